Background: an optimization exercise with open tools, aiming at small area and a short achievable clock period. Do not read the settings as production practice.
Where RTL was checked, it was by simulation tests only, not by an equivalence proof against the original.
Order is by start time. A run may have started before the one above it ended, and the first run may already hold edits.
Not every run is shown, and edits may drop behaviour that the tests do not exercise.
The RTL of run 2 was laid out without a check of its function.

==> design.v <==
`timescale 1ns / 1ps
module CalcDeterminant(clk, reset, MatrixIn, determinant);
input clk, reset; 
input [287:0] MatrixIn; 
output reg [31:0] determinant; 
reg [31:0] X; 
reg [31:0] Y; 
reg [31:0] Z; 
always @(posedge reset, posedge clk) begin 
    if (reset) begin 
        determinant <= 16'b0;
    end 
    else begin  
    X <= MatrixIn[287:256]*((MatrixIn[159:128]*MatrixIn[31:0])- (MatrixIn[63:32]*MatrixIn[127:96]));
    Y <= MatrixIn[255:224]*((MatrixIn[191:160]*MatrixIn[31:0])-(MatrixIn[95:64]*MatrixIn[127:96]));
    Z <= MatrixIn[223:192]*((MatrixIn[191:160]*MatrixIn[63:32])-(MatrixIn[95:64]*MatrixIn[159:128]));
    determinant <= X-Y+Z;
    end
 end 
endmodule
`timescale 1ns / 1ps
module DeterminantTopModule(clk, reset, SW, LED,
                             E00, E01, E02, 
                             E10, E11, E12, 
                             E20, E21, E22, 
                             determinant);
input clk, reset; 
input [2:0] SW; 
input [31:0] E00, E01, E02, 
             E10, E11, E12, 
             E20, E21, E22;
output  wire  [15:0] LED;
output wire [31:0] determinant;
CalcDeterminant one (.clk (clk), .reset(reset), .MatrixIn({E00, E01, E02, E10, E11, E12, E20, E21,E22}), 
                     .determinant(determinant));
assign LED = E02[15:0];
endmodule
==> run.sh <==
#!/bin/bash
# synth_recipe.tcl (not shown) runs the flow's synth.tcl, then flattens the netlist and writes it again
# the make line also repeats each setting of config.mk as NAME=value (left out here)
make -C /OpenROAD-flow-scripts/flow DESIGN_CONFIG=/design/flow/config.mk WORK_HOME=/design/flow/orfs CLKGATE_MAP_FILE= SYNTH_SCRIPT=/design/flow/synth_recipe.tcl finish
==> config.mk <==
export PLATFORM = sky130hd
export DESIGN_NAME = DeterminantTopModule
export DESIGN_NICKNAME = DeterminantTopModule
export VERILOG_FILES = /design/flow/design.v
export SDC_FILE = /design/flow/constraint.sdc
export NUM_CORES = 4
export LEC_CHECK = 0
export CAP_MARGIN = 20
export CORE_MARGIN = 2
export CORE_UTILIZATION = 40
export SLEW_MARGIN = 20
==> constraint.sdc <==
create_clock -name core_clock -period 24.0 [get_ports {clk}]
set_input_delay 4.8000 -clock core_clock [delete_from_list [all_inputs] [get_ports {clk}]]
set_output_delay 4.8000 -clock core_clock [all_outputs]
set_load 0.01 [all_outputs]
==> results of run 1 <==
==> cell usage in the layout, fill, tap and decap left out, types with 35 or more instances in the layout <==
master,instances
diode_2,47
xor2_1,112
edfxtp_1,96
fa_1,3886
ha_1,1235
xnor2_1,571
and2_1,2215
nand3_1,35
inv_1,4267
nand2_1,2503
nor3_1,55
o21bai_1,36
buf_2,94
buf_4,387
nand2b_1,85
a21oi_1,117
o21ai_0,50
nor2_1,99
clkdlybuf4s50_1,238
nor2b_1,38
==> how the worst min path moves through the flow <==
stage,end,cells after the start
3_5_place_dp,one.determinant[0],1
6_report,one.determinant[0],1
2_1_floorplan,one.determinant[0],1
3_3_place_gp,one.determinant[0],1
4_1_cts,one.determinant[0],1
5_1_grt,one.determinant[0],1
==> registers in the layout, indices dropped and copies added (netlist names) <==
| name | flops |
|---|---|
| one.Y | 32 |
| one.X | 32 |
| one.Z | 32 |
| one.determinant | 32 |
==> area by class of cell <==
type | instances | area, sq um
clock buffers | 19 | 475
well taps | 4994 | 6250
multi-input cells | 11296 | 128000
flip-flops and latches | 128 | 3680
fillers | 37210 | 215000
diodes | 47 | 118
clock inverters | 13 | 153
inverters | 4268 | 16000
repair buffers | 733 | 6020
==> worst max-delay path: cells and delay by family <==
| kind | cells | cell delay (ns) |
|---|---|---|
| xor+xnor | 21 | 4.56 |
| fa+ha+maj | 19 | 8.36 |
| buf+inv | 8 | 1.53 |
| compound gates | 12 | 3.19 |
| simple gates | 2 | 0.43 |
==> metrics by stage <==
stage,cells,utilization,hold slack (ns),setup WS [ns]
after detailed placement,21418,0.425,0.773,0.927
after CTS,21450,0.427,0.792,1.36
after global placement,21418,0.425,0.786,1.07
final,21498,0.427,0.787,1.24
after global routing,21480,0.427,0.793,0.477
after floorplan,16596,-,0.456,3.37
==> metal layers <==
metal  vias up  share of wire  GRT usage
met4        34          0.065      0.132
met5         -        0.00048          0
li1      46463              -          -
met2      4018           0.46      0.417
met3       904          0.079     0.0467
met1     56306           0.39      0.328
==> kinds of logic after synthesis <==
| group | Yosys count | synth area share |
|---|---|---|
| buffers and inverters | 5172 | 0.129 |
| adder cells (fa/ha/maj) | 5123 | 0.619 |
| AND/OR/NAND/NOR | 5079 | 0.167 |
| XOR/XNOR | 724 | 0.0433 |
| AO/OA/AOI/OAI | 369 | 0.0163 |
| flip-flops | 128 | 0.0245 |
| multiplexers | 1 | 0.0000665 |
==> summary.md, run 1 <==
| Metric | Value |
|---|---|
| Avg Cell Area, Syn | 9.07 sq um |
| Initial antenna violation count | 68 |
| Crit path largest cell delay | 0.73 ns |
| CP endpoint kind | flop |
| CTS Sinks | 128 |
| # Post-CTS Setup Buffers | 0 |
| Share of layout cells above drive strength 1 | 0.0353 |
| Final Net Count | 21860 |
| Final Skew | 0.0150 ns |
| Yosys warnings | 1 |
| CP required | 24.18 ns |
| Seq/Total Area, Yosys | 0.0245 |
| Critical R2R Capture | one.determinant[28] |
| Starting Density | 0.401 |
| Ys flop type | edfxtp_1 |
| Die extent in x | 618 um |
| Synthesized flop and latch total | 128 |
| Synth area leaders | fa_1 52%, inv_1 11%, ha_1 10% |
| Crit Path Class | input port to flop |
| GPL Wtd Cong | 0.961 |
| Netlist cell types | 67 |
| Drt wl/cell | 21.9 um |
| Worst-skew pair later-pin latency | 0.45 ns |
| TritonCTS clock tree | done |
| Maxcap violations | 0 |
| Worst R2R Path Depth | 23 |
| RSZ-0062 raised after global routing | no |
| Core Region | 0.375 sq mm |
| Setup TNS | 0 ns |
| Vias in the first global route | 118060 |
| Final hold violations | 0 |
| Post_cts resized | 0 |
| Post-DP HPWL | 387000 um |
| Synth async-reset ratio | 0.250 |
| First-pass DRT Iterations | 6 |
| Number of hold buffers added after CTS | 0 |
| Yosys top cell by area | fa_1 |
| Final Max Slew Viols | 0 |
| Final instance area | 0.160 sq mm |
| Vias/cell | 5.01 |
| Die height | 618 um |
| Rel. slew slack | 0.179 |
| Max H-tree Level | 4 |
| Via count | 107725 |
| Max Buffers Root-to-Sink | 2 |
| Crit path capture | one.Y[31] |
| Die footprint | 0.381 sq mm |
| Fmax | 43.9 MHz |
| Mapped Area | 0.151 sq mm |
| Synth top area share | 0.517 |
| Cells after Synth | 16596 |
| Final setup fails | 0 |
| Tcrit/Tclk final | 0.948 |
| Placement row count | 225 |
| Clock-pin slew of the registers on the worst-case setup and hold paths | 0.08 ns |
| Placed cell area | 0.160 sq mm |
| Crit path time final | 22.76 ns |
| Most frequent CP cell | xnor2_1 |
| Critical path arrival | 22.94 ns |
| # IOs | 341 |
| Commonest cells in the netlist | 4268 x inv_1, 3886 x fa_1, 2503 x nand2_1, 2215 x and2_1, 1237 x ha_1 |
| EDFF count, synth | 96 |
| Largest net degree at the start of global routing | 71 |
| Net Count, Synth | 22012 |
| R2r startpoint | one.Z[1] |
| Worst-Margin Slew | 1.23 ns |
| Min-delay src | one.Z[0] |
| Crit. Startpoint | E20[5] |
| CTS buffer count | 17 |
| Crit path max-delay cell type | buf_2 |
| DRC | 0 |
| CTS root buf | clkbuf_16 |
| Area growth syn-to-layout | 6.52% |
| Count leader, synth | inv_1 |
| Status | complete, no violations |
| Detailed Route Iter0 Violations | 7428 |
| Hold Path Class | flop to flop |
| GR Util All Layers | 0.257 |
| Port buffer count | 337 |
| Worst setup SP type | input port |
| Detail Route Antenna Nets | 0 |
| Grt ovf | 0 |
| Global-route wire length before repair | 733000 um |
| Max FO, Critical Path | 34 |
| Reg-to-reg slack, setup | 17.82 ns |
| Detailed Route WL | 471000 um |
Power of run 1 is left out: the tool's default activity adds up to more than one toggle a clock period on the data nets, which glitch-free logic cannot reach.
==> run 2: too many edits to list; what changed since run 1 <==
design.v: 37 -> 7438 lines; modules unchanged: 1
  CalcDeterminant: edited, 19 -> 7421 lines, shown in part
  code outside the modules changed too, not shown
==> module CalcDeterminant, changes in run 2, first 51 of 7439 lines <==
@@ -1,19 +1,7421 @@
 module CalcDeterminant(clk, reset, MatrixIn, determinant);
-input clk, reset; 
-input [287:0] MatrixIn; 
-output reg [31:0] determinant; 
-reg [31:0] X; 
-reg [31:0] Y; 
-reg [31:0] Z; 
-always @(posedge reset, posedge clk) begin 
-    if (reset) begin 
-        determinant <= 16'b0;
-    end 
-    else begin  
-    X <= MatrixIn[287:256]*((MatrixIn[159:128]*MatrixIn[31:0])- (MatrixIn[63:32]*MatrixIn[127:96]));
-    Y <= MatrixIn[255:224]*((MatrixIn[191:160]*MatrixIn[31:0])-(MatrixIn[95:64]*MatrixIn[127:96]));
-    Z <= MatrixIn[223:192]*((MatrixIn[191:160]*MatrixIn[63:32])-(MatrixIn[95:64]*MatrixIn[159:128]));
-    determinant <= X-Y+Z;
-    end
- end 
+input clk, reset;
+input [287:0] MatrixIn;
+output reg [31:0] determinant;
+wire [31:0] a = MatrixIn[287:256];
+wire [31:0] b = MatrixIn[255:224];
+wire [31:0] c = MatrixIn[223:192];
+wire [31:0] d = MatrixIn[191:160];
+wire [31:0] e = MatrixIn[159:128];
+wire [31:0] f = MatrixIn[127:96];
+wire [31:0] g = MatrixIn[95:64];
+wire [31:0] h = MatrixIn[63:32];
+wire [31:0] i = MatrixIn[31:0];
+reg [31:0] m1_s;
+reg [31:0] m1_c;
+reg [31:0] m2_s;
+reg [31:0] m2_c;
+reg [31:0] m3_s;
+reg [31:0] m3_c;
+reg [31:0] ra;
+reg [31:0] rb;
+reg [31:0] rc;
+  wire two1 = e[1] & ~e[0];
+  wire neg2 = e[1];
+  wire pp3 = (i[0] & e[0]) ^ neg2;
+  wire pp4 = ((i[1] & e[0]) | (i[0] & two1)) ^ neg2;
+  wire pp5 = ((i[2] & e[0]) | (i[1] & two1)) ^ neg2;
+  wire pp6 = ((i[3] & e[0]) | (i[2] & two1)) ^ neg2;
+  wire pp7 = ((i[4] & e[0]) | (i[3] & two1)) ^ neg2;
+  wire pp8 = ((i[5] & e[0]) | (i[4] & two1)) ^ neg2;
+  wire pp9 = ((i[6] & e[0]) | (i[5] & two1)) ^ neg2;
+  wire pp10 = ((i[7] & e[0]) | (i[6] & two1)) ^ neg2;
+  wire pp11 = ((i[8] & e[0]) | (i[7] & two1)) ^ neg2;
--- a/config.mk
+++ b/config.mk
@@ -5,7 +5,8 @@
 export SDC_FILE = /design/flow/constraint.sdc
 export NUM_CORES = 4
 export LEC_CHECK = 0
+export ABC_AREA = 1
 export CAP_MARGIN = 20
 export CORE_MARGIN = 2
-export CORE_UTILIZATION = 40
+export CORE_UTILIZATION = 50
 export SLEW_MARGIN = 20
==> run 2 against run 1 <==
  * Register-to-register slack lost 3.4 ns
  * Critical path depth shrank 40
  * Sequential cell count grew 192
  * Critical path type unchanged
  * Critical endpoint is now one.m2_c[31]
  * Largest cell class unchanged
==> summary.md, run 2 <==
| Metric | Value |
|---|---|
| Synthesized flop and latch total | 320 (+150%) |
| Core Region | 0.219 sq mm (-42%) |
| Clock-pin slew of the registers on the worst-case setup and hold paths | 0.06 ns (-0.02 ns) |
| Detailed Route Iter0 Violations | 14260 (+92%) |
| Crit path buffers/inverters | 5 (-3) |
| GR Util met1 | 0.555 (+0.226) |
| Yosys top cell by area | fa_1 |
| Net Count, Synth | 15430 (-30%) |
| Die footprint | 0.224 sq mm (-41%) |
| Worst setup SP type | input port |
| Storage element area | 0.00657 sq mm (+78%) |
| Vias/cell | 6.70 (+34%) |
| Delay-heaviest family, CP | adder cells |
| Netlist cell types | 51 (-24%) |
| Max FO, Critical Path | 18 (-47%) |
| Crit path largest cell delay | 0.66 ns (-0.07 ns) |
| TritonCTS clock tree | done |
| Rel. slew slack | 0.175 (-0.00402) |
| Starting Density | 0.502 (+0.100) |
| Final core area utilization | 0.535 (+0.108) |
| Die height | 473 um (-23%) |
| Status | complete, no violations |
| Met3 Track Usage GR | 0.179 (+0.132) |
| Placement row count | 172 (-24%) |
| Count leader, synth | xor2_1 |
| Ys flop type | dfxtp_1 |
| Final Max Slew Viols | 0 (unchanged) |
| Grt met2 use | 0.731 (+0.313) |
| Detail Route Antenna Nets | 0 (unchanged) |
| Fillers | 20447 (-45%) |
| Setup TNS | 0 ns (unchanged) |
| Detailed Route WL | 564000 um (+20%) |
| Final Net Count | 15116 (-31%) |
| Synth top area share | 0.376 (-0.141) |
| Hold WS | 0.977 ns (+0.191 ns) |
| Synth async-reset ratio | 0.100 (-0.150) |
| # IOs | 341 (unchanged) |
| Yosys warnings | 1 (unchanged) |
| Tcrit/Tclk final | 0.513 (-0.435) |
| CP required | 24.57 ns (+0.39 ns) |
| Worst-skew pair later-pin latency | 0.69 ns (+0.24 ns) |
| Max H-tree Level | 2 (-2) |
| Multi-input gate area | 0.0921 sq mm (-28%) |
| Largest net degree at the start of global routing | 59 (-17%) |
| Critical path arrival | 12.89 ns (-10.05 ns) |
| Number of hold buffers added after CTS | 0 (unchanged) |
| Initial antenna violation count | 25 (-63%) |
| Crit path max-delay cell type | o21ai_4 |
| Avg Cell Area, Syn | 8.57 sq um (-5.6%) |
| Drt wl/cell | 36.5 um (+67%) |
| Crit Path Class | input port to flop |
| Share of layout cells above drive strength 1 | 0.0538 (+0.0185) |
| Cells after Synth | 12825 (-23%) |
| CTS buffer count | 42 (+25) |
| CTS root buf | clkbuf_16 |
| Post_cts resized | 0 (unchanged) |
| Most frequent CP cell | xor2_1 |
| Port buffer count | 337 (unchanged) |
| Final Skew | 0.0444 ns (+0.0294 ns) |
| Mapped Area | 0.110 sq mm (-27%) |
| Vias in the first global route | 106173 (-10%) |
| CP Cell Sequence | clkdlybuf4s50_1 -> buf_4 -> inv_2 -> o21ai_4 -> buf_4 -> o22ai_1 -> xor2_1 -> fa_1 -> fa_1 -> fa_1 -> fa_1 -> fa_1 -> fa_1 -> xnor2_1 -> xnor2_1 -> xor2_1 -> xor2_1 -> xor2_1 -> xor2_1 -> xor2_1 -> xor2_1 -> inv_1 |
| Seq/Total Area, Yosys | 0.0598 (+0.0353) |
| Crit path time final | 12.32 ns (-10.44 ns) |
| Final setup fails | 0 (unchanged) |
| Synth area leaders | fa_1 38%, xor2_1 20%, o22ai_1 13% |
| Hold Path Class | flop to flop |
| Via count | 103454 (-4.0%) |
| Commonest non-fill, non-tap cell in the layout | xor2_1 |
| Most frequent cells in the layout | 2514 x xor2_1, 2241 x o22ai_1, 2064 x fa_1 |
| Global-route wire length before repair | 789000 um (+7.6%) |
| Fmax | 81.2 MHz (+85%) |
| Max Buffers Root-to-Sink | 3 (+1) |
| Area growth syn-to-layout | 6.68% |
| CP endpoint kind | flop |
| Worst-Margin Slew | 1.24 ns (+0.00851 ns) |
| CTS Sinks | 320 (+150%) |
| Die extent in x | 473 um (-23%) |
| # Post-CTS Setup Buffers | 0 (unchanged) |
| GR Util All Layers | 0.499 (+0.242) |
| First-pass DRT Iterations | 11 (+5) |
| Grt ovf | 0 (unchanged) |
| RSZ-0062 raised after global routing | no |
| Post-DP HPWL | 405000 um (+4.7%) |
| Final hold violations | 0 (unchanged) |
| Commonest cells in the netlist | 2518 x xor2_1, 2241 x o22ai_1, 2064 x fa_1, 1851 x inv_1, 1165 x nand2_1 |
| Grt peak-use layer | met2 |
| DRC | 0 (unchanged) |
| GPL Wtd Cong | 1.04 (+8.1%) |
| Maxcap violations | 0 (unchanged) |
| EDFF count, synth | 0 (-100%) |
-- run 2: worst min-delay path: cells and delay by family (launching register included) --
family	cells	cell delay, ns
flops	1	0.39
fa+ha+maj	2	0.27
simple gates	1	0.12
buf+inv	1	0.09
xor+xnor	1	0.06
-- run 2: per-stage QoR --
step / area, sq um / instances / setup slack [ns]
finish: 117000 / 15434 / 11.68
CTS: 117000 / 15411 / 12.11
global placement: 116000 / 15334 / 11.22
detailed placement: 116000 / 15334 / 11.38
floorplan: 110000 / 12825 / 13.52
global route: 117000 / 15419 / 11.67
-- run 2: layout make-up --
| class | instances | share of cell area |
|---|---|---|
| diodes | 19 | 0.000406 |
| clock buffers | 53 | 0.00993 |
| clock inverters | 24 | 0.00240 |
| inverters | 1973 | 0.0633 |
| multi-input cells | 9469 | 0.785 |
| flip-flops and latches | 320 | 0.0560 |
| well taps | 2871 | 0.0306 |
| repair buffers | 705 | 0.0521 |
-- run 2: metal layers --
metal	wire, um	share of wire	up-vias
met3	73600	0.13	3055
met5	173	0.00031	-
met1	182000	0.32	50689
met4	72500	0.13	16
li1	-	-	40623
met2	235000	0.42	9071
-- run 2: logic make-up (layout without fill, tap and decap cells) --
kind of cell,after synthesis,count (layout),synth area share
adders and majority gates,2312,2312,0.404
other,0,19,0
buffers and inverters,3036,2755,0.106
xor gates and xnor gates,2677,2677,0.213
DFF,320,320,0.0598
AOI/OAI and AO/OA,2561,2561,0.144
and+or+nand+nor,1919,1919,0.0729
-- run 2: final timing paths --
check                                      endpoint  slack (ns)         from  cells after the start
worst max register to register  one.determinant[31]       14.45  one.m1_c[0]                     39
worst max-delay path                   one.m2_c[31]       11.68      E20[19]                     22
min in group asynchronous        one.determinant[8]        4.53        reset                      3
worst min-delay path             one.determinant[0]        0.98    one.ra[0]                      5
max in group asynchronous       one.determinant[31]       19.10        reset                      3
worst min register to register   one.determinant[0]        0.98    one.ra[0]                      5
Power of run 2 is left out for the same reason.
--- run 3: outline of the changes from run 2 ---
design.v: 7438 -> 7592 lines; modules unchanged: 1
  CalcDeterminant: edited, 7421 -> 7567 lines, shown in part
  FA: new, 4 lines
  HA: new, 4 lines
==> module CalcDeterminant, changes in run 3, first 51 of 13675 lines <==
@@ -11,12 +11,15 @@
 wire [31:0] g = MatrixIn[95:64];
 wire [31:0] h = MatrixIn[63:32];
 wire [31:0] i = MatrixIn[31:0];
-reg [31:0] m1_s;
-reg [31:0] m1_c;
-reg [31:0] m2_s;
-reg [31:0] m2_c;
-reg [31:0] m3_s;
-reg [31:0] m3_c;
+reg [31:0] m1_r0;
+reg [31:0] m1_r1;
+reg [31:0] m1_r2;
+reg [31:0] m2_r0;
+reg [31:0] m2_r1;
+reg [31:0] m2_r2;
+reg [31:0] m3_r0;
+reg [31:0] m3_r1;
+reg [31:0] m3_r2;
 reg [31:0] ra;
 reg [31:0] rb;
 reg [31:0] rc;
@@ -658,6758 +661,6901 @@
   wire neg636 = ~h[31];
   wire pp637 = (f[0] & one634) ^ neg636;
   wire pp638 = ((f[1] & one634) | (f[0] & two635)) ^ neg636;
-  wire m1_s639 = neg301 ^ neg620 ^ pp122;
-  wire m1_c640 = (neg301 & neg620) | (pp122 & (neg301 ^ neg620));
-  wire m1_s641 = pp123 ^ pp150;
-  wire m1_c642 = pp123 & pp150;
-  wire m1_s643 = neg310 ^ neg629 ^ pp124;
-  wire m1_c644 = (neg310 & neg629) | (pp124 & (neg310 ^ neg629));
-  wire m1_s645 = pp151 ^ pp176 ^ pp199;
-  wire m1_c646 = (pp151 & pp176) | (pp199 & (pp151 ^ pp176));
-  wire m1_s647 = pp220 ^ pp239;
-  wire m1_c648 = pp220 & pp239;
-  wire m1_s649 = pp125 ^ pp152 ^ pp177;
-  wire m1_c650 = (pp125 & pp152) | (pp177 & (pp125 ^ pp152));
-  wire m1_s651 = pp200 ^ pp221 ^ pp240;
-  wire m1_c652 = (pp200 & pp221) | (pp240 & (pp200 ^ pp221));
-  wire m1_s653 = pp257 ^ pp272;
-  wire m1_c654 = pp257 & pp272;
-  wire m1_s655 = neg317 ^ neg636 ^ pp126;
-  wire m1_c656 = (neg317 & neg636) | (pp126 & (neg317 ^ neg636));
-  wire m1_s657 = pp153 ^ pp178 ^ pp201;
-  wire m1_c658 = (pp153 & pp178) | (pp201 & (pp153 ^ pp178));
-  wire m1_s659 = pp222 ^ pp241 ^ pp258;
-  wire m1_c660 = (pp222 & pp241) | (pp258 & (pp222 ^ pp241));
-  wire m1_s661 = pp273 ^ pp286 ^ pp297;
-  wire m1_c662 = (pp273 & pp286) | (pp297 & (pp273 ^ pp286));
-  wire m1_s663 = pp306 ^ pp313;
==> module FA as of run 3 <==
module FA(input a, input b, input c, output s, output co);
  assign s = a ^ b ^ c;
  assign co = (a & b) | (c & (a ^ b));
endmodule
==> module HA as of run 3 <==
module HA(input a, input b, output s, output co);
  assign s = a ^ b;
  assign co = a & b;
endmodule
removed: run.sh
==> flow/run.sh (new file) <==
#!/bin/bash
set -euo pipefail
export BUFFER_PORTS_ARGS="-buffer_cell sky130_fd_sc_hd__buf_2"
bash standard.sh > standard_flow.log 2>&1
==> standard.sh (new file) <==
#!/bin/bash
# synth_recipe.tcl (not shown) runs the flow's synth.tcl, then flattens the netlist and writes it again
# the make line also repeats each setting of config.mk as NAME=value (left out here)
make -C /OpenROAD-flow-scripts/flow DESIGN_CONFIG=/design/flow/config.mk WORK_HOME=/design/flow/orfs CLKGATE_MAP_FILE= SYNTH_SCRIPT=/design/flow/synth_recipe.tcl "${@:-finish}"
--- a/config.mk
+++ b/config.mk
@@ -10,3 +10,5 @@
 export CORE_MARGIN = 2
 export CORE_UTILIZATION = 50
 export SLEW_MARGIN = 20
+export SYNTH_HIERARCHICAL = 1
+export SYNTH_MINIMUM_KEEP_SIZE = 0
==> run 3 against run 2 <==
  * Wire length is 1.7% lower
  * Still clean on timing, DRC and antenna
  * Clock skew is 0.027 ns higher
  * Cell area is 0.15% higher
  * Global-route usage is 2.4 points lower
  * Non-clock buffer count is 66 lower
  * Critical path type unchanged
  * First-iteration DRC count is 14% higher
  * Via count is 4.4% higher
==> summary.md, run 3 <==
| Metric | Value |
|---|---|
| Reg-to-reg slack, setup | 14.50 ns (+0.05 ns) |
| Clock-pin slew of the registers on the worst-case setup and hold paths | 0.06 ns (about the same) |
| Grt peak-use layer | met2 |
| Mapped Area | 0.112 sq mm (+2.1%) |
| Synth top area share | 0.392 (+0.0164) |
| Max FO, Critical Path | 20 (+2) |
| Largest net degree at the start of global routing | 63 (+6.8%) |
| Critical R2R Capture | one.determinant[25] |
| Maxcap violations | 0 (unchanged) |
| Global-route wire length before repair | 778000 um (-1.3%) |
| Count leader, synth | nand2_1 |
| TritonCTS clock tree | done |
| Crit Path Class | input port to flop |
| Synth area leaders | fa_1 39%, xor2_1 16%, o22ai_1 10% |
| Min-Delay Endpoint | one.determinant[0] |
| Final hold violations | 0 (unchanged) |
| Commonest non-fill, non-tap cell in the layout | fa_1 |
| Die extent in x | 478 um (+1.0%) |
| Delay-heaviest family, CP | adder cells |
| Ys flop type | dfxtp_1 |
| Crit path largest cell delay | 1.33 ns (+0.67 ns) |
| Status | complete, no violations |
| CP endpoint kind | flop |
| First-pass DRT Iterations | 10 (-1) |
| Detailed Route Iter0 Violations | 16186 (+14%) |
| Storage element area | 0.00850 sq mm (+29%) |
| Max Buffers Root-to-Sink | 3 (unchanged) |
| Yosys warnings | 7 (+6) |
| Crit path buffers/inverters | 2 (-3) |
| Share of layout cells above drive strength 1 | 0.0787 (+0.0249) |
| Grt ovf | 0 (unchanged) |
| GPL Wtd Cong | 1.05 (+0.65%) |
| Vias/cell | 6.92 (+3.2%) |
| Synthesized flop and latch total | 416 (+30%) |
| CTS Sinks | 416 (+30%) |
| Net Count, Synth | 15764 (+2.2%) |
| Hold Path Class | flop to flop |
| Worst setup SP type | input port |
| Final setup fails | 0 (unchanged) |
| Worst-Margin Slew | 1.30 ns (+0.0661 ns) |
| R2r startpoint | one.m2_r0[7] |
| Number of hold buffers added after CTS | 0 (unchanged) |
| Area growth syn-to-layout | 4.62% |
| Final Skew | 0.0711 ns (+0.0267 ns) |
| Commonest cells in the netlist | 2212 x nand2_1, 2200 x fa_1, 2076 x xor2_1, 1865 x o22ai_1, 887 x nand3_1 |
| Starting Density | 0.504 (+0.00227) |
| Cells after Synth | 13019 (+1.5%) |
| RSZ-0062 raised after global routing | no |
| # IOs | 341 (unchanged) |
| Grt met2 use | 0.683 (-0.0478) |
| Final Max Slew Viols | 0 (unchanged) |
| Critical path arrival | 11.40 ns (-1.49 ns) |
| CP Cell Sequence | buf_2 -> clkinv_1 -> o21ai_2 -> o22ai_1 -> xor2_1 -> fa_1 -> fa_1 -> fa_1 -> fa_1 -> fa_1 -> fa_1 |
| Port buffer count | 337 (unchanged) |
| Worst R2R Path Depth | 29 (-26%) |
| Final Net Count | 15333 (+1.4%) |
| Most frequent cells in the layout | 2200 x fa_1, 2191 x nand2_1, 2072 x xor2_1 |
| Worst-skew pair later-pin latency | 0.78 ns (+0.09 ns) |
| Yosys top cell by area | fa_1 |
| CTS root buf | clkbuf_16 |
| Multi-input gate area | 0.0961 sq mm (+4.3%) |
| Netlist cell types | 43 (-16%) |
| Die height | 478 um (+1.0%) |
| Via count | 108026 (+4.4%) |
| Synth async-reset ratio | 0.0769 (-0.0231) |
| Max H-tree Level | 2 (unchanged) |
| Drt wl/cell | 35.5 um (-2.8%) |
| Most frequent CP cell | fa_1 |
| Crit path time final | 10.77 ns (-1.54 ns) |
| CTS buffer count | 52 (+24%) |
| Min-delay src | one.ra[0] |
| Placement row count | 173 (+0.58%) |
| Vias in the first global route | 108968 (+2.6%) |
| Met3 Track Usage GR | 0.178 (-0.000340) |
| Seq/Total Area, Yosys | 0.0756 (+0.0159) |
| EDFF count, synth | 0 (unchanged) |
| CP required | 24.62 ns (+0.05 ns) |
| Post_cts resized | 0 (unchanged) |
| GR Util met1 | 0.549 (-0.00580) |
| DRC | 0 (unchanged) |
| Crit path max-delay cell type | o21ai_2 |
| Core Region | 0.223 sq mm (+1.7%) |
| Fillers | 20839 (+1.9%) |
| Tcrit/Tclk final | 0.449 (-0.0643) |
| Rel. slew slack | 0.132 (-0.0432) |
| Crit. path cell count | 11 (-50%) |
| GR Util All Layers | 0.474 (-0.0245) |
| Worst Hold Depth | 5 (unchanged) |
| # Post-CTS Setup Buffers | 0 (unchanged) |
| Fmax | 92.8 MHz (+14%) |
| Post-DP HPWL | 385000 um (-5.0%) |
| Initial antenna violation count | 12 (-52%) |
| Detailed Route WL | 554000 um (-1.7%) |
| Die footprint | 0.228 sq mm (+2.1%) |
| Detail Route Antenna Nets | 0 (unchanged) |
| Avg Cell Area, Syn | 8.62 sq um (+0.61%) |
| Setup TNS | 0 ns (unchanged) |
[run 3: cell types whose count changed after synthesis, sizes merged, moves of 96 or more]
cell / delta
xor2: -442
fa: +136
dfxtp: +96
o22ai: -376
nand2: +1057
inv: -1103
o21ai: +193
buf: +147
nand3: +700
xnor2: -141
[run 3: kinds of logic (layout without fill, tap and decap cells)]
| kind of cell | Yosys count | count (layout) | synth area share |
|---|---|---|---|
| buf+inv | 2011 | 1623 | 0.0721 |
| simple gates | 3654 | 3654 | 0.138 |
| other cells | 0 | 10 | 0 |
| xor+xnor | 2094 | 2094 | 0.164 |
| compound gates | 2392 | 2392 | 0.130 |
| flops | 416 | 416 | 0.0756 |
| fa+ha+maj | 2452 | 2452 | 0.421 |
[run 3: area by class of cell]
type	instances	share of cell area
Clock buffer	72	0.0123
Tap cell	2975	0.0317
Antenna cell	10	0.000213
Timing Repair Buffer	639	0.0341
Sequential cell	416	0.0724
Clock inverter	25	0.00272
Inverter	887	0.0285
Multi-Input combinational cell	10592	0.818
[run 3: tightest hold or removal path, stage by stage, from the launching register on]
cell	delay (ns)
dfxtp_1	0.29
buf_4	0.28
nand2_1	0.15
xor2_1	0.10
ha_1	0.28
ha_1	0.13
[run 3: modules after synthesis (local to each module, per instance)]
module	copies in the design	cell area, sq um	flip-flops and latches
DeterminantTopModule	1	120	0
CalcDeterminant	1	66600	416
FA	2196	20.0	0
HA	128	12.5	0
[run 3: stage by stage]
step / area (sq um) / worst slack, ns / std cells / utilization / hold slack (ns)
after floorplan: 112000 / 14.28 / 13019 / - / 0.761
after global placement: 116000 / 12.99 / 15505 / 0.519 / 1.24
after global routing: 117000 / 13.54 / 15609 / 0.527 / 1.32
after detailed placement: 116000 / 12.98 / 15507 / 0.519 / 1.25
final: 117000 / 13.23 / 15616 / 0.527 / 1.27
after CTS: 117000 / 13.76 / 15604 / 0.527 / 1.27
[run 3: worst max-delay path by stage]
stage | start | to
after floorplan | E02[0] | LED[0]
after global placement | E11[17] | one.m1_r2[31]
after detailed placement | E11[17] | one.m1_r2[31]
after CTS | E11[17] | one.m1_r2[31]
after global routing | E11[17] | one.m1_r2[31]
final | E11[17] | one.m1_r2[31]
[run 3: per-layer routing]
metal  up-vias  routed length (um)
met1     52680              185000
met5         -                 135
met3      2997               77200
met2     10270              230000
met4        10               62500
li1      42069                   -
Power of run 3 is left out for the same reason.
==> run 4, diff against run 3 <==
==> flow/run.sh (replaced) <==
#!/bin/bash
set -euo pipefail
export BUFFER_PORTS_ARGS="-buffer_cell sky130_fd_sc_hd__buf_2"
export SETUP_SLACK_MARGIN=14.1
bash standard.sh > standard_flow.log 2>&1
==> run 4 against run 3 <==
  * Final cell count is essentially flat
  * Worst hold slack lost 0.014 ns
  * Clock skew is essentially flat
  * Fmax grew 7.5%
  * Register-to-register slack is essentially flat
  * Critical endpoint unchanged
==> summary.md, run 4 <==
| Metric | Value |
|---|---|
| CP required | 24.61 ns (about the same) |
| Detail Route Antenna Nets | 0 (unchanged) |
| Critical path arrival | 10.64 ns (-0.76 ns) |
| Via count | 108048 (+0.020%) |
| EDFF count, synth | 0 (unchanged) |
| TritonCTS clock tree | done |
| Die extent in x | 478 um (unchanged) |
| Seq/Total Area, Yosys | 0.0756 (unchanged) |
| Synth top area share | 0.392 (unchanged) |
| Maxcap violations | 0 (unchanged) |
| Hold Path Class | flop to flop |
| # IOs | 341 (unchanged) |
| CP endpoint kind | flop |
| Global-route wire length before repair | 779000 um (about the same) |
| Yosys top cell by area | fa_1 |
| Cells after Synth | 13019 (unchanged) |
| Tcrit/Tclk final | 0.418 (-0.0312) |
| Max FO, Critical Path | 62 (+210%) |
| Worst setup SP type | input port |
| Final Skew | 0.0714 ns (+0.000372 ns) |
| GPL Wtd Cong | 1.05 (unchanged) |
| Delay-heaviest family, CP | adder cells |
| Worst-Margin Slew | 1.32 ns (+0.0210 ns) |
| Port buffer count | 337 (unchanged) |
| Synth async-reset ratio | 0.0769 (unchanged) |
| CTS root buf | clkbuf_16 |
| Net Count, Synth | 15764 (unchanged) |
| Synth area leaders | fa_1 39%, xor2_1 16%, o22ai_1 10% |
| Max Buffers Root-to-Sink | 3 (unchanged) |
| Count leader, synth | nand2_1 |
| Largest net degree at the start of global routing | 63 (unchanged) |
| Post-DP HPWL | 385000 um (unchanged) |
| RSZ-0062 raised after global routing | no |
| Starting Density | 0.504 (unchanged) |
| Mapped Area | 0.112 sq mm (unchanged) |
| Share of layout cells above drive strength 1 | 0.0789 (+0.000219) |
| Final setup fails | 0 (unchanged) |
| Final Net Count | 15336 (+0.020%) |
| Netlist cell types | 43 (unchanged) |
| Yosys warnings | 7 (unchanged) |
| Avg Cell Area, Syn | 8.62 sq um (unchanged) |
| Fmax | 99.8 MHz (+7.5%) |
| Initial antenna violation count | 18 (+6) |
| Commonest non-fill, non-tap cell in the layout | fa_1 |
| Status | complete, no violations |
| Worst-skew pair later-pin latency | 0.77 ns (about the same) |
| Detailed Route WL | 555000 um (+0.20%) |
| DRC | 0 (unchanged) |
| Crit path buffers/inverters | 3 (+1) |
| Ys flop type | dfxtp_1 |
| Fillers | 20833 (-0.029%) |
| CTS Sinks | 416 (unchanged) |
| Final Max Slew Viols | 0 (unchanged) |
| First-pass DRT Iterations | 10 (unchanged) |
| Rel. slew slack | 0.118 (-0.0140) |
| Area growth syn-to-layout | 4.68% (about the same) |
| Synthesized flop and latch total | 416 (unchanged) |
| Max H-tree Level | 2 (unchanged) |
| Setup TNS | 0 ns (unchanged) |
| Clock-pin slew of the registers on the worst-case setup and hold paths | 0.06 ns (about the same) |
| Commonest cells in the netlist | 2212 x nand2_1, 2200 x fa_1, 2076 x xor2_1, 1865 x o22ai_1, 887 x nand3_1 |
| Drt wl/cell | 35.6 um (+0.18%) |
| Most frequent cells in the layout | 2200 x fa_1, 2191 x nand2_1, 2072 x xor2_1 |
| CTS buffer count | 52 (unchanged) |
| Most frequent CP cell | fa_1 |
| GR Util All Layers | 0.475 (+0.000643) |
| Crit path largest cell delay | 0.87 ns (-0.46 ns) |
| Final core area utilization | 0.527 (about the same) |
| Storage element area | 0.00850 sq mm (unchanged) |
| Crit path time final | 10.02 ns (-0.750 ns) |
| Crit Path Class | input port to flop |
| Crit path max-delay cell type | buf_4 |
| Die height | 478 um (unchanged) |
| Die footprint | 0.228 sq mm (unchanged) |
| Detailed Route Iter0 Violations | 16673 (+3.0%) |
| Core Region | 0.223 sq mm (unchanged) |
| Multi-input gate area | 0.0961 sq mm (about the same) |
| Vias/cell | 6.92 (about the same) |
| Grt ovf | 0 (unchanged) |
| Vias in the first global route | 108885 (-0.076%) |
| Final hold violations | 0 (unchanged) |
| Placement row count | 173 (unchanged) |
| CP Cell Sequence | buf_2 -> inv_2 -> buf_4 -> nand2_2 -> o22ai_1 -> xor2_1 -> fa_1 -> fa_1 -> fa_1 -> fa_1 -> fa_1 -> fa_1 |
-- run 4: through the flow --
stage	hold slack (ns)	cells	worst slack (ns)	area, sq um
after global routing	1.32	15612	14.15	117000
after CTS	1.27	15604	14.12	117000
final	1.26	15620	13.98	117000
after global placement	1.24	15505	12.99	116000
after detailed placement	1.25	15507	12.98	116000
after floorplan	0.761	13019	14.28	112000
-- run 4: tightest hold or removal path: stages, from the launching register on --
cell and delay, ns:
dfxtp_1 0.29, buf_4 0.28, nand2_1 0.15, xor2_1 0.21, ha_1 0.16, ha_1 0.13
-- run 4: path summary, 6_finish.rpt --
path	slack (ns)	startpoint	endpoint	cells after the start
min	1.26	one.ra[0]	one.determinant[0]	5
max reg2reg	14.50	one.m2_r0[8]	one.determinant[26]	30
min in group asynchronous	4.18	reset	one.determinant[29]	3
min reg2reg	1.26	one.ra[0]	one.determinant[0]	5
max in group asynchronous	19.50	reset	one.determinant[1]	3
max	13.98	E21[0]	one.m1_r2[31]	12
-- run 4: final cells by class --
type / instances / area share
multi-input combinational: 10593 / 0.818
sequential: 416 / 0.0723
timing repair buffer: 641 / 0.0345
tap: 2975 / 0.0317
inverter: 887 / 0.0285
clock buffer: 72 / 0.0123
clock inverter: 25 / 0.00272
antenna: 11 / 0.000234
-- run 4: logic make-up after synthesis --
family,count (synthesis),synth area share
xor gates and xnor gates,2094,0.164
adders and majority gates,2452,0.421
and+or+nand+nor,3654,0.138
AOI/OAI and AO/OA,2392,0.130
buffers and inverters,2011,0.0721
DFF,416,0.0756
-- run 4: what timing repair did --
| action | in CTS | in global routing |
|---|---|---|
| gates cloned | 0 | 1 |
| setup buffers | 0 | 0 |
| pin swaps | 1 | 1 |
| hold buffers | 0 | 0 |
| resized for setup | 2 | 5 |
| endpoints found under the setup margin | 16 | 9 |
-- run 4: metal layers --
metal  share of wire  GRT usage  up-vias  wire length (um)
met2            0.41      0.682    10142            229000
li1                -          -    42125                 -
met1            0.33      0.551    52725            186000
met4            0.12      0.425       12             64000
met3            0.14      0.177     3044             76400
met5         0.00021    0.00273        -               118
-- run 4: modules after synthesis, one instance, submodules excluded --
module,flip-flops and latches,times used,cells
CalcDeterminant,416,1,10679
DeterminantTopModule,0,1,16
FA,0,2196,1
HA,0,128,1
Power of run 4 is left out for the same reason.
==> run 5, diff against run 4 <==
==> flow/run.sh (replaced) <==
#!/bin/bash
set -euo pipefail
export BUFFER_PORTS_ARGS="-buffer_cell sky130_fd_sc_hd__buf_2"
export SETUP_SLACK_MARGIN=14.5
bash standard.sh > standard_flow.log 2>&1
==> run 5 against run 4 <==
  * Via count shrank 0.40%
  * Die area did not move
  * Area after synthesis unchanged
  * Non-clock buffer count grew 17
  * Critical endpoint is now LED[11]
  * Synthesized cell count is the same
  * Highest routed layer unchanged
  * Worst hold slack lost 0.0041 ns
  * Register-to-register slack gained 0.36 ns
  * Final cell count is 0.13% higher
  * Sequential cell count unchanged
  * Critical path depth fell by 10
  * First-iteration DRC count down 4.2%
==> summary.md, run 5 <==
| Metric | Value |
|---|---|
| Yosys top cell by area | fa_1 |
| Seq/Total Area, Yosys | 0.0756 (unchanged) |
| Min-delay src | one.ra[0] |
| Worst-skew pair later-pin latency | 0.77 ns (about the same) |
| Vias/cell | 6.88 (-0.52%) |
| Yosys warnings | 7 (unchanged) |
| Starting Density | 0.504 (unchanged) |
| Die footprint | 0.228 sq mm (unchanged) |
| Ys flop type | dfxtp_1 |
| Die height | 478 um (unchanged) |
| Delay-heaviest family, CP | buffers and inverters |
| CP required | 19.20 ns (-5.41 ns) |
| Worst setup SP type | input port |
| Status | complete, no violations |
| Commonest non-fill, non-tap cell in the layout | fa_1 |
| Setup TNS | 0 ns (unchanged) |
| GR Util All Layers | 0.471 (-0.00380) |
| Vias in the first global route | 108291 (-0.55%) |
| CTS root buf | clkbuf_16 |
| Most frequent CP cell | buf_6 |
| Global-route wire length before repair | 773000 um (-0.76%) |
| GPL Wtd Cong | 1.02 (-2.3%) |
| Grt peak-use layer | met2 |
| CTS Sinks | 416 (unchanged) |
| Crit. Startpoint | E02[11] |
| Met3 Track Usage GR | 0.164 (-0.0129) |
| DRC | 0 (unchanged) |
| Synthesized flop and latch total | 416 (unchanged) |
| Number of hold buffers added after CTS | 0 (unchanged) |
| Grt ovf | 0 (unchanged) |
| Commonest cells in the netlist | 2212 x nand2_1, 2200 x fa_1, 2076 x xor2_1, 1865 x o22ai_1, 887 x nand3_1 |
| Netlist cell types | 43 (unchanged) |
| Final setup fails | 0 (unchanged) |
| EDFF count, synth | 0 (unchanged) |
| Clock-pin slew of the registers on the worst-case setup and hold paths | 0.07 ns (about the same) |
| Net Count, Synth | 15764 (unchanged) |
| Post-DP HPWL | 383000 um (-0.30%) |
| Avg Cell Area, Syn | 8.62 sq um (unchanged) |
| Hold Path Class | flop to flop |
| Count leader, synth | nand2_1 |
| Mapped Area | 0.112 sq mm (unchanged) |
| Placement row count | 173 (unchanged) |
| Max FO, Critical Path | 2 (-97%) |
| Die extent in x | 478 um (unchanged) |
| Grt met2 use | 0.681 (-0.000958) |
| # IOs | 341 (unchanged) |
| Synth async-reset ratio | 0.0769 (unchanged) |
| Critical path arrival | 5.00 ns (-5.64 ns) |
| Cells after Synth | 13019 (unchanged) |
| Fmax | 102 MHz (+2.2%) |
| Rel. slew slack | 0.0973 (-0.0206) |
| Max Buffers Root-to-Sink | 3 (unchanged) |
| Core Region | 0.223 sq mm (unchanged) |
| Share of layout cells above drive strength 1 | 0.0803 (+0.00140) |
| Crit path max-delay cell type | buf_6 |
| Via count | 107620 (-0.40%) |
| Final Max Slew Viols | 0 (unchanged) |
| Initial antenna violation count | 19 (+1) |
| Max H-tree Level | 2 (unchanged) |
| Crit path buffers/inverters | 2 (-1) |
| CP Cell Sequence | buf_6 -> buf_6 |
| R2r startpoint | one.m1_r0[3] |
| Port buffer count | 337 (unchanged) |
| Detailed Route Iter0 Violations | 15970 (-4.2%) |
| Maxcap violations | 0 (unchanged) |
| Final Net Count | 15354 (+0.12%) |
| Area growth syn-to-layout | 5.17% |
| Largest net degree at the start of global routing | 62 (-1.6%) |
| CTS buffer count | 50 (-3.8%) |
| Final Skew | 0.0645 ns (-0.00692 ns) |
| GR Util met1 | 0.544 (-0.00759) |
| Synth area leaders | fa_1 39%, xor2_1 16%, o22ai_1 10% |
| Final hold violations | 0 (unchanged) |
| First-pass DRT Iterations | 9 (-1) |
| Crit path largest cell delay | 0.11 ns (-0.76 ns) |
| Most frequent cells in the layout | 2200 x fa_1, 2190 x nand2_1, 2072 x xor2_1 |
| Detailed Route WL | 552000 um (-0.57%) |
| Detail Route Antenna Nets | 0 (unchanged) |
| Crit Path Class | input port to primary output |
| CP endpoint kind | primary output |
| Worst-Margin Slew | 1.35 ns (+0.0276 ns) |
| Crit path time final | 9.80 ns (-0.220 ns) |
| TritonCTS clock tree | done |
| Tcrit/Tclk final | 0.408 (-0.00915) |
| Drt wl/cell | 35.3 um (-0.70%) |
| Synth top area share | 0.392 (unchanged) |
| RSZ-0062 raised after global routing | yes |
run 5: cell counts after synthesis:
No cell type changed its count.
run 5: layer usage:
metal / vias up / wire length [um]
met2: 9909 / 229000
li1: 42149 / -
met5: - / 152
met3: 2852 / 73900
met1: 52696 / 184000
met4: 14 / 65000
run 5: area by class of cell:
cell class                 count  area, sq um
antenna                       15         37.5
clock buffer                  65         1370
clock inverter                28          375
fill                       20726       105000
inverter                     887         3360
multi-input combinational  10596        96100
sequential                   416         8500
tap                         2975         3720
timing repair buffer         658         4530
run 5: per-stage QoR:
| stage | utilization | area (sq um) | hold slack [ns] | instances | setup slack [ns] |
|---|---|---|---|---|---|
| 6_report | 0.530 | 118000 | 1.26 | 15640 | 14.20 |
| 5_1_grt | 0.530 | 118000 | 1.36 | 15630 | 14.19 |
| 4_1_cts | 0.528 | 118000 | 1.26 | 15608 | 14.20 |
| 3_3_place_gp | 0.518 | 115000 | 1.23 | 15499 | 13.15 |
| 2_1_floorplan | - | 112000 | 0.761 | 13019 | 14.30 |
| 3_5_place_dp | 0.519 | 116000 | 1.23 | 15503 | 13.27 |
run 5: per-module statistics from Yosys, one instance, submodules excluded:
module                times used  cells  area (sq um)  flip-flops and latches
CalcDeterminant                1  10679         66600                     416
DeterminantTopModule           1     16           120                       0
FA                          2196      1          20.0                       0
HA                           128      1          12.5                       0
run 5: final timing paths:
kind                                       end  slack, ns  cells after the start
min in group asynchronous  one.determinant[30]       4.18                      3
max reg2reg                one.determinant[26]      14.86                     27
max in group asynchronous   one.determinant[4]      19.51                      3
min reg2reg                 one.determinant[0]       1.26                      5
min                         one.determinant[0]       1.26                      5
max                                    LED[11]      14.20                      2
run 5: kinds of logic after synthesis:
group           Yosys count  synth area share
compound gates         2392             0.130
xor+xnor               2094             0.164
fa+ha+maj              2452             0.421
buf+inv                2011            0.0721
flops                   416            0.0756
simple gates           3654             0.138
run 5: what timing repair did:
action / CTS / global route
setup endpoints to repair: 69 / 60
pin swaps: 5 / 4
buffers inserted: 9 / 13
resized for setup: 52 / 48
hold endpoints to repair: 0 / 0
gates cloned: 3 / 1
Power of run 5 is left out for the same reason.
--- run 6: outline of the changes from run 5 ---
design.v: 7592 -> 7670 lines; modules unchanged: 3
  CalcDeterminant: edited, 7567 -> 7645 lines, shown in part
==> module CalcDeterminant as of run 6, first 49 of 7645 lines <==
module CalcDeterminant(clk, reset, MatrixIn, determinant);
input clk, reset;
input [287:0] MatrixIn;
output reg [31:0] determinant;
wire [31:0] a = MatrixIn[287:256];
wire [31:0] b = MatrixIn[255:224];
wire [31:0] c = MatrixIn[223:192];
wire [31:0] d = MatrixIn[191:160];
wire [31:0] e = MatrixIn[159:128];
wire [31:0] f = MatrixIn[127:96];
wire [31:0] g = MatrixIn[95:64];
wire [31:0] h = MatrixIn[63:32];
wire [31:0] i = MatrixIn[31:0];
reg [31:0] m1_r0;
reg [31:0] m1_r1;
reg [31:0] m1_r2;
reg [31:0] m1_r3;
reg [31:0] m2_r0;
reg [31:0] m2_r1;
reg [31:0] m2_r2;
reg [31:0] m2_r3;
reg [31:0] m3_r0;
reg [31:0] m3_r1;
reg [31:0] m3_r2;
reg [31:0] m3_r3;
reg [31:0] ra;
reg [31:0] rb;
reg [31:0] rc;
  wire two1 = e[1] & ~e[0];
  wire neg2 = e[1];
  wire pp3 = (i[0] & e[0]) ^ neg2;
  wire pp4 = ((i[1] & e[0]) | (i[0] & two1)) ^ neg2;
  wire pp5 = ((i[2] & e[0]) | (i[1] & two1)) ^ neg2;
  wire pp6 = ((i[3] & e[0]) | (i[2] & two1)) ^ neg2;
  wire pp7 = ((i[4] & e[0]) | (i[3] & two1)) ^ neg2;
  wire pp8 = ((i[5] & e[0]) | (i[4] & two1)) ^ neg2;
  wire pp9 = ((i[6] & e[0]) | (i[5] & two1)) ^ neg2;
  wire pp10 = ((i[7] & e[0]) | (i[6] & two1)) ^ neg2;
  wire pp11 = ((i[8] & e[0]) | (i[7] & two1)) ^ neg2;
  wire pp12 = ((i[9] & e[0]) | (i[8] & two1)) ^ neg2;
  wire pp13 = ((i[10] & e[0]) | (i[9] & two1)) ^ neg2;
  wire pp14 = ((i[11] & e[0]) | (i[10] & two1)) ^ neg2;
  wire pp15 = ((i[12] & e[0]) | (i[11] & two1)) ^ neg2;
  wire pp16 = ((i[13] & e[0]) | (i[12] & two1)) ^ neg2;
  wire pp17 = ((i[14] & e[0]) | (i[13] & two1)) ^ neg2;
  wire pp18 = ((i[15] & e[0]) | (i[14] & two1)) ^ neg2;
  wire pp19 = ((i[16] & e[0]) | (i[15] & two1)) ^ neg2;
  wire pp20 = ((i[17] & e[0]) | (i[16] & two1)) ^ neg2;
  wire pp21 = ((i[18] & e[0]) | (i[17] & two1)) ^ neg2;
==> run 6 against run 5 <==
  * Critical path depth unchanged
  * Cell area decreased by 0.93%
  * Count of clock-buffer cells in the layout is 10 lower
  * Sequential cell count is 57 lower
  * Non-clock buffer count grew 12
  * Fmax hardly changed
  * Die area fell by 0.92%
  * Global-route usage grew 0.72 points
  * Largest cell class unchanged
==> summary.md, run 6 <==
| Metric | Value |
|---|---|
| Initial antenna violation count | 15 (-4) |
| EDFF count, synth | 0 (unchanged) |
| Final Max Slew Viols | 0 (unchanged) |
| Clock-pin slew of the registers on the worst-case setup and hold paths | 0.06 ns (about the same) |
| Ys flop type | dfxtp_1 |
| Mapped Area | 0.111 sq mm (-0.93%) |
| Count leader, synth | nand2_1 |
| Synthesized flop and latch total | 359 (-14%) |
| RSZ-0062 raised after global routing | yes |
| Grt ovf | 0 (unchanged) |
| Synth top area share | 0.396 (+0.00315) |
| Max FO, Critical Path | 2 (unchanged) |
| Largest family of logic cells by synthesized area | adder cells |
| Yosys top cell by area | fa_1 |
| Crit path max-delay cell type | buf_6 |
| Worst setup SP type | input port |
| Hold Path Class | flop to flop |
| CP Cell Sequence | buf_6 -> buf_6 |
| Worst-Margin Slew | 1.26 ns (-0.0894 ns) |
| Seq/Total Area, Yosys | 0.0661 (-0.00955) |
| Most frequent cells in the layout | 2197 x fa_1, 2181 x nand2_1, 2073 x xor2_1 |
| Cells after Synth | 12984 (-0.27%) |
| Fmax | 102 MHz (about the same) |
| Fillers | 20705 (-0.10%) |
| Area growth syn-to-layout | 5.18% (about the same) |
| Synth async-reset ratio | 0.0891 (+0.0122) |
| CP endpoint kind | primary output |
| TritonCTS clock tree | done |
| Compound-gate portion of the synthesized area | 0.132 (+0.00238) |
| Setup TNS | 0 ns (unchanged) |
| Status | complete, no violations |
| # IOs | 341 (unchanged) |
| Netlist cell types | 42 (-2.3%) |
| Crit path time final | 9.80 ns (+0.000400 ns) |
| Global-route wire length before repair | 772000 um (about the same) |
| GR Util All Layers | 0.478 (+0.00717) |
| Crit path largest cell delay | 0.11 ns (about the same) |
| Vias/cell | 6.89 (+0.19%) |
| Yosys warnings | 7 (unchanged) |
| First-pass DRT Iterations | 9 (unchanged) |
| Xor and xnor area share after synthesis | 0.165 (+0.00114) |
| Net Count, Synth | 15765 (+0.0063%) |
| Starting Density | 0.502 (-0.00225) |
| Adder-Cell Fraction of Synth Area | 0.428 (+0.00780) |
| Avg Cell Area, Syn | 8.56 sq um (-0.66%) |
| CP required | 19.20 ns (about the same) |
| Maxcap violations | 0 (unchanged) |
| Max H-tree Level | 2 (unchanged) |
| Detailed Route WL | 552000 um (-0.11%) |
| DRC | 0 (unchanged) |
| Via count | 107565 (-0.051%) |
| Share of layout cells above drive strength 1 | 0.0765 (-0.00383) |
| Crit Path Class | input port to primary output |
| Placement row count | 173 (unchanged) |
| Largest net degree at the start of global routing | 62 (unchanged) |
| Post-DP HPWL | 383000 um (-0.25%) |
| Most frequent CP cell | buf_6 |
| Die extent in x | 476 um (-0.46%) |
| Commonest non-fill, non-tap cell in the layout | fa_1 |
| CTS root buf | clkbuf_16 |
| Rel. slew slack | 0.158 (+0.0605) |
| Final Skew | 0.0376 ns (-0.0269 ns) |
| Final setup fails | 0 (unchanged) |
| Core Region | 0.222 sq mm (-0.49%) |
| Vias in the first global route | 108034 (-0.24%) |
| Port buffer count | 337 (unchanged) |
| GPL Wtd Cong | 1.03 (+0.48%) |
| Final Net Count | 15362 (+0.052%) |
| CTS Sinks | 359 (-14%) |
| Drt wl/cell | 35.4 um (+0.12%) |
| Max Buffers Root-to-Sink | 3 (unchanged) |
| Mux cell area share after synthesis | 0 (unchanged) |
| CTS buffer count | 45 (-10%) |
| Commonest cells in the netlist | 2206 x nand2_1, 2197 x fa_1, 2076 x xor2_1, 1865 x o22ai_1, 919 x nand3_1 |
| Tcrit/Tclk final | 0.409 (about the same) |
| Synth area leaders | fa_1 40%, xor2_1 16%, o22ai_1 10% |
| Critical path arrival | 5.00 ns (about the same) |
| Simple-gate area share of the yosys netlist | 0.137 (-0.000809) |
| Die height | 476 um (-0.46%) |
| Delay-heaviest family, CP | buffers and inverters |
| Detailed Route Iter0 Violations | 16223 (+1.6%) |
| Crit path buffers/inverters | 2 (unchanged) |
| Worst-skew pair later-pin latency | 0.71 ns (-0.06 ns) |
| Final hold violations | 0 (unchanged) |
| Detail Route Antenna Nets | 0 (unchanged) |
| Die footprint | 0.226 sq mm (-0.92%) |
run 6: cell count changes after synthesis, moves of 32 or more:
cell,previous run,this run
buf_2,253,205
clkbuf_1,676,727
dfxtp_1,384,327
ha_1,252,291
nand3_1,887,919
o21ai_0,169,278
o21ai_1,159,47
run 6: worst paths after layout:
kind / start / endpoint / cells past startpoint / slack (ns)
worst min register to register: one.ra[0] / one.determinant[0] / 5 / 1.23
worst max register to register: one.m1_r0[21] / one.determinant[30] / 28 / 14.76
worst max-delay path: E02[2] / LED[2] / 2 / 14.20
max in group asynchronous: reset / one.determinant[1] / 3 / 19.48
worst min-delay path: one.ra[0] / one.determinant[0] / 5 / 1.23
min in group asynchronous: reset / one.determinant[23] / 3 / 4.18
run 6: layout make-up:
type                            instances  area (sq um)  share of cell area
Multi-Input combinational cell      10640         96500               0.825
Sequential cell                       359          7360              0.0629
Timing Repair Buffer                  670          4590              0.0392
Tap cell                             2975          3720              0.0318
Inverter                              865          3280              0.0280
Clock buffer                           55          1190              0.0102
Clock inverter                         27           293             0.00250
Antenna cell                           12          30.0            0.000257
run 6: cells by family after synthesis:
| group | count (synthesis) |
|---|---|
| flip-flops | 359 |
| buffers and inverters | 1991 |
| AND/OR/NAND/NOR | 3645 |
| XOR/XNOR | 2094 |
| adder cells (fa/ha/maj) | 2488 |
| AO/OA/AOI/OAI | 2407 |
run 6: per-stage QoR:
stage | cell area, sq um | setup slack (ns) | instances | util | hold WS, ns
5_1_grt | 117000 | 14.19 | 15594 | 0.528 | 1.29
3_5_place_dp | 115000 | 13.06 | 15477 | 0.517 | 1.20
2_1_floorplan | 111000 | 14.30 | 12984 | - | 0.816
3_3_place_gp | 115000 | 13.09 | 15474 | 0.517 | 1.20
6_report | 117000 | 14.20 | 15603 | 0.528 | 1.23
4_1_cts | 117000 | 14.20 | 15573 | 0.526 | 1.23
run 6: per-module statistics from Yosys, one instance, submodules excluded:
module / flops+latches / copies in the design / cell area, sq um / cells inside
HA: 0 / 167 / 12.5 / 1
FA: 0 / 2193 / 20.0 / 1
CalcDeterminant: 359 / 1 / 65100 / 10608
DeterminantTopModule: 0 / 1 / 120 / 16
run 6: per-layer routing:
layer	vias up	routed length [um]	global-route usage	share of wire
li1	42124	-	-	-
met1	52659	184000	0.549	0.33
met2	9829	228000	0.687	0.41
met3	2945	73200	0.168	0.13
met4	8	66600	0.459	0.12
met5	-	137	0.00448	0.00025
run 6: repair_timing:
action | CTS | global route
buffers inserted | 9 | 15
setup endpoints to repair | 130 | 72
gates cloned | 5 | 1
resized for setup | 65 | 45
hold buffers | 0 | 0
pin swaps | 7 | 6
Power of run 6 is left out for the same reason.
==> run 7: too many edits to list; what changed since run 6 <==
design.v: 7670 -> 8690 lines; modules unchanged: 3
  CalcDeterminant: edited, 7645 -> 8665 lines, shown in part
==> module CalcDeterminant as of run 7, first 49 of 8665 lines <==
module CalcDeterminant(clk, reset, MatrixIn, determinant);
input clk, reset;
input [287:0] MatrixIn;
output reg [31:0] determinant;
wire [31:0] a = MatrixIn[287:256];
wire [31:0] b = MatrixIn[255:224];
wire [31:0] c = MatrixIn[223:192];
wire [31:0] d = MatrixIn[191:160];
wire [31:0] e = MatrixIn[159:128];
wire [31:0] f = MatrixIn[127:96];
wire [31:0] g = MatrixIn[95:64];
wire [31:0] h = MatrixIn[63:32];
wire [31:0] i = MatrixIn[31:0];
reg [31:0] m1_r0;
reg [31:0] m1_r1;
reg [31:0] m1_r2;
reg [31:0] m1_r3;
reg [31:0] m2_r0;
reg [31:0] m2_r1;
reg [31:0] m2_r2;
reg [31:0] m2_r3;
reg [31:0] m3_r0;
reg [31:0] m3_r1;
reg [31:0] m3_r2;
reg [31:0] m3_r3;
reg [31:0] ra;
reg [31:0] rb;
reg [31:0] rc;
  wire two1 = e[1] & ~e[0];
  wire neg2 = e[1];
  wire pp3 = (i[0] & e[0]) ^ neg2;
  wire pp4 = ((i[1] & e[0]) | (i[0] & two1)) ^ neg2;
  wire pp5 = ((i[2] & e[0]) | (i[1] & two1)) ^ neg2;
  wire pp6 = ((i[3] & e[0]) | (i[2] & two1)) ^ neg2;
  wire pp7 = ((i[4] & e[0]) | (i[3] & two1)) ^ neg2;
  wire pp8 = ((i[5] & e[0]) | (i[4] & two1)) ^ neg2;
  wire pp9 = ((i[6] & e[0]) | (i[5] & two1)) ^ neg2;
  wire pp10 = ((i[7] & e[0]) | (i[6] & two1)) ^ neg2;
  wire pp11 = ((i[8] & e[0]) | (i[7] & two1)) ^ neg2;
  wire pp12 = ((i[9] & e[0]) | (i[8] & two1)) ^ neg2;
  wire pp13 = ((i[10] & e[0]) | (i[9] & two1)) ^ neg2;
  wire pp14 = ((i[11] & e[0]) | (i[10] & two1)) ^ neg2;
  wire pp15 = ((i[12] & e[0]) | (i[11] & two1)) ^ neg2;
  wire pp16 = ((i[13] & e[0]) | (i[12] & two1)) ^ neg2;
  wire pp17 = ((i[14] & e[0]) | (i[13] & two1)) ^ neg2;
  wire pp18 = ((i[15] & e[0]) | (i[14] & two1)) ^ neg2;
  wire pp19 = ((i[16] & e[0]) | (i[15] & two1)) ^ neg2;
  wire pp20 = ((i[17] & e[0]) | (i[16] & two1)) ^ neg2;
  wire pp21 = ((i[18] & e[0]) | (i[17] & two1)) ^ neg2;
==> run 7 against run 6 <==
  * Worst hold slack worse by 0.0023 ns
  * Final cell count down 4.3%
  * Critical path type unchanged
  * Die area down 2.6%
  * Core utilization up 0.37 points
  * Synthesized cell count down 4.5%
  * Area after synthesis down 2.6%
  * Clock skew up 0.026 ns
  * Non-clock buffer count up 16
  * Wire length down 4.0%
==> summary.md, run 7 <==
| Metric | Value |
|---|---|
| Worst R2R Path Depth | 30 (+7.1%) |
| Die height | 469 um (-1.3%) |
| RSZ-0062 raised after global routing | yes |
| Detailed Route WL | 530000 um (-4.0%) |
| Worst setup SP type | input port |
| CTS Sinks | 359 (unchanged) |
| CP endpoint kind | primary output |
| First-pass DRT Iterations | 9 (unchanged) |
| Most frequent CP cell | buf_6 |
| Die footprint | 0.220 sq mm (-2.6%) |
| Ys flop type | dfxtp_1 |
| Global-route wire length before repair | 747000 um (-3.3%) |
| EDFF count, synth | 0 (unchanged) |
| Mapped Area | 0.108 sq mm (-2.6%) |
| Avg Cell Area, Syn | 8.74 sq um (+2.0%) |
| Maxcap violations | 0 (unchanged) |
| Detailed Route Iter0 Violations | 15550 (-4.1%) |
| Tcrit/Tclk final | 0.408 (about the same) |
| Hold Path Class | flop to flop |
| Area growth syn-to-layout | 5.50% |
| Crit path capture | LED[1] |
| Max H-tree Level | 2 (unchanged) |
| Initial antenna violation count | 13 (-2) |
| Crit path largest cell delay | 0.11 ns (about the same) |
| Worst-Margin Slew | 1.28 ns (+0.0164 ns) |
| Worst-skew pair later-pin latency | 0.73 ns (+0.02 ns) |
| Rel. slew slack | 0.142 (-0.0154) |
| Crit Path Class | input port to primary output |
| CTS buffer count | 48 (+6.7%) |
| Port buffer count | 337 (unchanged) |
| Crit path time final | 9.80 ns (-0.00120 ns) |
| Netlist cell types | 42 (unchanged) |
| Commonest cells in the netlist | 2213 x fa_1, 2108 x nand2_1, 2039 x xor2_1, 1911 x o22ai_1, 859 x nand3_1 |
| Share of layout cells above drive strength 1 | 0.0799 (+0.00342) |
| Critical R2R Capture | one.determinant[17] |
| Placement row count | 170 (-1.7%) |
| Critical path arrival | 5.00 ns (about the same) |
| CP required | 19.20 ns (about the same) |
| Multi-input gate area | 0.0942 sq mm (-2.4%) |
| Pre-CTS setup slack | 12.88 ns (-0.176 ns) |
| Synth area leaders | fa_1 41%, xor2_1 16%, o22ai_1 11% |
| # IOs | 341 (unchanged) |
| Starting Density | 0.504 (+0.00197) |
| Vias in the first global route | 104819 (-3.0%) |
| Fmax | 102 MHz (about the same) |
| Largest net degree at the start of global routing | 56 (-9.7%) |
| Most frequent cells in the layout | 2212 x fa_1, 2087 x nand2_1, 2034 x xor2_1 |
| Grt ovf | 0 (unchanged) |
| Crit. path cell count | 2 (unchanged) |
| Delay-heaviest family, CP | buffers and inverters |
| Count leader, synth | fa_1 |
| GR Util All Layers | 0.470 (-0.00797) |
| Synth top area share | 0.409 (+0.0135) |
| Yosys warnings | 7 (unchanged) |
| Die extent in x | 469 um (-1.3%) |
| Cells after Synth | 12395 (-4.5%) |
| Crit. Startpoint | E02[1] |
| GPL Wtd Cong | 1.02 (-0.27%) |
| Fillers | 19792 (-4.4%) |
| Final WS setup | 14.20 ns (+0.00120 ns) |
| Final Skew | 0.0635 ns (+0.0258 ns) |
| Crit path buffers/inverters | 2 (unchanged) |
| Detail Route Antenna Nets | 0 (unchanged) |
| Max Buffers Root-to-Sink | 3 (unchanged) |
| Final Net Count | 14843 (-3.4%) |
| Drt wl/cell | 35.4 um (+0.28%) |
| Commonest non-fill, non-tap cell in the layout | fa_1 |
| Via count | 103444 (-3.8%) |
| Yosys top cell by area | fa_1 |
| Clock-pin slew of the registers on the worst-case setup and hold paths | 0.06 ns (about the same) |
| R2r startpoint | one.m1_r0[0] |
| Final hold violations | 0 (unchanged) |
| Synthesized flop and latch total | 359 (unchanged) |
| Crit path max-delay cell type | buf_6 |
| Seq/Total Area, Yosys | 0.0678 (+0.00176) |
| Final setup fails | 0 (unchanged) |
| Core Region | 0.215 sq mm (-3.0%) |
| DRC | 0 (unchanged) |
| Post-DP HPWL | 369000 um (-3.6%) |
| Vias/cell | 6.92 (+0.45%) |
| Storage element area | 0.00735 sq mm (-0.10%) |
| Synth async-reset ratio | 0.0891 (unchanged) |
| CP Cell Sequence | buf_6 -> buf_6 |
| CTS root buf | clkbuf_16 |
| TritonCTS clock tree | done |
| Setup TNS | 0 ns (unchanged) |
| Reg-to-reg slack, setup | 14.87 ns (+0.11 ns) |
| Max FO, Critical Path | 2 (unchanged) |
| Net Count, Synth | 15188 (-3.7%) |
| Final Max Slew Viols | 0 (unchanged) |
| Status | complete, no violations |
| Final core area utilization | 0.531 (+0.00370) |
## run 7: cell count changes in the layout (fill, tap and decap cells not counted), moves of 27 or more
cell / before / now
buf_4: 298 / 325
inv_1: 708 / 587
nand2_1: 2181 / 2087
nand3_1: 919 / 859
nand4_1: 53 / 11
nor2_1: 370 / 331
o211ai_1: 100 / 3
o21ai_0: 263 / 135
o22ai_1: 1864 / 1911
xor2_1: 2073 / 2034
## run 7: worst reg2reg max path: cells and delay by family (launching register included)
family / cells / cell delay (ns)
AOI/OAI and AO/OA: 2 / 0.33
adders and majority gates: 11 / 5.29
buffers and inverters: 3 / 0.80
xor gates and xnor gates: 1 / 0.17
DFF: 1 / 0.31
and+or+nand+nor: 13 / 2.08
## run 7: layout make-up
class / instances / area share
Sequential cell: 359 / 0.0644
Clock buffer: 67 / 0.0116
Inverter: 756 / 0.0252
Clock inverter: 21 / 0.00252
Timing Repair Buffer: 686 / 0.0409
Antenna cell: 12 / 0.000263
Multi-Input combinational cell: 10199 / 0.824
Tap cell: 2838 / 0.0311
## run 7: logic make-up after synthesis
| kind of cell | Yosys count | share of synthesized area |
|---|---|---|
| DFF | 359 | 0.0678 |
| buffers and inverters | 1840 | 0.0670 |
| AOI/OAI and AO/OA | 2264 | 0.128 |
| and+or+nand+nor | 3382 | 0.129 |
| adders and majority gates | 2500 | 0.442 |
| xor gates and xnor gates | 2050 | 0.166 |
## run 7: stage by stage
step | std cells | hold slack (ns) | instance area (sq um)
CTS | 14909 | 1.24 | 114000
global placement | 14799 | 1.17 | 112000
global route | 14930 | 1.26 | 114000
finish | 14938 | 1.23 | 114000
floorplan | 12395 | 0.785 | 108000
detailed placement | 14801 | 1.18 | 112000
## run 7: modules after synthesis, one instance, submodules excluded
module,flops+latches,cells inside,area (sq um)
DeterminantTopModule,0,16,120
HA,0,1,12.5
FA,0,1,20.0
CalcDeterminant,359,10019,62200
## run 7: timing repair
item,CTS,global route
buffers inserted,18,13
gates resized for setup,52,37
hold buffers,0,0
endpoints found under the setup margin,133,102
cloned,2,1
pin swaps,6,3
## run 7: worst min path at each step
stage | start | to | slack [ns] | depth (start not counted)
2_1_floorplan | one.rc[1] | one.determinant[0] | 0.78 | 3
3_3_place_gp | one.rb[1] | one.determinant[0] | 1.17 | 4
3_5_place_dp | one.rb[1] | one.determinant[0] | 1.18 | 4
4_1_cts | one.rb[1] | one.determinant[0] | 1.24 | 4
5_1_grt | one.rb[1] | one.determinant[0] | 1.26 | 4
6_report | one.rb[1] | one.determinant[0] | 1.23 | 4
## run 7: per-layer routing
layer,vias up,track usage,share of wire
met5,-,0.00562,0.00057
met1,50652,0.546,0.33
met3,2865,0.169,0.14
met4,12,0.431,0.12
met2,9671,0.677,0.41
li1,40244,-,-
Power of run 7 is left out for the same reason.
==> run 8: too many edits to list; what changed since run 7 <==
design.v: 8690 -> 8630 lines; modules unchanged: 3
  CalcDeterminant: edited, 8665 -> 8605 lines, shown in part
==> module CalcDeterminant as of run 8, first 49 of 8605 lines <==
module CalcDeterminant(clk, reset, MatrixIn, determinant);
input clk, reset;
input [287:0] MatrixIn;
output reg [31:0] determinant;
wire [31:0] a = MatrixIn[287:256];
wire [31:0] b = MatrixIn[255:224];
wire [31:0] c = MatrixIn[223:192];
wire [31:0] d = MatrixIn[191:160];
wire [31:0] e = MatrixIn[159:128];
wire [31:0] f = MatrixIn[127:96];
wire [31:0] g = MatrixIn[95:64];
wire [31:0] h = MatrixIn[63:32];
wire [31:0] i = MatrixIn[31:0];
reg [31:0] m1_r0;
reg [31:0] m1_r1;
reg [31:0] m1_r2;
reg [31:0] m1_r3;
reg [31:0] m2_r0;
reg [31:0] m2_r1;
reg [31:0] m2_r2;
reg [31:0] m2_r3;
reg [31:0] m3_r0;
reg [31:0] m3_r1;
reg [31:0] m3_r2;
reg [31:0] m3_r3;
reg [31:0] ra;
reg [31:0] rb;
reg [31:0] rc;
  wire two1 = e[1] & ~e[0];
  wire neg2 = e[1];
  wire pp3 = (i[0] & e[0]) ^ neg2;
  wire pp4 = ((i[1] & e[0]) | (i[0] & two1)) ^ neg2;
  wire pp5 = ((i[2] & e[0]) | (i[1] & two1)) ^ neg2;
  wire pp6 = ((i[3] & e[0]) | (i[2] & two1)) ^ neg2;
  wire pp7 = ((i[4] & e[0]) | (i[3] & two1)) ^ neg2;
  wire pp8 = ((i[5] & e[0]) | (i[4] & two1)) ^ neg2;
  wire pp9 = ((i[6] & e[0]) | (i[5] & two1)) ^ neg2;
  wire pp10 = ((i[7] & e[0]) | (i[6] & two1)) ^ neg2;
  wire pp11 = ((i[8] & e[0]) | (i[7] & two1)) ^ neg2;
  wire pp12 = ((i[9] & e[0]) | (i[8] & two1)) ^ neg2;
  wire pp13 = ((i[10] & e[0]) | (i[9] & two1)) ^ neg2;
  wire pp14 = ((i[11] & e[0]) | (i[10] & two1)) ^ neg2;
  wire pp15 = ((i[12] & e[0]) | (i[11] & two1)) ^ neg2;
  wire pp16 = ((i[13] & e[0]) | (i[12] & two1)) ^ neg2;
  wire pp17 = ((i[14] & e[0]) | (i[13] & two1)) ^ neg2;
  wire pp18 = ((i[15] & e[0]) | (i[14] & two1)) ^ neg2;
  wire pp19 = ((i[16] & e[0]) | (i[15] & two1)) ^ neg2;
  wire pp20 = ((i[17] & e[0]) | (i[16] & two1)) ^ neg2;
  wire pp21 = ((i[18] & e[0]) | (i[17] & two1)) ^ neg2;
==> run 8 against run 7 <==
  * Critical endpoint is now LED[11]
  * Wire length fell by 3.3%
  * Count of clock-buffer cells in the layout fell by 14
  * Area after synthesis fell by 1.3%
  * Via count fell by 8.7%
  * Sequential share of layout area rose by 0.14 points
  * Critical path type unchanged
  * Clock skew fell by 0.015 ns
  * Global-route usage fell by 0.90 points
==> summary.md, run 8 <==
| Metric | Value |
|---|---|
| # IOs | 341 (unchanged) |
| Grt ovf | 0 (unchanged) |
| Post-DP HPWL | 339000 um (-8.0%) |
| Rel. slew slack | 0.168 (+0.0258) |
| Crit. path cell count | 2 (unchanged) |
| Commonest non-fill, non-tap cell in the layout | xor2_1 |
| First-pass DRT Iterations | 10 (+1) |
| Maxcap violations | 0 (unchanged) |
| Worst-skew pair later-pin latency | 0.73 ns (about the same) |
| Initial antenna violation count | 13 (unchanged) |
| Worst R2R Path Depth | 29 (-3.3%) |
| Crit path max-delay cell type | buf_6 |
| Critical R2R Capture | one.determinant[31] |
| GR Util All Layers | 0.461 (-0.00903) |
| Yosys warnings | 7 (unchanged) |
| Net Count, Synth | 13582 (-11%) |
| Placement row count | 169 (-0.59%) |
| Synth async-reset ratio | 0.0891 (unchanged) |
| Die extent in x | 466 um (-0.63%) |
| EDFF count, synth | 0 (unchanged) |
| Clock-pin slew of the registers on the worst-case setup and hold paths | 0.07 ns (about the same) |
| Ys flop type | dfxtp_1 |
| RSZ-0062 raised after global routing | yes |
| Hold Path Class | flop to flop |
| Delay-heaviest family, CP | buffers and inverters |
| Crit path time final | 9.81 ns (+0.00290 ns) |
| Crit path largest cell delay | 0.11 ns (about the same) |
| Crit. Startpoint | E02[11] |
| Synth area leaders | fa_1 42%, xor2_1 20%, o22ai_1 12% |
| Detail Route Antenna Nets | 0 (unchanged) |
| Final Net Count | 13170 (-11%) |
| Seq/Total Area, Yosys | 0.0687 (+0.000866) |
| Via count | 94488 (-8.7%) |
| Global-route wire length before repair | 713000 um (-4.5%) |
| CTS root buf | clkbuf_16 |
| Die footprint | 0.218 sq mm (-1.2%) |
| Port buffer count | 337 (unchanged) |
| Max Buffers Root-to-Sink | 3 (unchanged) |
| Placed cell area | 0.109 sq mm (-2.5%) |
| Vias/cell | 7.15 (+3.3%) |
| TritonCTS clock tree | done |
| Crit Path Class | input port to primary output |
| CTS Sinks | 359 (unchanged) |
| Cells after Synth | 10749 (-13%) |
| Netlist cell types | 37 (-12%) |
| Mapped Area | 0.107 sq mm (-1.3%) |
| R2r startpoint | one.m3_r0[21] |
| Crit path capture | LED[11] |
| Final Max Slew Viols | 0 (unchanged) |
| Final Skew | 0.0484 ns (-0.0150 ns) |
| Crit path buffers/inverters | 2 (unchanged) |
| Die height | 466 um (-0.63%) |
| Avg Cell Area, Syn | 9.95 sq um (+14%) |
| Detailed Route WL | 512000 um (-3.3%) |
| Yosys top cell by area | fa_1 |
| Fmax | 102 MHz (about the same) |
| Critical path arrival | 5.01 ns (about the same) |
| Count leader, synth | xor2_1 |
| Area growth syn-to-layout | 4.71% |
| CP Cell Sequence | buf_8 -> buf_6 |
| Final core area utilization | 0.527 (-0.00393) |
| Starting Density | 0.504 (about the same) |
| Synthesized flop and latch total | 359 (unchanged) |
| Vias in the first global route | 97883 (-6.6%) |
| CP required | 19.20 ns (about the same) |
| Setup TNS | 0 ns (unchanged) |
| Largest net degree at the start of global routing | 57 (+1.8%) |
| Worst setup SP type | input port |
| Tcrit/Tclk final | 0.409 (about the same) |
| Final setup fails | 0 (unchanged) |
| Number of hold buffers added after CTS | 0 (unchanged) |
| Max H-tree Level | 2 (unchanged) |
| Status | complete, no violations |
| Max FO, Critical Path | 2 (unchanged) |
| Core Region | 0.212 sq mm (-1.3%) |
| Reg-to-reg slack, setup | 14.55 ns (-0.32 ns) |
| Final hold violations | 0 (unchanged) |
| DRC | 0 (unchanged) |
| Most frequent cells in the layout | 2465 x xor2_1, 2240 x fa_1, 2084 x o22ai_1 |
| Fillers | 19116 (-3.4%) |
| Share of layout cells above drive strength 1 | 0.116 (+0.0356) |
| CTS buffer count | 48 (unchanged) |
| Drt wl/cell | 38.8 um (+9.3%) |
| Final instance area | 0.112 sq mm (-2.0%) |
| GPL Wtd Cong | 1.02 (-0.37%) |
| CP endpoint kind | primary output |
| Commonest cells in the netlist | 2481 x xor2_1, 2257 x fa_1, 2084 x o22ai_1, 909 x nand2_1, 590 x buf_2 |
| Synth top area share | 0.423 (+0.0135) |
| Worst-Margin Slew | 1.25 ns (-0.0302 ns) |
| Detailed Route Iter0 Violations | 14253 (-8.3%) |
==> run 8: cell types whose count changed after synthesis, moves of 48 or more <==
cell	delta
xor2_1	+442
nand3_1	-798
clkinv_1	-72
nand2_1	-1199
clkbuf_1	-424
o21ai_1	-70
o22ai_2	+210
a21oi_1	-48
buf_2	+433
o22ai_1	+173
nor2_1	-104
o21ai_0	-139
inv_1	-112
buf_1	-55
==> run 8: modules after synthesis, one instance, submodules excluded <==
module,area (sq um),cells,times used,flops+latches
DeterminantTopModule,120,16,1,0
HA,12.5,1,167,0
CalcDeterminant,60800,8373,1,359
FA,20.0,1,2193,0
==> run 8: worst min-delay path by stage <==
stage / from / endpoint / slack (ns) / cells after the start
2_1_floorplan: one.rc[1] / one.determinant[0] / 0.75 / 3
3_3_place_gp: one.rb[1] / one.determinant[0] / 1.04 / 3
3_5_place_dp: one.rb[1] / one.determinant[0] / 1.03 / 3
4_1_cts: one.rb[1] / one.determinant[0] / 1.04 / 3
5_1_grt: one.rb[1] / one.determinant[0] / 1.05 / 3
6_report: one.rb[1] / one.determinant[0] / 1.05 / 3
==> run 8: cell families (layout without fill, tap and decap cells) <==
kind of cell	Yosys count	after routing	share of synthesized area
buffers and inverters	1699	1321	0.0720
DFF	359	359	0.0687
and+or+nand+nor	1276	1277	0.0473
xor gates and xnor gates	2505	2505	0.206
AOI/OAI and AO/OA	2370	2370	0.150
adders and majority gates	2540	2540	0.456
other	0	16	0
==> run 8: metrics by stage <==
stage	setup WS, ns	hold WS (ns)	cells
after floorplan	14.30	0.752	10749
after global placement	12.99	1.04	13083
after detailed placement	12.90	1.03	13085
after CTS	14.20	1.04	13183
after global routing	14.19	1.05	13197
final	14.19	1.05	13209
==> run 8: final cells by class <==
type | count | area, sq um | share of cell area
Multi-Input combinational cell | 8692 | 92500 | 0.826
Sequential cell | 359 | 7370 | 0.0658
Timing Repair Buffer | 642 | 4510 | 0.0403
Tap cell | 2821 | 3530 | 0.0315
Inverter | 594 | 2330 | 0.0208
Clock buffer | 53 | 1250 | 0.0112
Clock inverter | 32 | 487 | 0.00435
Antenna cell | 16 | 40.0 | 0.000358
==> run 8: worst reg2reg max path: cells and delay by family, from the launching register on <==
family,cells,cell delay (ns)
AOI/OAI and AO/OA,4,0.80
xor gates and xnor gates,2,0.41
adders and majority gates,14,6.86
buffers and inverters,1,0.06
DFF,1,0.34
and+or+nand+nor,8,0.82
==> run 8: per-layer routing <==
metal  GRT usage  share of wire
met1       0.527           0.33
met2       0.661           0.41
met3       0.184           0.14
met4       0.420           0.12
met5     0.00725        0.00037
==> run 8: what timing repair did <==
action / 4_1_cts / 5_1_grt
hold endpoints to repair: 0 / 0
setup buffers: 13 / 7
resized for setup: 104 / 93
cloned: 0 / 1
pin swaps: 0 / 2
endpoints found under the setup margin: 148 / 80
Power of run 8 is left out for the same reason.

static timing again, ports no longer ideal:
No port has a modelled driver above. Below, the same layouts with a new extraction and two added sets of constraints.
Step 1: set_driving_cell puts a clkbuf_16 on clk and a buf_2 on each other input, an assumption about the parent block.
Step 2 adds t to the input delays and takes it off the output delays; t is the mean of the earliest and latest rising clock arrival at the registers after step 1. Input paths then give back, and output paths get back, about the clock's delay inside the block.
Three values: ideal, step 1, step 2; two values: the first two.
run | t (ns) | setup slack, ns | slew at the worst register clock pin (ns)
run 1 | 0.496 | 1.240 / 1.135 / 0.639 | 0.08 / 0.08
run 2 | 0.760 | 11.684 / 11.748 / 10.988 | 0.08 / 0.08
run 3 | 0.837 | 13.227 / 13.226 / 12.389 | 0.07 / 0.07
run 4 | 0.840 | 13.977 / 14.056 / 13.216 | 0.07 / 0.07
run 5 | 0.837 | 14.196 / 14.152 / 13.541 | 0.07 / 0.07
run 6 | 0.803 | 14.196 / 14.158 / 13.591 | 0.07 / 0.07
run 7 | 0.806 | 14.197 / 14.156 / 13.507 | 0.07 / 0.07
run 8 | 0.806 | 14.194 / 14.152 / 13.674 | 0.08 / 0.08
After both steps every run listed still meets setup and hold. The setup slack of run 3, which loses most, moves by -0.001 ns with the drivers and by -0.838 ns with both steps.
